Context: an optimization exercise on an open-source flow, tuned for small area. The choices shown serve that exercise and are no tape-out recipe.
The RTL was checked by simulation tests, not by an equivalence proof against the original design.
The runs stand in the order in which they began. Some may have run side by side, so a run need not build on the results above it, and the first need not be the original design.
The series may have gaps, and a smaller design here may also do less where the tests do not look.
The clock port is modelled as an ideal driver; clocking choices that lean on that would not hold on a real chip.
Power is estimated from default activity; no workload was simulated.

<file path="constraint.sdc">
create_clock -name core_clock -period 20.0 [get_ports {clock}]
set_input_delay 4.0000 -clock core_clock [delete_from_list [all_inputs] [get_ports {clock}]]
set_output_delay 4.0000 -clock core_clock [all_outputs]
set_load 0.01 [all_outputs]
</file>
<file path="run.sh">
#!/bin/bash
# synth_recipe.tcl (not shown) runs the flow's synth.tcl, then flattens the netlist and writes it again
# the make line also repeats each setting of config.mk as NAME=value (left out here)
make -C /OpenROAD-flow-scripts/flow DESIGN_CONFIG=/design/flow/config.mk WORK_HOME=/design/flow/orfs CLKGATE_MAP_FILE= SYNTH_SCRIPT=/design/flow/synth_recipe.tcl finish
</file>
<file path="config.mk">
export PLATFORM = sky130hd
export DESIGN_NAME = projeto
export DESIGN_NICKNAME = projeto
export VERILOG_FILES = /design/flow/design.v
export SDC_FILE = /design/flow/constraint.sdc
export NUM_CORES = 4
export LEC_CHECK = 0
export CAP_MARGIN = 20
export CORE_MARGIN = 2
export CORE_UTILIZATION = 40
export SLEW_MARGIN = 20
</file>
<file path="design.v">
module projeto (sec_out, milsec_out, curr_state, clock, HEX7, HEX6, HEX5, HEX4, HEX3, HEX2, HEX1, HEX0,
					 colunas, linhas, number, pressed, ledA, ledB, ledC, ledD, negative_led, rst);
output reg[9:0] sec_out;
output reg[3:0] milsec_out;
reg[31:0] pulsos;
reg[31:0] pulsos_aux;
output reg[1:0] curr_state;
output reg[6:0] HEX7;
output reg[6:0] HEX6;
output reg[6:0] HEX5;
output reg[6:0] HEX4;
output reg[6:0] HEX3;
output reg[6:0] HEX2;
output reg[6:0] HEX1;
output reg[6:0] HEX0;
output reg [3:0] colunas;
input [3:0] linhas;
output reg [3:0] number;
output pressed;
parameter frequence = 100;
parameter delay_debounce = frequence / 10;
reg[31:0] pulsos_debounce;
reg[31:0] pulsos_debounce_aux;
reg A;
reg B;
reg C;
reg D;
reg calcMode;
reg soma_flag;
reg sub_flag;
reg mult_flag;
reg negative_flag;
reg [1:0] currInput;
reg [1:0] curr_state_calc;
reg [6:0] ln1;
reg [6:0] ln2;
reg [3:0] dezena1, dezena2;
reg [3:0] unidade1, unidade2;
reg [31:0] result;
output reg ledA;
output reg ledB;
output reg ledC;
output reg ledD;
output reg negative_led;
input clock;
input rst;
parameter reset = 0, contar = 1, pausar = 2, parar = 3;
parameter input0 = 0, input1 = 1, input2 = 2, input3 = 3;
parameter soma = 1, sub = 2, mult = 3;
assign pressed = 1'b0;
function [6:0] HEX (input [3:0] n); begin
	case(n)
		4'b0000: HEX=7'b1000000;
		4'b0001: HEX=7'b1111001;
		4'b0010: HEX=7'b0100100;
		4'b0011: HEX=7'b0110000;
		4'b0100: HEX=7'b0011001;
		4'b0101: HEX=7'b0010010;
		4'b0110: HEX=7'b0000010;
		4'b0111: HEX=7'b1111000;
		4'b1000: HEX=7'b0000000;
		4'b1001: HEX=7'b0011000;
		default: HEX=7'b1111111;
	endcase
end
endfunction
always @(posedge clock) begin
	if (rst) begin
		sec_out <= 0; milsec_out <= 0; pulsos <= 0; pulsos_aux <= 0;
	end else begin
	if (sec_out == 999 && milsec_out == 9) begin
		sec_out <= 0;
		milsec_out <= 0;
	end
	case (curr_state)
		reset: begin
			sec_out <= 0; milsec_out <= 0; pulsos <= 0; pulsos_aux <= 0;
		end
		contar: begin
			pulsos <= pulsos + 1;
			pulsos_aux <= pulsos_aux + 1;
			if(pulsos_aux == frequence / 10)begin
				pulsos_aux <= 0;
				if(milsec_out == 9) begin
					milsec_out <= 0;
				end else milsec_out <= milsec_out + 1'b1;
			end
			if(pulsos == frequence) begin
				sec_out <= sec_out + 1'b1;
				pulsos <= 0;
			end
		end
		pausar: begin
			pulsos <= pulsos + 1;
			pulsos_aux <= pulsos_aux + 1;
			if(pulsos_aux == frequence / 10)begin
					pulsos_aux <= 0;
					if(milsec_out == 9) begin
						milsec_out <= 0;
					end else milsec_out <= milsec_out + 1'b1;
			end
			if(pulsos == frequence) begin
				sec_out <= sec_out + 1'b1;
				pulsos <= 0;
			end
		end
		parar: begin
		end
	endcase
	end
end
always @ (posedge clock) begin
	if (rst) curr_state <= parar;
	else
	case (curr_state)
		reset: begin
			if (B == 1) begin
				curr_state <= contar;
			end else if (C == 1) begin
				curr_state <= pausar;
			end else if (D == 1) curr_state <= parar;
		end
		contar: begin
			if (A == 1) begin
				curr_state <= reset;
			end else if (C == 1) begin
				curr_state <= pausar;
			end else if (D == 1) begin
				curr_state <= parar;
			end
		end
		pausar: begin
			if (A == 1) begin
				curr_state <= reset;
			end else if (B == 1) begin
				curr_state <= contar;
			end else if (D == 1) begin
				curr_state <= parar;
			end
		end
		parar: begin
			if (B == 1) begin
				curr_state <= contar;
			end
		end
	endcase
end
always @ (posedge clock) begin
	if (rst) curr_state_calc <= 0;
	else if (soma_flag) curr_state_calc <= soma;
	else if (sub_flag) curr_state_calc <= sub;
	else if (mult_flag) curr_state_calc <= mult;
	else curr_state_calc <= 0;
end
always @ (posedge clock) begin
	if (rst) begin
		HEX7 <= 7'b1111111; HEX6 <= 7'b1111111; HEX5 <= 7'b1111111; HEX4 <= 7'b1111111;
		HEX3 <= 7'b1111111; HEX2 <= 7'b1111111; HEX1 <= 7'b1111111; HEX0 <= 7'b1111111;
		ledA <= 0; ledB <= 0; ledC <= 0; ledD <= 0; negative_led <= 0; negative_flag <= 0;
		ln1 <= 0; ln2 <= 0; dezena1 <= 0; unidade1 <= 0; dezena2 <= 0; unidade2 <= 0;
		result <= 0;
	end else if (calcMode) begin
		HEX3 <= 7'b1111111;
		HEX2 <= 7'b1111111;
		HEX1 <= 7'b1111111;
		HEX0 <= 7'b1111111;
		case (currInput)
			input0: begin
				HEX7 <= HEX(number);
				dezena1 <= number;
				ledA <= 1;
				ledB <= 0;
				ledC <= 0;
				ledD <= 0;
			end
			input1: begin
				HEX6 <= HEX(number);
				unidade1 <= number;
				ledA <= 0;
				ledB <= 1;
				ledC <= 0;
				ledD <= 0;
			end
			input2: begin
				HEX5 <= HEX(number);
				dezena2 <= number;
				ledA <= 0;
				ledB <= 0;
				ledC <= 1;
				ledD <= 0;
			end
			input3: begin
				HEX4 <= HEX(number);
				unidade2 <= number;
				ledA <= 0;
				ledB <= 0;
				ledC <= 0;
				ledD <= 1;
			end
		endcase
		ln1 <= unidade1 + (dezena1 * 10);
		ln2 <= unidade2 + (dezena2 * 10);
		case (curr_state_calc) 
			soma: begin
				result <= ln1 + ln2;
			end
			sub: begin
				if (ln1 > ln2) result <= ln1 - ln2;
				else begin
					result <= ln2 - ln1;
					negative_flag <= 1;
				end
			end
			mult: begin
				result <= ln1 * ln2;
			end
		endcase
		negative_flag <= 0;
		if (result != 0) begin
			HEX3 <= HEX(result / 1000);
			HEX2 <= HEX(((result % 1000)/100));
			HEX1 <= HEX((result % 100) / 10);
			HEX0 <= HEX(result % 10);
			if (ln2 > ln1 && sub_flag) negative_led <= 1;
			else negative_led <= 0;
		end else begin
			HEX3 <= HEX(0);
			HEX2 <= HEX(0);
			HEX1 <= HEX(0);
			HEX0 <= HEX(0);
		end
	end else begin
		HEX7 <= 7'b1111111;
		HEX6 <= 7'b1111111;
		HEX5 <= 7'b1111111;
		HEX4 <= 7'b1111111;
		ledA <= 0;
		ledB <= 0;
		ledC <= 0;
		ledD <= 0;
		ln1 <= 0;
		ln1 <= 0;
		dezena1 <= 0;
		unidade1 <= 0;
		dezena2 <= 0;
		unidade2 <= 0;
		result <= 0;
		case (curr_state) 
			reset: begin	
				HEX3 <= HEX(4'b0000);
				HEX2 <= HEX(4'b0000);
				HEX1 <= HEX(4'b0000);
				HEX0 <= HEX(4'b0000);
			end
			default: begin
				HEX3 <= HEX(sec_out / 100);
				HEX2 <= HEX(((sec_out % 100)/10));
				HEX1 <= HEX(sec_out % 10);
				HEX0 <= HEX(milsec_out);
			end
		endcase
	end
end
always @ (posedge clock) begin
	if (rst) begin
		pulsos_debounce <= 0; pulsos_debounce_aux <= 0; colunas <= 4'b1111; number <= 0;
		calcMode <= 0; currInput <= input0; A <= 0; B <= 0; C <= 0; D <= 0;
		soma_flag <= 0; sub_flag <= 0; mult_flag <= 0;
	end else if (pulsos_debounce < delay_debounce) begin
		pulsos_debounce <= pulsos_debounce + 1;
	end else begin
		pulsos_debounce <= 0;
		case (pulsos_debounce_aux)
			0: colunas <= 4'b0111;
			1: colunas <= 4'b1011;
			2: colunas <= 4'b1101;
			3: colunas <= 4'b1110;
		endcase
		if (pulsos_debounce_aux >= 3) pulsos_debounce_aux <= 0;
		else pulsos_debounce_aux <= pulsos_debounce_aux + 1;
		if (~&linhas) begin
			if (~colunas[0]) begin
				if (~linhas[0]) number <= 4'd1;
				else if (~linhas[1]) number <= 4'd4;
				else if (~linhas[2]) number <= 4'd7;
				else if (~linhas[3]) calcMode <= 1;
			end
			else if (~colunas[1]) begin
				if (~linhas[0]) number <= 4'd2;
				else if (~linhas[1]) number <= 4'd5;
				else if (~linhas[2]) number <= 4'd8;
				else if (~linhas[3]) number <= 4'd0;
			end
			else if (~colunas[2]) begin
				if (~linhas[0]) number <= 4'd3;
				else if (~linhas[1]) number <= 4'd6;
				else if (~linhas[2]) number <= 4'd9;
				else if (~linhas[3]) begin
					if (currInput >= 3) currInput <= 0;
					else currInput <= currInput + 1;
				end
			end
			else if (~colunas[3]) begin
				if (~linhas[0]) begin
					A <= 1;
					B <= 0;
					C <= 0;
					D <= 0;
					if (calcMode) begin
						soma_flag <= 1;
						sub_flag <= 0;
						mult_flag <= 0;
					end
				end else if (~linhas[1]) begin
					A <= 0;
					B <= 1;
					C <= 0;
					D <= 0;
					if (calcMode) begin
						soma_flag <= 0;
						sub_flag <= 1;
						mult_flag <= 0;
					end
				end else if (~linhas[2]) begin
					A <= 0;
					B <= 0;
					C <= 1;
					D <= 0;
					if (calcMode) begin
						soma_flag <= 0;
						sub_flag <= 0;
						mult_flag <= 1;
					end
				end else if (~linhas[3]) begin
					if (~calcMode) begin
						A <= 0;
						B <= 0;
						C <= 0;
						D <= 1;
					end else calcMode <= 0;
				end
			end
		end
	end
end
endmodule
</file>
==> results of run 1 <==
-- metrics by stage --
stage,total power [mW],utilization (%),cell area [um^2],hold WS (ns)
floorplan,0.7051,-,22920,0.4133
global placement,0.7572,43.17,24340,0.4287
detailed placement,0.7610,43.17,24340,0.4320
CTS,1.403,45.24,25510,0.4444
global route,1.449,45.25,25510,0.4589
finish,1.381,45.25,25510,0.4375
-- cells by family (layout without fill, tap and decap cells) --
logic type / after synthesis / in the layout / share of synthesized area (%)
and+or+nand+nor: 1131 / 1131 / 23.57
other: 1 / 29 / 0.01643
adders and majority gates: 186 / 186 / 11.10
AOI/OAI and AO/OA: 845 / 845 / 24.99
xor gates and xnor gates: 158 / 158 / 6.163
DFF: 277 / 277 / 24.30
buffers and inverters: 321 / 345 / 5.741
muxes: 86 / 86 / 4.113
-- cell usage in the layout, fill, tap and decap left out, drive strengths merged, types with 22 or more instances in the layout --
| cell type | instances |
|---|---|
| nor2 | 353 |
| nand2 | 302 |
| dfxtp | 277 |
| a21oi | 212 |
| o21ai | 204 |
| inv | 152 |
| ha | 144 |
| xnor2 | 105 |
| clkdlybuf4s50 | 89 |
| nor3 | 85 |
| nand3 | 77 |
| mux2i | 63 |
| xor2 | 53 |
| a31oi | 47 |
| nand4 | 44 |
| clkbuf | 43 |
| nor4 | 39 |
| buf | 39 |
| a211oi | 37 |
| and2 | 36 |
| a21o | 35 |
| nand2b | 34 |
| or3 | 33 |
| o211ai | 33 |
| nor2b | 33 |
| fa | 31 |
| conb | 29 |
| and3 | 28 |
| a22oi | 26 |
| o31ai | 22 |
-- registers in the layout, indices dropped and copies added (netlist names), 7 cells and up, named ones only --
name                 cells
HEX2                     7
HEX6                     7
pulsos_debounce_aux     32
HEX0                     7
sec_out                 10
pulsos_debounce         32
HEX5                     7
result                  15
ln1                      7
pulsos_aux              32
HEX3                     7
HEX7                     7
pulsos                  32
ln2                      7
HEX1                     7
HEX4                     7
-- path summary, 6_finish.rpt --
check	startpoint	endpoint	slack, ns	depth (start not counted)
setup / recovery	result[10]	HEX2[3]	10.79	28
hold / removal	flop	HEX0[3]	0.44	2
setup reg to reg	result[10]	HEX2[3]	10.79	28
hold reg to reg	flop	HEX0[3]	0.44	2
-- power breakdown --
part,internal (mW),switching [mW]
clock network,0.379,0.253
registers,0.568,0.0206
logic,0.0590,0.103
total,1.01,0.376
-- worst max-delay path: cells and delay by family, from the launching register on --
kind / cells / cell delay [ns]
simple gates: 7 / 2.21
buf+inv: 3 / 0.88
mux: 1 / 0.30
compound gates: 16 / 5.10
fa+ha+maj: 1 / 0.31
flops: 1 / 0.31
-- area by class of cell --
cell class | instances | area share [%]
clock inverters | 18 | 0.8533
repair buffers | 128 | 4.629
inverters | 156 | 2.295
well taps | 756 | 3.707
multi-input cells | 2435 | 63.08
clock buffers | 43 | 3.702
flip-flops and latches | 277 | 21.73
-- per-layer routing --
metal  vias to the layer above  part of all wire [%]  GRT usage, %
met3                        79                   4.9         2.842
met5                         -                     0             0
met4                         0                   2.0         5.269
met2                       519                    47         34.46
met1                     10260                    46         26.40
li1                      10840                     -             -
==> impl_metrics.toml, run 1 <==
[logic_synthesis]
yosysWarnings = 1
ys_seq_area_share_pct = 24.30
synthTopCellsByArea = "dfxtp_1, ha_1, nor2_1"
yosysMostFrequentCell = "nor2_1"
yosysTopAreaCell = "dfxtp_1"
ys_types = 113
ys_ff_latch = 277
synth.avg_cell_area_um2 = 7.593
syn_area_mm2 = 0.02282
async_reset_ff_share_pct = 0
synth_edf_count = 0
synth_common_cells = "nor2_1, nand2_1, dfxtp_1"
synth_top_area_share_pct = 24.30
synthCells = 3005
ys.flop_type = "dfxtp_1"

[clock_tree]
tritoncts = "built"
ctsResizeCount = 0
numCtsBuffers = 34
h-tree-depth = 2
hold_buffers = 0
clk_path_buf_depth = 3
clkSlewWorstSetupHoldPaths_ns = 0.06
cts_root_buf = "clkbuf_16"
clock_sinks = 277
clock_latency_ns = 0.55
post_cts_buffers = 0

[place]
place_inst = 3752
pre_cts_ws_ns = 10.94
io_buffer_count = 90
dp_hpwl_um = 44310
gp_congestion = 0.8721

[sta]
fin_ws_ns = 10.79
hold_violations = 0
setup_tns_ns = 0
setup_violations = 0
fin_crit_ns = 9.207
period_share_pct = 46.04
slew_violations = 0
maxSlewHeadroom_pct = 27.51
rsz0062_at_grt = "false"
max_freq_ghz = 0.1086
fin_worst_skew_ns = 0.02614
worst_pin_slew_ns = 1.080

[detailed_routing]
postRouteAntennaNets = 0
drt-vias-per-instance = 5.690
drt-initial-drc-count = 1323
drc = 0
post_drt_wl_per_cell_um = 15.86
drt_wl_total_um = 60470
drt_pass1_iterations = 7
vias = 21700

[global_route]
grt_pass1_wl_um = 102100
antenna_found_initial = 0
grtUsageTotal_pct = 20.10
globalRouteOverflowTotal = 0
grt_pass1_vias = 20640
grt_start_max_net_pins = 68

[die]
die_height_um = 242.8
initial_core_util_pct = 40.47
std_cell_rows = 87
dieArea_mm2 = 0.05897
io-pin-count = 92
core_mm2 = 0.05639
die_w_um = 242.8

[layout]
syn2layout_area_growth_pct = 11.82
drive_gt1_share_pct = 6.150
layout.cells.non_filler = 3813
final_nets = 3213
num-fill-cells = 5678
seq_area_mm2 = 0.005545
multi_input_area_mm2 = 0.01609
diodes = 0

[run_status]
status = "complete, no violations"

[worst_setup_path]
slowest_stage = "a21oi_1"
critPathMostFrequentCell = "nor2_1"
cp.required_ns = 20.43
endpoint_kind = "flop"
crit_path_start_kind = "flop"
path_max_fanout = 35
crit_type = "reg2reg"
arrival_ns = 9.63
max_stage_delay_ns = 0.75

[job]
drv_cap = 0

[pwr]
powerDensity_mw_per_mm2 = 54.13
ir_drop_mv = 0.07313
p_leak_nw = 9.835

[worst_hold_path]
min-delay-path-class = "reg2reg"
==> inputs of run 2 (changes only) <==
==> design.v (replaced) <==
module projeto (sec_out, milsec_out, curr_state, clock, HEX7, HEX6, HEX5, HEX4, HEX3, HEX2, HEX1, HEX0,
					 colunas, linhas, number, pressed, ledA, ledB, ledC, ledD, negative_led, rst);
output reg [9:0] sec_out;
output reg [3:0] milsec_out;
output reg [1:0] curr_state;
output [6:0] HEX7, HEX6, HEX5, HEX4, HEX3, HEX2, HEX1, HEX0;
output reg [3:0] colunas;
input [3:0] linhas;
output reg [3:0] number;
output pressed;
output reg ledA, ledB, ledC, ledD;
output reg negative_led;
input clock;
input rst;
assign pressed = 1'b0;
function [6:0] seg (input [3:0] k); begin
	seg[0] = (k[2]&~k[1]&~k[0]) | (~k[3]&~k[2]&~k[1]&k[0]) | (k[3]&k[1]);
	seg[1] = k[2] & ~(~k[3]&k[1]&k[0]) & ~(~k[1]&~k[0]);
	seg[2] = (k[3]&k[1]) | (~k[2]&k[1]&~k[0]);
	seg[3] = (k[2]&~k[1]&~k[0]) | (~k[2]&~k[1]&k[0]) | (k[2]&k[1]&k[0]);
	seg[4] = k[0] | (k[2]&~k[1]);
	seg[5] = (~k[2]&k[1]) | (k[1]&k[0]) | (~k[3]&~k[2]&k[0]);
	seg[6] = (k[2]&k[1]&k[0]) | (~k[3]&~k[2]&~k[1]);
end
endfunction
function [3:0] add3 (input [3:0] x); begin
	add3[3] = x[3] | (x[2]&x[1]) | (x[2]&x[0]);
	add3[2] = (x[2]&~x[1]&~x[0]) | (x[3]&x[0]);
	add3[1] = (~x[2]&x[1]) | (x[1]&x[0]) | (x[3]&~x[0]);
	add3[0] = (x[2]&x[1]&~x[0]) | (x[3]&~x[0]) | (~x[3]&~x[2]&x[0]);
end
endfunction
function [15:0] bcd (input [13:0] b);
	integer i;
	reg [29:0] s;
	begin
		s = {16'd0, b};
		for (i = 0; i < 14; i = i + 1) begin
			s[17:14] = add3(s[17:14]);
			s[21:18] = add3(s[21:18]);
			s[25:22] = add3(s[25:22]);
			s = s << 1;
		end
		bcd = s[29:14];
	end
endfunction
reg [3:0] pd;           
wire tick = pd[3] & pd[1];
reg calcMode;
reg [1:0] currInput;
reg [1:0] target;       
reg [1:0] op;           
reg [1:0] csc;
wire any = ~&linhas;
wire r0 = ~linhas[0];
wire r1 = linhas[0] & ~linhas[1];
wire r2 = linhas[0] & linhas[1] & ~linhas[2];
wire r3 = linhas[0] & linhas[1] & linhas[2] & ~linhas[3];
wire c0 = ~colunas[0], c1 = ~colunas[1], c2 = ~colunas[2], c3 = ~colunas[3];
wire t3 = target[1] & target[0];
always @(posedge clock) begin
	if (rst) begin
		pd <= 0; colunas <= 4'b1111; number <= 0; calcMode <= 0; currInput <= 0;
		target <= 2'd3; op <= 0;
	end else if (!tick) begin
		pd <= pd + 1'b1;
	end else begin
		pd <= 0;
		colunas <= {~(colunas[3] & colunas[2] & colunas[1]), colunas[3], colunas[2], colunas[1]};
		if (c0) begin
			if (r0) number <= 4'd1;
			else if (r1) number <= 4'd4;
			else if (r2) number <= 4'd7;
			else if (r3) calcMode <= 1'b1;
		end else if (c1) begin
			if (r0) number <= 4'd2;
			else if (r1) number <= 4'd5;
			else if (r2) number <= 4'd8;
			else if (r3) number <= 4'd0;
		end else if (c2) begin
			if (r0) number <= 4'd3;
			else if (r1) number <= 4'd6;
			else if (r2) number <= 4'd9;
			else if (r3) currInput <= currInput + 1'b1;
		end else if (c3) begin
			if (r0) begin
				target <= {t3, t3};
				if (calcMode) op <= 2'd1;
			end else if (r1) begin
				target <= 2'd1;
				if (calcMode) op <= 2'd2;
			end else if (r2) begin
				target <= {1'b1, t3};
				if (calcMode) op <= 2'd3;
			end else if (r3) begin
				if (!calcMode) target <= 2'd3;
				else calcMode <= 1'b0;
			end
		end
	end
end
always @(posedge clock) begin
	if (rst) curr_state <= 2'd3;
	else curr_state <= target;
	csc <= op;
end
reg [6:0] pulsos;       
reg [3:0] pulsos_aux;   
wire p_end = pulsos[6] & pulsos[5] & pulsos[2];
wire pa_end = pulsos_aux[3] & pulsos_aux[1];
wire ms9 = milsec_out[3] & milsec_out[0];
wire counting = curr_state == 2'd1 || curr_state == 2'd2;
always @(posedge clock) begin
	if (rst || curr_state == 2'd0) begin
		sec_out <= 0; milsec_out <= 0; pulsos <= 0; pulsos_aux <= 0;
	end else begin
		if (sec_out == 10'd999 && ms9) begin
			sec_out <= 0; milsec_out <= 0;
		end
		if (counting) begin
			pulsos <= p_end ? 7'd0 : pulsos + 1'b1;
			pulsos_aux <= pa_end ? 4'd0 : pulsos_aux + 1'b1;
			if (pa_end) milsec_out <= ms9 ? 4'd0 : milsec_out + 1'b1;
			if (p_end) sec_out <= sec_out + 1'b1;
		end
	end
end
reg [3:0] k7, k6, k5, k4, k3, k2, k1, k0;    
reg [6:0] ln1, ln2;
reg [13:0] result;
function [3:0] dig (input [3:0] k); dig = (k[3] & k[2]) ? 4'd0 : k; endfunction
wire [7:0] diff = {1'b0, ln1} - {1'b0, ln2};
wire ln2_gt = diff[7];
wire [6:0] absd = ln2_gt ? (ln2 - ln1) : diff[6:0];
wire [13:0] conv_in = calcMode ? result : (curr_state == 2'd0 ? 14'd0 : {4'd0, sec_out});
wire [15:0] b = bcd(conv_in);
always @(posedge clock) begin
	if (rst) begin
		k7 <= 4'hf; k6 <= 4'hf; k5 <= 4'hf; k4 <= 4'hf;
		k3 <= 4'hf; k2 <= 4'hf; k1 <= 4'hf; k0 <= 4'hf;
		ledA <= 0; ledB <= 0; ledC <= 0; ledD <= 0; negative_led <= 0;
		ln2 <= 0;
	end else if (calcMode) begin
		case (currInput)
			2'd0: k7 <= number;
			2'd1: k6 <= number;
			2'd2: k5 <= number;
			2'd3: k4 <= number;
		endcase
		ledA <= currInput == 2'd0;
		ledB <= currInput == 2'd1;
		ledC <= currInput == 2'd2;
		ledD <= currInput == 2'd3;
		ln2 <= dig(k4) + dig(k5) * 4'd10;
		{k3, k2, k1, k0} <= b;
		if (result != 0) negative_led <= ln2_gt & (op == 2'd2);
	end else begin
		k7 <= 4'hf; k6 <= 4'hf; k5 <= 4'hf; k4 <= 4'hf;
		ledA <= 0; ledB <= 0; ledC <= 0; ledD <= 0;
		k3 <= b[11:8] | {4{b[12]}};
		k2 <= b[7:4];
		k1 <= b[3:0];
		k0 <= curr_state == 2'd0 ? 4'd0 : milsec_out;
	end
end
always @(posedge clock) begin
	if (!calcMode) begin
		ln1 <= 0; result <= 0;
	end else begin
		ln1 <= dig(k6) + dig(k7) * 4'd10;
		case (csc)
			2'd1: result <= ln1 + ln2;
			2'd2: result <= absd;
			2'd3: result <= ln1 * ln2;
			default: ;
		endcase
	end
end
assign HEX7 = seg(k7);
assign HEX6 = seg(k6);
assign HEX5 = seg(k5);
assign HEX4 = seg(k4);
assign HEX3 = seg(k3);
assign HEX2 = seg(k2);
assign HEX1 = seg(k1);
assign HEX0 = seg(k0);
endmodule
--- a/config.mk
+++ b/config.mk
@@ -7,2 +7,3 @@
 export LEC_CHECK = 0
+export ABC_AREA = 1
 export CAP_MARGIN = 20
==> run 2 against run 1 <==
Compared with the run above: first-iteration DRC count is 56% lower; design area is 54% lower; hold slack lost 0.079 ns.
==> impl_metrics.toml, run 2 <==
[run_status]
status = "complete, no violations"

[logic_synthesis]
yosysMostFrequentCell = "nand2_1"
yosysWarnings = 1
muxShareOfSynthArea_pct = 0
ys_types = 53
synth_top_area_share_pct = 23.01
yosysTopAreaCell = "dfxtp_1"
synthCells = 1512
synth_simple_gate_area_share_pct = 31.24
synth-xor-area-share_pct = 1.069
synthTopCellsByArea = "dfxtp_1, nand2_1, inv_1"
ys.flop_type = "dfxtp_1"
synth_edf_count = 0
syn_area_mm2 = 0.009832
ys_seq_area_share_pct = 23.01
synth_top_family_by_area = "simple AND/OR/NAND/NOR gates"
ys_ff_latch = 113
synth.avg_cell_area_um2 = 6.503
synth_common_cells = "nand2_1, inv_1, nor2_1"
synth-compound-area-share_pct = 17.21
async_reset_ff_share_pct = 0
synth_adder_area_share_pct = 15.73

[sta]
rsz0062_at_grt = "false"
hold_violations = 0
fin_crit_ns = 6.868
setup_violations = 0
hold_ws_ns = 0.3583
period_share_pct = 34.34
slew_violations = 0
fin_worst_skew_ns = 0.01027
max_freq_ghz = 0.1456
maxSlewHeadroom_pct = 30.12
worst_pin_slew_ns = 1.042
setup_tns_ns = 0

[global_route]
grt_pass1_vias = 9481
antenna_found_initial = 0
grtUsageTotal_pct = 20.50
grt_start_max_net_pins = 32
grt_pass1_wl_um = 44420
globalRouteOverflowTotal = 0

[clock_tree]
cts_root_buf = "clkbuf_16"
numCtsBuffers = 17
ctsResizeCount = 0
clock_sinks = 113
clock_latency_ns = 0.42
hold_buffers = 0
tritoncts = "built"
h-tree-depth = 4
post_cts_buffers = 0
clk_path_buf_depth = 2
clkSlewWorstSetupHoldPaths_ns = 0.05

[layout]
final_nets = 1709
syn2layout_area_growth_pct = 18.48
seq_area_mm2 = 0.002262
fin_util_pct = 48.04
mostFrequentLayoutCells = "nand2_1, inv_1, nor2_1"
largest_registers = "result: 14 flops, sec_out: 10 flops"
diodes = 0
largest_reg_flops = 14
drive_gt1_share_pct = 6.273
regMostFlops = "result"
num-fill-cells = 2531
multi_input_area_mm2 = 0.006419
layout_commonest_cell = "nand2_1"

[detailed_routing]
vias = 9829
post_drt_wl_per_cell_um = 13.32
drt_pass1_iterations = 5
drt-vias-per-instance = 5.082
drc = 0
postRouteAntennaNets = 0
drt_wl_total_um = 25760
drt-initial-drc-count = 576

[place]
gp_congestion = 0.8557
dp_hpwl_um = 19790
io_buffer_count = 90

[worst_setup_path]
crit_type = "in2reg"
path_max_fanout = 31
arrival_ns = 7.17
crit_path_start_kind = "primary input"
endpoint_kind = "flop"
cp.required_ns = 20.30

[die]
die_w_um = 160.8
initial_core_util_pct = 40.55
die_height_um = 160.8
io-pin-count = 92
core_mm2 = 0.02425
std_cell_rows = 57
dieArea_mm2 = 0.02585

[pwr]
ir_drop_mv = 0.05776
fin_total_pwr_uw = 581.3
p_leak_nw = 5.690
powerDensity_mw_per_mm2 = 49.90

[worst_hold_path]
min-delay-path-class = "reg2reg"

[job]
drv_cap = 0
## run 2: cell count changes after synthesis, moves of 55 or more
cell      change
clkbuf_1     -94
nand3_1      +55
nor3_1       -59
ha_1         -70
a21oi_1     -134
xnor2_1     -100
o21ai_0      -86
dfxtp_1     -164
nor2_1      -210
mux2i_1      -62
inv_1       +110
## run 2: final cells by class
type | instances | area share (%)
Clock buffer | 18 | 3.684
Timing Repair Buffer | 91 | 7.798
Multi-Input combinational cell | 1100 | 55.10
Sequential cell | 113 | 19.42
Inverter | 275 | 8.904
Clock inverter | 13 | 1.611
Tap cell | 324 | 3.480
## run 2: logic make-up after synthesis
kind of cell	Yosys count
and+or+nand+nor	697
buffers and inverters	299
AOI/OAI and AO/OA	285
DFF	113
adders and majority gates	105
xor gates and xnor gates	12
other	1
## run 2: worst paths after layout
check,startpoint,to,slack (ns),cells after the start
hold / removal,op[0],csc[0],0.36,0
hold reg to reg,op[0],csc[0],0.36,0
setup reg to reg,ln2[2],result[12],14.89,26
setup / recovery,rst,k3[2],13.13,5
## run 2: worst max-delay path, cell delays in order
cell and delay (ns):
clkdlybuf4s50_1 0.71, nor2_1 0.78, clkinv_1 1.08, a211oi_1 0.51
nor2_1 0.08
## run 2: report_power, final
group          leakage [nW]  total, mW  switching, mW  internal [mW]
Sequential            0.917      0.230        0.00232          0.228
Clock                 0.292      0.324          0.116          0.208
Combinational          4.48     0.0274         0.0143         0.0131
Total                  5.69      0.581          0.133          0.449
## run 2: layer usage
metal | wire (um) | global-route usage, % | up-vias
li1 | - | - | 5116
met1 | 12350 | 26.92 | 4456
met2 | 11820 | 34.91 | 223
met3 | 1040 | 3.177 | 34
met4 | 546 | 5.966 | 0
met5 | 0 | 0 | -
## run 2: metrics by stage
stage          setup WS, ns  std cells  cell area (um^2)
6_report              13.13       1934             11650
5_1_grt               12.97       1934             11650
4_1_cts               13.62       1934             11650
3_5_place_dp          13.20       1903             11030
3_3_place_gp          13.31       1903             11030
2_1_floorplan         14.90       1512              9832
==> inputs of run 3 (changes only) <==
--- a/design.v
+++ b/design.v
@@ -133,3 +133,3 @@
 wire ln2_gt = diff[7];
-wire [6:0] absd = ln2_gt ? (ln2 - ln1) : diff[6:0];
+wire [6:0] absd = (diff[6:0] ^ {7{ln2_gt}}) + ln2_gt;
 wire [13:0] conv_in = calcMode ? result : (curr_state == 2'd0 ? 14'd0 : {4'd0, sec_out});
@@ -174,3 +174,3 @@
 			2'd3: result <= ln1 * ln2;
-			default: ;
+			default: result <= 0;
 		endcase
==> flow/run.sh (new file) <==
#!/bin/bash
# Own layout flow: the standard synthesis, then an area re-mapping of the
# combinational logic only (registers untouched), then the standard layout
# with port buffers of the smallest buffer and a clock tree of small buffers.
set -euo pipefail
W=$(pwd)
R=$W/orfs/results/$FLOW_PLATFORM/projeto/base
LIB=$FLOW_HOME/platforms/$FLOW_PLATFORM/lib/sky130_fd_sc_hd__tt_025C_1v80.lib
YOSYS=$FLOW_HOME/../tools/install/yosys/bin/yosys
command -v yosys >/dev/null 2>&1 && YOSYS=$(command -v yosys)

bash standard.sh synth > $W/log_1_standard_synth.txt 2>&1
cp $R/1_2_yosys.v $W/std_synth.v

sed "s#@LIB@#$LIB#g" flow/reopt.ys > $W/reopt_run.ys
$YOSYS -s $W/reopt_run.ys > $W/log_2_reopt_yosys.txt 2>&1
cp $W/reopt_synth.v $R/1_2_yosys.v
rm -f $R/1_synth.odb $R/1_synth.sdc

bash standard.sh \
  "BUFFER_PORTS_ARGS=-buffer_cell sky130_fd_sc_hd__buf_1" \
  "CTS_ARGS=-sink_clustering_enable -repair_clock_nets -dont_use_dummy_load -buf_list sky130_fd_sc_hd__clkbuf_4 -sink_clustering_size 16 -sink_clustering_max_diameter 60" \
  finish > $W/log_3_standard_layout.txt 2>&1
==> flow/area.abc (new file) <==
strash
&get -n
&deepsyn -T 60
&put
dch -f
amap
topo
==> flow/reopt.ys (new file) <==
# Re-map the combinational logic of the standard synthesis netlist for area.
# Flip-flop instances are kept as they are (same cells, same names).
read_liberty -ignore_miss_func @LIB@
read_verilog std_synth.v
hierarchy -top projeto
setattr -mod -set keep_hierarchy 1 sky130_fd_sc_hd__df* sky130_fd_sc_hd__edf* sky130_fd_sc_hd__sdf* sky130_fd_sc_hd__dl*
flatten
opt_clean
abc -liberty @LIB@ -dont_use *probe* -dont_use *lpflow* -script flow/area.abc
opt_clean -purge
hilomap -singleton -hicell sky130_fd_sc_hd__conb_1 HI -locell sky130_fd_sc_hd__conb_1 LO
splitnets
opt_clean -purge
select projeto
write_verilog -selected -noattr -noexpr -nohex -nodec reopt_synth.v
select -clear
read_liberty -lib -overwrite @LIB@
tee -o reopt_stat.txt stat -liberty @LIB@ -top projeto
==> standard.sh (new file) <==
#!/bin/bash
# synth_recipe.tcl (not shown) runs the flow's synth.tcl, then flattens the netlist and writes it again
# the make line also repeats each setting of config.mk as NAME=value (left out here)
make -C /OpenROAD-flow-scripts/flow DESIGN_CONFIG=/design/flow/config.mk WORK_HOME=/design/flow/orfs CLKGATE_MAP_FILE= SYNTH_SCRIPT=/design/flow/synth_recipe.tcl "${@:-finish}"
removed: run.sh
==> run 3 against run 2 <==
Compared with the run above: utilization shrank 2.5 points; total power decreased by 38%; global-route usage up 0.79 points; largest power group is now sequential cells; count of clock-buffer cells in the layout is 1 lower; clock power decreased by 65%; setup slack lost 2.3 ns; fmax down 25%; highest routed layer unchanged.
==> impl_metrics.toml, run 3 <==
[clock_tree]
clock_latency_ns = 0.54
cts_root_buf = "clkbuf_4"
hold_buffers = 0
ctsResizeCount = 0
numCtsBuffers = 17
clkSlewWorstSetupHoldPaths_ns = 0.11
clk_path_buf_depth = 2
clock_sinks = 113
post_cts_buffers = 0
tritoncts = "built"
h-tree-depth = 4

[sta]
maxSlewHeadroom_pct = 54.57
fin_worst_skew_ns = 0.03966
hold_violations = 0
setup_violations = 0
worst_pin_slew_ns = 0.6773
period_share_pct = 45.95
fin_ws_ns = 10.81
setup_tns_ns = 0
rsz0062_at_grt = "false"
max_freq_ghz = 0.1088
slew_violations = 0
fin_crit_ns = 9.190

[die]
io-pin-count = 92
initial_core_util_pct = 41.19
dieArea_mm2 = 0.01980
die_w_um = 140.7
core_mm2 = 0.01815
std_cell_rows = 49
die_height_um = 140.7

[worst_setup_path]
path_max_fanout = 23
crit_type = "reg2reg"
cp.required_ns = 20.42
critPathMostFrequentCell = "o21ai_0"
r2r-start = "calcMode"
arrival_ns = 9.61
endpoint_kind = "flop"
r2r_slack_ns = 10.81
crit_path_start_kind = "flop"
slowest_stage = "clkinv_1"
max_stage_delay_ns = 0.54
reg2reg_depth = 46
timing.rr.end = "k2[1]"

[place]
gp_congestion = 0.8889
pre_cts_ws_ns = 10.92
dp_hpwl_um = 16670
placed_cell_area_mm2 = 0.008129
io_buffer_count = 90

[layout]
syn2layout_area_growth_pct = 10.50
layout_commonest_cell = "nor2_1"
largest_reg_flops = 14
design_area_mm2 = 0.008259
fin_util_pct = 45.51
drive_gt1_share_pct = 1.601
largest_registers = "result: 14 flops, sec_out: 10 flops"
final_nets = 1320
mostFrequentLayoutCells = "nor2_1, clkinv_1, nand2_1"
regMostFlops = "result"

[worst_hold_path]
hold_end = "csc[0]"
whs_path_depth = 0
min-delay-path-class = "reg2reg"
hold_start = "op[0]"

[logic_synthesis]
synth.avg_cell_area_um2 = 6.224
synthCells = 1201
syn_area_mm2 = 0.007475
yosysWarnings = 1

[detailed_routing]
drc = 0
drt-initial-drc-count = 573
vias = 8299
drt_pass1_iterations = 5
drt-vias-per-instance = 5.382
post_drt_wl_per_cell_um = 13.43
postRouteAntennaNets = 0
drt_wl_total_um = 20700

[pwr]
powerDensity_mw_per_mm2 = 43.91
p_leak_nw = 2.732
ir_drop_mv = 0.02752

[job]
drv_cap = 0

[global_route]
antenna_found_initial = 1
globalRouteOverflowTotal = 0
grt_pass1_vias = 7381
grtUsageTotal_pct = 21.29
grt_pass1_wl_um = 34680
grt_start_max_net_pins = 28

[run_status]
status = "complete, no violations"
run 3: area by class of cell:
type                            count  area (um^2)
Fill cell                        1996         9888
Multi-Input combinational cell    935         4638
Tap cell                          229        286.5
Timing Repair Buffer               94        367.9
Clock buffer                       17        127.6
Inverter                          153        574.3
Sequential cell                   113         2262
Antenna cell                        1        2.502
run 3: metal layers:
layer	up-vias	wire, um	GRT usage (%)
met5	-	0	0
met4	0	368	6.053
met3	31	766	3.838
met2	155	9680	36.30
met1	3682	9889	27.65
li1	4431	-	-
run 3: power breakdown:
part           internal (mW)  switching, mW  leakage (nW)
Sequential             0.227        0.00216         0.918
Clock                 0.0386         0.0751        0.0782
Combinational        0.00662         0.0131          1.74
Total                  0.272         0.0903          2.73
run 3: through the flow:
stage / std cells / hold slack, ns / total power [mW]
after detailed placement: 1524 / 0.3763 / 0.2543
after global placement: 1524 / 0.3682 / 0.2542
after global routing: 1542 / 0.3934 / 0.3789
final: 1542 / 0.3800 / 0.3627
after CTS: 1541 / 0.3820 / 0.3659
after floorplan: 1201 / 0.3464 / 0.2469
run 3: worst max path at each step:
stage / start / slack (ns) / end / cells past startpoint
global placement: calcMode / 11.33 / k2[1] / 46
floorplan: calcMode / 11.77 / k2[1] / 46
detailed placement: calcMode / 10.92 / k2[1] / 46
global route: calcMode / 9.42 / k2[1] / 46
CTS: calcMode / 10.90 / k2[1] / 46
finish: calcMode / 10.81 / k2[1] / 46
run 3: worst max-delay path: cells and delay by family (launching register included):
| kind | cells | cell delay (ns) |
|---|---|---|
| AND/OR/NAND/NOR | 14 | 1.75 |
| buffers and inverters | 9 | 1.78 |
| AO/OA/AOI/OAI | 23 | 5.21 |
| flip-flops | 1 | 0.34 |
==> inputs of run 4 (changes only) <==
--- a/design.v
+++ b/design.v
@@ -15,10 +15,24 @@
 assign pressed = 1'b0;
-function [6:0] seg (input [3:0] k); begin
-	seg[0] = (k[2]&~k[1]&~k[0]) | (~k[3]&~k[2]&~k[1]&k[0]) | (k[3]&k[1]);
-	seg[1] = k[2] & ~(~k[3]&k[1]&k[0]) & ~(~k[1]&~k[0]);
-	seg[2] = (k[3]&k[1]) | (~k[2]&k[1]&~k[0]);
-	seg[3] = (k[2]&~k[1]&~k[0]) | (~k[2]&~k[1]&k[0]) | (k[2]&k[1]&k[0]);
-	seg[4] = k[0] | (k[2]&~k[1]);
-	seg[5] = (~k[2]&k[1]) | (k[1]&k[0]) | (~k[3]&~k[2]&k[0]);
-	seg[6] = (k[2]&k[1]&k[0]) | (~k[3]&~k[2]&~k[1]);
+function [6:0] segc (input [3:0] k); begin
+	segc[0] = (~k[3]&k[1]);
+	segc[1] = (k[3]&k[1]&~k[0]) | (~k[3]&~k[2]&k[0]);
+	segc[2] = (~k[2]&k[1]&k[0]);
+	segc[3] = (~k[3]);
+	segc[4] = ~((k[3]&~k[2]));
+	segc[5] = ~((~k[0]) | (~k[2]&~k[1]));
+	segc[6] = ~((~k[0]) | (k[3]&k[1]));
+end
+endfunction
+function [3:0] enc (input [3:0] d); begin
+	enc[0] = (d[1]&d[0]) | (~d[3]&~d[2]);
+	enc[1] = (~d[3]&~d[1]&d[0]) | (~d[2]&d[1]) | (d[2]&~d[0]);
+	enc[2] = (d[0]);
+	enc[3] = ~((d[2]&~d[1]&~d[0]) | (~d[2]&~d[1]&d[0]) | (d[2]&d[1]&d[0]));
+end
+endfunction
+function [3:0] decc (input [3:0] k); begin
+	decc[0] = (k[2]);
+	decc[1] = ~((~k[2]&~k[1]) | (k[2]&~k[0]) | (~k[3]&k[1]));
+	decc[2] = (k[1]&~k[0]) | (k[2]&~k[1]&k[0]);
+	decc[3] = (~k[1]&~k[0]);
 end
@@ -130,3 +144,3 @@
 reg [13:0] result;
-function [3:0] dig (input [3:0] k); dig = (k[3] & k[2]) ? 4'd0 : k; endfunction
+wire [3:0] ncode = enc(number);
 wire [7:0] diff = {1'b0, ln1} - {1'b0, ln2};
@@ -138,4 +152,4 @@
 	if (rst) begin
-		k7 <= 4'hf; k6 <= 4'hf; k5 <= 4'hf; k4 <= 4'hf;
-		k3 <= 4'hf; k2 <= 4'hf; k1 <= 4'hf; k0 <= 4'hf;
+		k7 <= 4'd3; k6 <= 4'd3; k5 <= 4'd3; k4 <= 4'd3;
+		k3 <= 4'd3; k2 <= 4'd3; k1 <= 4'd3; k0 <= 4'd3;
 		ledA <= 0; ledB <= 0; ledC <= 0; ledD <= 0; negative_led <= 0;
@@ -144,6 +158,6 @@
 		case (currInput)
-			2'd0: k7 <= number;
-			2'd1: k6 <= number;
-			2'd2: k5 <= number;
-			2'd3: k4 <= number;
+			2'd0: k7 <= ncode;
+			2'd1: k6 <= ncode;
+			2'd2: k5 <= ncode;
+			2'd3: k4 <= ncode;
 		endcase
@@ -153,12 +167,12 @@
 		ledD <= currInput == 2'd3;
-		ln2 <= dig(k4) + dig(k5) * 4'd10;
-		{k3, k2, k1, k0} <= b;
+		ln2 <= decc(k4) + decc(k5) * 4'd10;
+		k3 <= enc(b[15:12]); k2 <= enc(b[11:8]); k1 <= enc(b[7:4]); k0 <= enc(b[3:0]);
 		if (result != 0) negative_led <= ln2_gt & (op == 2'd2);
 	end else begin
-		k7 <= 4'hf; k6 <= 4'hf; k5 <= 4'hf; k4 <= 4'hf;
+		k7 <= 4'd3; k6 <= 4'd3; k5 <= 4'd3; k4 <= 4'd3;
 		ledA <= 0; ledB <= 0; ledC <= 0; ledD <= 0;
-		k3 <= b[11:8] | {4{b[12]}};
-		k2 <= b[7:4];
-		k1 <= b[3:0];
-		k0 <= curr_state == 2'd0 ? 4'd0 : milsec_out;
+		k3 <= b[12] ? 4'd3 : enc(b[11:8]);
+		k2 <= enc(b[7:4]);
+		k1 <= enc(b[3:0]);
+		k0 <= enc(curr_state == 2'd0 ? 4'd0 : milsec_out);
 	end
@@ -169,3 +183,3 @@
 	end else begin
-		ln1 <= dig(k6) + dig(k7) * 4'd10;
+		ln1 <= decc(k6) + decc(k7) * 4'd10;
 		case (csc)
@@ -178,10 +192,10 @@
 end
-assign HEX7 = seg(k7);
-assign HEX6 = seg(k6);
-assign HEX5 = seg(k5);
-assign HEX4 = seg(k4);
-assign HEX3 = seg(k3);
-assign HEX2 = seg(k2);
-assign HEX1 = seg(k1);
-assign HEX0 = seg(k0);
+assign HEX7 = segc(k7);
+assign HEX6 = segc(k6);
+assign HEX5 = segc(k5);
+assign HEX4 = segc(k4);
+assign HEX3 = segc(k3);
+assign HEX2 = segc(k2);
+assign HEX1 = segc(k1);
+assign HEX0 = segc(k0);
 endmodule
==> flow/area.abc (replaced) <==
strash
&get -n
&deepsyn -T 30
&if -K 4 -a
&mfs
&st
&deepsyn -T 30
&put
dch -f
amap
topo
==> run 4 against run 3 <==
Compared with the run above: die area fell by 2.2%; design area down 2.3%; non-clock buffer count is 2 lower; still clean; utilization shrank 0.58 points; fmax down 9.2%; final cell count is 3.4% lower; combinational power shrank 16%.
==> impl_metrics.toml, run 4 <==
[pwr]
power.switching_uw = 88.74
p_sw_share_pct = 24.58
fin_total_pwr_uw = 360.9
clkPwrFrac_pct = 31.7
combinationalPowerShare_pct = 4.6
p_leak_nw = 2.756
seqPwrFrac_pct = 63.7
intPower_uw = 272.2
ir_drop_mv = 0.02799
powerDensity_mw_per_mm2 = 44.72

[layout]
regMostFlops = "result"
drive_gt1_share_pct = 1.508
layout_commonest_cell = "nor2_1"
final_nets = 1268
mostFrequentLayoutCells = "nor2_1, clkinv_1, nand2_1"
largest_registers = "result: 14 flops, sec_out: 10 flops"
syn2layout_area_growth_pct = 10.54
num-fill-cells = 1944
seq_area_mm2 = 0.002262
design_area_mm2 = 0.008071
largest_reg_flops = 14
multi_input_area_mm2 = 0.004462

[worst_setup_path]
crit_path_start_kind = "flop"
r2r-start = "calcMode"
cp.required_ns = 20.40
max_stage_delay_ns = 0.65
slowest_stage = "o21ai_0"
crit_type = "reg2reg"
endpoint_kind = "flop"
arrival_ns = 10.52
critPathLaunch = "calcMode"
critPathMostFrequentCell = "nor2_1"
path_max_fanout = 20

[global_route]
grt_pass1_vias = 7322
antenna_found_initial = 1
grtUsageTotal_pct = 21.53
globalRouteOverflowTotal = 0
grt_pass1_wl_um = 34310
grt_start_max_net_pins = 22

[sta]
setup_violations = 0
fin_crit_ns = 10.12
fin_worst_skew_ns = 0.04757
max_freq_ghz = 0.09879
setup_tns_ns = 0
rsz0062_at_grt = "false"
period_share_pct = 50.61
maxSlewHeadroom_pct = 43.34
hold_violations = 0
worst_pin_slew_ns = 0.8285
slew_violations = 0

[clock_tree]
clock_sinks = 113
h-tree-depth = 4
tritoncts = "built"
clkSlewWorstSetupHoldPaths_ns = 0.11
cts_root_buf = "clkbuf_4"
clock_latency_ns = 0.54
ctsResizeCount = 0
numCtsBuffers = 17
post_cts_buffers = 0
hold_buffers = 0
clk_path_buf_depth = 2

[die]
die_height_um = 139.1
dieArea_mm2 = 0.01935
core_mm2 = 0.01796
std_cell_rows = 49
io-pin-count = 92
initial_core_util_pct = 40.65
die_w_um = 139.1

[worst_hold_path]
min-delay-path-class = "reg2reg"
hold_start = "op[1]"

[detailed_routing]
vias = 8208
postRouteAntennaNets = 0
drc = 0
drt-vias-per-instance = 5.509
drt_wl_total_um = 20860
drt_pass1_iterations = 5
drt-initial-drc-count = 607
post_drt_wl_per_cell_um = 14.00

[logic_synthesis]
yosysWarnings = 1
synth.avg_cell_area_um2 = 6.344
synthCells = 1151
syn_area_mm2 = 0.007302

[place]
dp_hpwl_um = 16270
io_buffer_count = 90
gp_congestion = 0.9030
placed_cell_area_mm2 = 0.007941

[run_status]
status = "complete, no violations"

[job]
drv_cap = 0
run 4: area by class of cell:
class,instances,share of cell area (%)
timing repair buffer,92,4.371
inverter,154,7.162
clock buffer,17,1.581
multi-input combinational,884,55.28
antenna,1,0.03100
sequential,113,28.03
tap,229,3.550
run 4: power groups by stage:
stage | clock network (mW) | registers (mW) | logic (mW)
after global placement | 0 | 0.235 | 0.0167
final | 0.115 | 0.230 | 0.0166
after global routing | 0.129 | 0.230 | 0.0188
after CTS | 0.119 | 0.230 | 0.0167
after floorplan | 0 | 0.235 | 0.0110
after detailed placement | 0 | 0.235 | 0.0167
run 4: final timing paths:
kind,slack (ns),cells after the start,endpoint
min,0.36,0,csc[1]
min reg2reg,0.36,0,csc[1]
max reg2reg,9.88,45,k2[0]
max,9.88,45,k2[0]
run 4: through the flow:
| stage | setup WS (ns) | std cells | util [%] | hold WS (ns) |
|---|---|---|---|---|
| 2_1_floorplan | 11.63 | 1151 | - | 0.3311 |
| 3_3_place_gp | 10.46 | 1472 | 44.21 | 0.3395 |
| 3_5_place_dp | 10.12 | 1472 | 44.21 | 0.3473 |
| 4_1_cts | 10.02 | 1489 | 44.92 | 0.3643 |
| 5_1_grt | 8.310 | 1490 | 44.93 | 0.3685 |
| 6_report | 9.877 | 1490 | 44.93 | 0.3587 |
run 4: routing by layer:
layer	wire length, um	GRT usage, %
met1	9591	27.43
met2	9558	36.04
met3	1057	3.902
met4	648	8.772
met5	0	0
run 4: critical path: cells and delay by family (launching register included):
kind,cells,cell delay [ns]
AO/OA/AOI/OAI,17,4.42
flip-flops,1,0.33
buffers and inverters,10,2.04
AND/OR/NAND/NOR,18,3.18
==> inputs of run 5 (changes only) <==
--- a/flow/run.sh
+++ b/flow/run.sh
@@ -2,4 +2,6 @@
 # Own layout flow: the standard synthesis, then an area re-mapping of the
-# combinational logic only (registers untouched), then the standard layout
-# with port buffers of the smallest buffer and a clock tree of small buffers.
+# combinational logic only (registers untouched; several ABC seeds, the
+# smallest netlist is kept), then the standard layout with port buffers of
+# the smallest buffer and a clock tree of small buffers without dummy loads,
+# where clock buffers driving slow clock edges are upsized (flow/post_cts.tcl).
 set -euo pipefail
@@ -14,4 +16,16 @@
 
-sed "s#@LIB@#$LIB#g" flow/reopt.ys > $W/reopt_run.ys
-$YOSYS -s $W/reopt_run.ys > $W/log_2_reopt_yosys.txt 2>&1
+best=""; best_area=""
+for seed in 1 3 5 11; do
+  sed "s#@SEED@#$seed#g" flow/area.abc > $W/area_$seed.abc
+  sed "s#@LIB@#$LIB#g; s#@ABC@#$W/area_$seed.abc#g; s#@OUT@#reopt_$seed.v#g" flow/reopt.ys > $W/reopt_$seed.ys
+  $YOSYS -s $W/reopt_$seed.ys > $W/log_2_reopt_yosys_$seed.txt 2>&1 &
+done
+wait
+for seed in 1 3 5 11; do
+  a=$(awk '/Chip area/ {print $NF}' $W/reopt_$seed.v.stat)
+  echo "seed $seed area $a" >> $W/reopt_areas.txt
+  if [[ -z "$best" ]] || awk -v a="$a" -v b="$best_area" 'BEGIN {exit !(a < b)}'; then best=$seed; best_area=$a; fi
+done
+echo "kept seed $best area $best_area" >> $W/reopt_areas.txt
+cp $W/reopt_$best.v $W/reopt_synth.v
 cp $W/reopt_synth.v $R/1_2_yosys.v
@@ -22,2 +36,3 @@
   "CTS_ARGS=-sink_clustering_enable -repair_clock_nets -dont_use_dummy_load -buf_list sky130_fd_sc_hd__clkbuf_4 -sink_clustering_size 16 -sink_clustering_max_diameter 60" \
+  "POST_CTS_TCL=$W/flow/post_cts.tcl" \
   finish > $W/log_3_standard_layout.txt 2>&1
==> flow/area.abc (replaced) <==
strash
&get -n
&deepsyn -T 30 -S @SEED@
&if -K 4 -a
&mfs
&st
&deepsyn -T 30 -S @SEED@
&put
dch -f
amap
topo
==> flow/post_cts.tcl (new file) <==
estimate_parasitics -placement
set upsized 0
foreach inst [get_cells clkbuf_*] {
  set m [get_property $inst ref_name]
  if {$m ne "sky130_fd_sc_hd__clkbuf_4"} continue
  set worst 0.0
  foreach pin [get_pins -of_objects [get_nets -of_objects [get_pins [get_name $inst]/X]] -filter "direction == input"] {
    set s [get_property $pin slew_max]
    if {$s > $worst} { set worst $s }
  }
  if {$worst > 0.100} {
    replace_cell $inst sky130_fd_sc_hd__clkbuf_8
    incr upsized
    puts "post-cts: [get_name $inst] clock slew [format %.3f $worst] ns, now clkbuf_8"
  }
}
puts "post-cts: upsized $upsized clock buffers"
if {$upsized > 0} {
  detailed_placement
  check_placement -verbose
  estimate_parasitics -placement
}
--- a/flow/reopt.ys
+++ b/flow/reopt.ys
@@ -8,3 +8,3 @@
 opt_clean
-abc -liberty @LIB@ -dont_use *probe* -dont_use *lpflow* -script flow/area.abc
+abc -liberty @LIB@ -dont_use *probe* -dont_use *lpflow* -script @ABC@
 opt_clean -purge
@@ -14,5 +14,5 @@
 select projeto
-write_verilog -selected -noattr -noexpr -nohex -nodec reopt_synth.v
+write_verilog -selected -noattr -noexpr -nohex -nodec @OUT@
 select -clear
 read_liberty -lib -overwrite @LIB@
-tee -o reopt_stat.txt stat -liberty @LIB@ -top projeto
+tee -o @OUT@.stat stat -liberty @LIB@ -top projeto
==> run 5 against run 4 <==
Compared with the run above: still clean; routed wire length shrank 4.6%; non-clock buffer count shrank 1; utilization is essentially flat; total power grew 0.68%; combinational power shrank 25%; setup slack lost 0.99 ns; clock power grew 8%; largest power group unchanged; highest routed layer unchanged.
==> impl_metrics.toml, run 5 <==
[run_status]
status = "complete, no violations"

[worst_setup_path]
crit_path_start_kind = "flop"
arrival_ns = 11.42
cp.required_ns = 20.30
crit_type = "reg2reg"
timing.rr.end = "k2[0]"
max_stage_delay_ns = 0.75
slowest_stage = "dfxtp_1"
r2r_slack_ns = 8.88
endpoint_kind = "flop"
path_max_fanout = 20
reg2reg_depth = 47
critPathLaunch = "calcMode"
r2r-start = "calcMode"
critPathMostFrequentCell = "nor2_1"

[place]
dp_hpwl_um = 15850
placed_cell_area_mm2 = 0.007850
io_buffer_count = 90
place_inst = 1453
pre_cts_ws_ns = 9.150
gp_congestion = 0.9104

[layout]
drive_gt1_share_pct = 1.450
regMostFlops = "result"
mostFrequentLayoutCells = "nor2_1, clkinv_1, nand2_1"
fin_util_pct = 44.89
largest_reg_flops = 14
layout.cells.non_filler = 1470
largest_registers = "result: 14 flops, sec_out: 10 flops"
syn2layout_area_growth_pct = 10.96
diodes = 0
design_area_mm2 = 0.008009
final_nets = 1249
layout_commonest_cell = "nor2_1"

[pwr]
p_leak_nw = 2.632
fin_total_pwr_uw = 363.4
powerDensity_mw_per_mm2 = 45.37
ir_drop_mv = 0.03277

[detailed_routing]
wirelength_met1_um = 9567
wl_met3_um = 885
vias = 7898
drc = 0
drt_pass1_iterations = 5
post_drt_wl_per_cell_um = 13.53
drt-initial-drc-count = 408
postRouteAntennaNets = 0
wl_met2_um = 9031
drt_wl_total_um = 19890
drt-vias-per-instance = 5.373
top_layer = "met4"

[logic_synthesis]
syn_area_mm2 = 0.007218
synthCells = 1133
synth.avg_cell_area_um2 = 6.371
yosysWarnings = 1

[clock_tree]
clock_sinks = 113
clkSlewWorstSetupHoldPaths_ns = 0.08
clock_latency_ns = 0.41
tritoncts = "built"

[worst_hold_path]
hold_start = "op[0]"
hold_end = "csc[0]"
min-delay-path-class = "reg2reg"
whs_path_depth = 0

[die]
dieArea_mm2 = 0.01914
std_cell_rows = 49
core_mm2 = 0.01784
die_w_um = 138.3
die_height_um = 138.3
io-pin-count = 92
initial_core_util_pct = 40.46

[sta]
maxSlewHeadroom_pct = 53.87
max_freq_ghz = 0.08996
fin_ws_ns = 8.884
rsz0062_at_grt = "false"
setup_tns_ns = 0
fin_worst_skew_ns = 0.02505
hold_violations = 0
slew_violations = 0
setup_violations = 0
worst_pin_slew_ns = 0.6877
hold_ws_ns = 0.3974
fin_crit_ns = 11.12
period_share_pct = 55.58

[job]
drv_cap = 0

[global_route]
grtUsageTotal_pct = 20.79
antenna_found_initial = 0
grt_pass1_vias = 7174
globalRouteOverflowTotal = 0
grt_pass1_wl_um = 33320
grt_start_max_net_pins = 24
[run 5: cell type report]
class,count,area [um^2]
Multi-Input combinational cell,882,4438
Inverter,138,518.0
Timing Repair Buffer,91,345.3
Tap cell,229,286.5
Sequential cell,113,2262
Clock buffer,17,158.9
Fill cell,1947,9832
[run 5: power by group]
part	internal [mW]	switching [mW]	total, mW
clock	0.0499	0.0739	0.124
sequential	0.226	0.000903	0.227
combinational	0.00385	0.00866	0.0125
total	0.280	0.0835	0.363
[run 5: critical path: cells and delay by family (launching register included)]
kind | cells | cell delay (ns)
flip-flops | 1 | 0.75
buffers and inverters | 6 | 1.69
AO/OA/AOI/OAI | 21 | 5.82
AND/OR/NAND/NOR | 20 | 2.79
[run 5: how the worst max path moves through the flow]
stage                       end  slack, ns  depth (start not counted)
after global placement    k2[0]       9.75                         45
after detailed placement  k2[0]       9.15                         45
after global routing      k2[0]       7.42                         46
final                     k2[0]       8.88                         47
after floorplan           k2[0]      11.13                         48
[run 5: per-layer routing]
metal	up-vias	global-route usage [%]
met5	-	0
met4	0	7.734
met3	34	3.221
met2	205	34.60
met1	3448	27.32
li1	4211	-
==> inputs of run 6 (changes only) <==
--- a/design.v
+++ b/design.v
@@ -6,3 +6,3 @@
 output [6:0] HEX7, HEX6, HEX5, HEX4, HEX3, HEX2, HEX1, HEX0;
-output reg [3:0] colunas;
+output [3:0] colunas;
 input [3:0] linhas;
@@ -10,3 +10,3 @@
 output pressed;
-output reg ledA, ledB, ledC, ledD;
+output ledA, ledB, ledC, ledD;
 output reg negative_led;
@@ -72,3 +72,7 @@
 wire r3 = linhas[0] & linhas[1] & linhas[2] & ~linhas[3];
-wire c0 = ~colunas[0], c1 = ~colunas[1], c2 = ~colunas[2], c3 = ~colunas[3];
+reg started;            
+reg [1:0] col;          
+wire c0 = started & (col == 2'd0), c1 = started & (col == 2'd1);
+wire c2 = started & (col == 2'd2), c3 = started & (col == 2'd3);
+assign colunas = ~{c3, c2, c1, c0};
 wire t3 = target[1] & target[0];
@@ -76,3 +80,3 @@
 	if (rst) begin
-		pd <= 0; colunas <= 4'b1111; number <= 0; calcMode <= 0; currInput <= 0;
+		pd <= 0; started <= 0; col <= 0; number <= 0; calcMode <= 0; currInput <= 0;
 		target <= 2'd3; op <= 0;
@@ -82,3 +86,4 @@
 		pd <= 0;
-		colunas <= {~(colunas[3] & colunas[2] & colunas[1]), colunas[3], colunas[2], colunas[1]};
+		started <= 1'b1;
+		col <= started ? col - 1'b1 : 2'd3;
 		if (c0) begin
@@ -154,3 +159,3 @@
 		k3 <= 4'd3; k2 <= 4'd3; k1 <= 4'd3; k0 <= 4'd3;
-		ledA <= 0; ledB <= 0; ledC <= 0; ledD <= 0; negative_led <= 0;
+		negative_led <= 0;
 		ln2 <= 0;
@@ -163,6 +168,2 @@
 		endcase
-		ledA <= currInput == 2'd0;
-		ledB <= currInput == 2'd1;
-		ledC <= currInput == 2'd2;
-		ledD <= currInput == 2'd3;
 		ln2 <= decc(k4) + decc(k5) * 4'd10;
@@ -172,3 +173,2 @@
 		k7 <= 4'd3; k6 <= 4'd3; k5 <= 4'd3; k4 <= 4'd3;
-		ledA <= 0; ledB <= 0; ledC <= 0; ledD <= 0;
 		k3 <= b[12] ? 4'd3 : enc(b[11:8]);
@@ -180,6 +180,6 @@
 always @(posedge clock) begin
+	ln1 <= decc(k6) + decc(k7) * 4'd10;
 	if (!calcMode) begin
-		ln1 <= 0; result <= 0;
-	end else begin
-		ln1 <= decc(k6) + decc(k7) * 4'd10;
+		result <= 0;
+	end else begin
 		case (csc)
@@ -192,2 +192,12 @@
 end
+reg cm_d;
+reg [1:0] ci_d;
+always @(posedge clock) begin
+	cm_d <= calcMode & ~rst;
+	ci_d <= currInput;
+end
+assign ledA = cm_d & (ci_d == 2'd0);
+assign ledB = cm_d & (ci_d == 2'd1);
+assign ledC = cm_d & (ci_d == 2'd2);
+assign ledD = cm_d & (ci_d == 2'd3);
 assign HEX7 = segc(k7);
--- a/flow/run.sh
+++ b/flow/run.sh
@@ -17,11 +17,21 @@
 best=""; best_area=""
-for seed in 1 3 5 11; do
+SEEDS="1 3 5 7 9 11 13 15"
+run_seed() {
+  local seed=$1
   sed "s#@SEED@#$seed#g" flow/area.abc > $W/area_$seed.abc
   sed "s#@LIB@#$LIB#g; s#@ABC@#$W/area_$seed.abc#g; s#@OUT@#reopt_$seed.v#g" flow/reopt.ys > $W/reopt_$seed.ys
-  $YOSYS -s $W/reopt_$seed.ys > $W/log_2_reopt_yosys_$seed.txt 2>&1 &
+  $YOSYS -s $W/reopt_$seed.ys > $W/log_2_reopt_yosys_$seed.txt 2>&1
+}
+# four at a time (the flow has 4 CPUs)
+n=0
+for seed in $SEEDS; do
+  run_seed $seed &
+  n=$((n + 1))
+  if (( n % 4 == 0 )); then wait; fi
 done
 wait
-for seed in 1 3 5 11; do
-  a=$(awk '/Chip area/ {print $NF}' $W/reopt_$seed.v.stat)
+for seed in $SEEDS; do
+  a=$(awk '/Chip area/ {print $NF}' $W/reopt_$seed.v.stat 2>/dev/null || true)
   echo "seed $seed area $a" >> $W/reopt_areas.txt
+  [[ -n "$a" ]] || continue
   if [[ -z "$best" ]] || awk -v a="$a" -v b="$best_area" 'BEGIN {exit !(a < b)}'; then best=$seed; best_area=$a; fi
==> run 6 against run 5 <==
Compared with the run above: clock skew up 0.0098 ns; sequential share of layout area decreased by 0.28 points; setup slack improved by 0.13 ns; clock power fell by 11%; count of clock-buffer cells in the layout is 8 lower; sequential power is 2% lower; fmax rose by 1.2%; utilization down 0.20 points; register-to-register slack improved by 0.13 ns; critical endpoint is now k2[3]; largest cell class unchanged; highest routed layer unchanged.
==> impl_metrics.toml, run 6 <==
[run_status]
status = "complete, no violations"

[die]
initial_core_util_pct = 40.44
io-pin-count = 92
std_cell_rows = 49
core_mm2 = 0.01778
die_w_um = 138.1
die_height_um = 138.1
dieArea_mm2 = 0.01906

[detailed_routing]
vias = 7886
post_drt_wl_per_cell_um = 13.26
postRouteAntennaNets = 0
drt-vias-per-instance = 5.289
drt_wl_total_um = 19770
drc = 0
drt_pass1_iterations = 7
drt-initial-drc-count = 485

[worst_setup_path]
critPathLaunch = "calcMode"
path_max_fanout = 21
crit_type = "reg2reg"
max_stage_delay_ns = 0.79
arrival_ns = 11.21
r2r-start = "calcMode"
slowest_stage = "a311oi_1"
endpoint_kind = "flop"
reg2reg_depth = 49
cp.required_ns = 20.23
crit_path_start_kind = "flop"

[pwr]
p_leak_nw = 2.594
powerDensity_mw_per_mm2 = 43.49
ir_drop_mv = 0.02856

[sta]
hold_ws_ns = 0.3776
hold_violations = 0
maxSlewHeadroom_pct = 38.88
rsz0062_at_grt = "false"
max_freq_ghz = 0.09106
fin_ws_ns = 9.018
slew_violations = 0
setup_tns_ns = 0
fin_worst_skew_ns = 0.03481
fin_crit_ns = 10.98
setup_violations = 0
period_share_pct = 54.91
worst_pin_slew_ns = 0.9106

[clock_tree]
tritoncts = "built"
clock_latency_ns = 0.39
clkSlewWorstSetupHoldPaths_ns = 0.09
clock_sinks = 111

[layout]
largest_reg_flops = 14
layout_commonest_cell = "nor2_1"
regMostFlops = "result"
drive_gt1_share_pct = 0.8716
diodes = 0
syn2layout_area_growth_pct = 10.53
largest_registers = "result: 14 flops, sec_out: 10 flops"
mostFrequentLayoutCells = "nor2_1, clkinv_1, nand2_1"
final_nets = 1270
num-fill-cells = 1952
layout.cells.non_filler = 1491

[logic_synthesis]
synth.avg_cell_area_um2 = 6.192
yosysWarnings = 1
syn_area_mm2 = 0.007189
synthCells = 1161

[global_route]
grt_pass1_vias = 6860
grt_pass1_wl_um = 32170
grtUsageTotal_pct = 20.04
grt_start_max_net_pins = 30
antenna_found_initial = 0
globalRouteOverflowTotal = 0

[worst_hold_path]
whs_path_depth = 0
min-delay-path-class = "reg2reg"
hold_start = "op[1]"

[job]
drv_cap = 0

[place]
io_buffer_count = 90
pre_cts_ws_ns = 9.285
dp_hpwl_um = 15620
gp_congestion = 0.8779
place_inst = 1482
run 6: changes by cell type in the layout (fill, tap and decap cells not counted), sizes merged, moves of 5 or more:
cell / before / now
a21oi: 90 / 109
a22oi: 18 / 4
clkbuf: 17 / 9
clkinv: 138 / 145
nand2: 124 / 130
nand3: 6 / 14
nor2: 274 / 295
nor4: 7 / 2
o21ai: 113 / 119
o22a: 15 / 7
run 6: metal layers:
layer | vias up | track usage, % | part of all wire, %
met4 | 0 | 5.263 | 1.3
met1 | 3475 | 25.25 | 46
li1 | 4237 | - | -
met3 | 16 | 3.187 | 4.1
met5 | - | 0 | 0
met2 | 158 | 35.67 | 48
run 6: report_power, final:
group	switching, mW	internal, mW
Combinational	0.00883	0.00396
Sequential	0.000930	0.222
Clock	0.0710	0.0386
run 6: area by class of cell:
class                      count  area [um^2]  area share (%)
clock buffer                   9        117.6           1.480
inverter                     145        544.3           6.849
multi-input combinational    905         4423           55.66
sequential                   111         2222           27.96
tap                          229        286.5           3.606
timing repair buffer          92        352.8           4.440
run 6: worst max-delay path: cells and delay by family, from the launching register on:
| family | cells | cell delay (ns) |
|---|---|---|
| compound gates | 24 | 6.17 |
| flops | 1 | 0.65 |
| buf+inv | 9 | 1.73 |
| simple gates | 16 | 2.25 |
run 6: worst paths after layout:
path              slack [ns]     end
hold / removal          0.38  csc[1]
setup / recovery        9.02   k2[3]
setup reg to reg        9.02   k2[3]
hold reg to reg         0.38  csc[1]
run 6: through the flow:
stage	total power, mW	utilization [%]	cell area, um^2
2_1_floorplan	0.2359	-	7189
3_3_place_gp	0.2412	44.03	7829
3_5_place_dp	0.2412	44.03	7829
5_1_grt	0.3584	44.69	7946
6_report	0.3456	44.69	7946
==> inputs of run 7 (changes only) <==
--- a/flow/run.sh
+++ b/flow/run.sh
@@ -17,3 +17,3 @@
 best=""; best_area=""
-SEEDS="1 3 5 7 9 11 13 15"
+SEEDS="1 2 3 4 5 6 7 8 9 10 11 12 13 14 15 16"
 run_seed() {
==> run 7 against run 6 <==
Compared with the run above: clock skew increased by 0.0035 ns; setup slack improved by 1.2 ns; sequential share of layout area about the same; total power increased by 1.2%; still clean on timing, DRC and antenna; critical endpoint is now k1[3]; sequential power about the same.
==> impl_metrics.toml, run 7 <==
[layout]
mostFrequentLayoutCells = "nor2_1, clkinv_1, nand2_1"
drive_gt1_share_pct = 0.8900
layout.cells.non_filler = 1465
syn2layout_area_growth_pct = 10.62
design_area_mm2 = 0.007948
fin_util_pct = 44.70
largest_reg_flops = 14
final_nets = 1244
num-fill-cells = 1911
regMostFlops = "result"
layout_commonest_cell = "nor2_1"
diodes = 0
largest_registers = "result: 14 flops, sec_out: 10 flops"

[place]
placed_cell_area_mm2 = 0.007824
io_buffer_count = 90
place_inst = 1456
pre_cts_ws_ns = 10.36
gp_congestion = 0.9419
dp_hpwl_um = 16470

[detailed_routing]
post_drt_wl_per_cell_um = 14.10
drt-initial-drc-count = 609
drc = 0
drt-vias-per-instance = 5.418
drt_pass1_iterations = 8
vias = 7937
drt_wl_total_um = 20660
postRouteAntennaNets = 0

[worst_setup_path]
crit_family = "compound AO/OA/AOI/OAI gates"
reg2reg_depth = 46
crit_buf_inv = 9
critPathLaunch = "calcMode"
r2r-start = "calcMode"
max_stage_delay_ns = 0.54
crit_path_start_kind = "flop"
crit_cells = 46
cp.required_ns = 20.24
path_max_fanout = 22
endpoint = "k1[3]"
r2r_slack_ns = 10.18
arrival_ns = 10.07
timing.rr.end = "k1[3]"
slowest_stage = "a211oi_1"
crit_type = "reg2reg"
endpoint_kind = "flop"

[sta]
slew_violations = 0
setup_tns_ns = 0
period_share_pct = 49.11
hold_ws_ns = 0.3945
max_freq_ghz = 0.1018
fin_ws_ns = 10.18
maxSlewHeadroom_pct = 47.29
rsz0062_at_grt = "false"
fin_crit_ns = 9.823
worst_pin_slew_ns = 0.7878
setup_violations = 0
fin_worst_skew_ns = 0.03835
hold_violations = 0

[logic_synthesis]
syn_area_mm2 = 0.007184
yosysWarnings = 1
synthCells = 1135
synth.avg_cell_area_um2 = 6.330

[die]
initial_core_util_pct = 40.41
std_cell_rows = 49
die_w_um = 138.0
core_mm2 = 0.01778
dieArea_mm2 = 0.01905
io-pin-count = 92
die_height_um = 138.0

[global_route]
antenna_found_initial = 0
grt_pass1_wl_um = 33620
grtUsageTotal_pct = 21.15
globalRouteOverflowTotal = 0
grt_start_max_net_pins = 23
grt_pass1_vias = 6889

[worst_hold_path]
min-delay-path-class = "reg2reg"

[pwr]
p_leak_nw = 2.579
ir_drop_mv = 0.03729
powerDensity_mw_per_mm2 = 44.02
fin_total_pwr_uw = 349.9

[clock_tree]
clock_sinks = 111
clock_latency_ns = 0.40
tritoncts = "built"
clkSlewWorstSetupHoldPaths_ns = 0.12

[run_status]
status = "complete, no violations"

[job]
drv_cap = 0
-- run 7: final cells by class --
class	count	area (um^2)	area share, %
Tap cell	229	286.5	3.605
Multi-Input combinational cell	881	4425	55.68
Clock buffer	9	123.9	1.559
Timing Repair Buffer	92	352.8	4.440
Inverter	143	536.8	6.754
Sequential cell	111	2222	27.96
-- run 7: worst min path at each step --
stage | start | to | slack [ns] | cells past startpoint
after global routing | op[1] | csc[1] | 0.41 | 0
after detailed placement | op[1] | csc[1] | 0.38 | 0
after floorplan | op[1] | csc[1] | 0.35 | 0
final | op[0] | csc[0] | 0.39 | 0
after global placement | op[0] | csc[0] | 0.38 | 0
-- run 7: where the power goes --
part,internal (mW),switching [mW]
clock network,0.0408,0.0731
registers,0.222,0.00113
logic,0.00386,0.00882
-- run 7: per-layer routing --
layer	vias up	routed length, um	GRT usage (%)
li1	4187	-	-
met1	3497	10020	29.15
met2	221	9207	34.13
met3	32	996	3.395
met4	0	433	6.498
met5	-	0	0
==> inputs of run 8 (changes only) <==
--- a/flow/run.sh
+++ b/flow/run.sh
@@ -17,3 +17,3 @@
 best=""; best_area=""
-SEEDS="1 2 3 4 5 6 7 8 9 10 11 12 13 14 15 16"
+SEEDS="1 3 5 7 9 11 13 15"
 run_seed() {
--- a/flow/post_cts.tcl
+++ b/flow/post_cts.tcl
@@ -10,3 +10,3 @@
   }
-  if {$worst > 0.100} {
+  if {$worst > 0.085} {
     replace_cell $inst sky130_fd_sc_hd__clkbuf_8
==> run 8 against run 7 <==
Compared with the run above: design area about the same; clock power about the same; critical path depth increased by 3; highest routed layer unchanged; setup slack got worse by 1.1 ns; global-route usage decreased by 1.1 points; sequential power about the same.
==> impl_metrics.toml, run 8 <==
[worst_setup_path]
endpoint_kind = "flop"
r2r_slack_ns = 9.05
cp.required_ns = 20.23
path_max_fanout = 21
max_stage_delay_ns = 0.78
slowest_stage = "a311oi_1"
r2r-start = "calcMode"
arrival_ns = 11.18
crit_type = "reg2reg"
critPathLaunch = "calcMode"
crit_path_start_kind = "flop"
reg2reg_depth = 49
timing.rr.end = "k2[3]"

[layout]
final_nets = 1270
layout.cells.non_filler = 1491
regMostFlops = "result"
largest_registers = "result: 14 flops, sec_out: 10 flops"
mostFrequentLayoutCells = "nor2_1, clkinv_1, nand2_1"
layout_commonest_cell = "nor2_1"
drive_gt1_share_pct = 0.8716
fin_util_pct = 44.73
largest_reg_flops = 14
syn2layout_area_growth_pct = 10.62
diodes = 0

[sta]
fin_worst_skew_ns = 0.04464
period_share_pct = 54.74
hold_ws_ns = 0.3776
setup_violations = 0
hold_violations = 0
max_freq_ghz = 0.09135
worst_pin_slew_ns = 0.8950
setup_tns_ns = 0
fin_crit_ns = 10.95
slew_violations = 0
rsz0062_at_grt = "false"
maxSlewHeadroom_pct = 39.93

[logic_synthesis]
synth.avg_cell_area_um2 = 6.192
synthCells = 1161
syn_area_mm2 = 0.007189
yosysWarnings = 1

[global_route]
grtUsageTotal_pct = 20.06
grt_pass1_vias = 6871
grt_start_max_net_pins = 30
antenna_found_initial = 0
globalRouteOverflowTotal = 0
grt_pass1_wl_um = 32200

[clock_tree]
clock_sinks = 111
clock_latency_ns = 0.39
clkSlewWorstSetupHoldPaths_ns = 0.09
tritoncts = "built"

[place]
place_inst = 1482
dp_hpwl_um = 15620
gp_congestion = 0.8779
io_buffer_count = 90

[die]
die_height_um = 138.1
die_w_um = 138.1
io-pin-count = 92
initial_core_util_pct = 40.44
dieArea_mm2 = 0.01906
std_cell_rows = 49
core_mm2 = 0.01778

[pwr]
p_leak_nw = 2.596
ir_drop_mv = 0.02856
powerDensity_mw_per_mm2 = 43.67
fin_total_pwr_uw = 347.3

[detailed_routing]
drt_wl_total_um = 19780
post_drt_wl_per_cell_um = 13.26
vias = 7877
drt-initial-drc-count = 488
drc = 0
drt_pass1_iterations = 5
drt-vias-per-instance = 5.283
postRouteAntennaNets = 0

[worst_hold_path]
hold_end = "csc[1]"
whs_path_depth = 0
min-delay-path-class = "reg2reg"
hold_start = "op[1]"

[run_status]
status = "complete, no violations"

[job]
drv_cap = 0
## run 8: worst max-delay path by stage
stage	to	slack [ns]	cells after the start
global placement	k1[3]	9.85	55
global route	k1[3]	7.75	49
finish	k2[3]	9.05	49
detailed placement	k1[3]	9.29	49
floorplan	k2[1]	11.13	54
## run 8: report_power, final
| part | switching (mW) | internal, mW |
|---|---|---|
| Sequential | 0.000929 | 0.222 |
| Combinational | 0.00884 | 0.00396 |
| Clock | 0.0706 | 0.0407 |
## run 8: worst max-delay path: cells and delay by family, from the launching register on
| family | cells | cell delay [ns] |
|---|---|---|
| AO/OA/AOI/OAI | 24 | 6.10 |
| AND/OR/NAND/NOR | 16 | 2.26 |
| buffers and inverters | 9 | 1.74 |
| flip-flops | 1 | 0.65 |
## run 8: area by class of cell
type / count / area (um^2)
multi-input cells: 905 / 4423
well taps: 229 / 286.5
repair buffers: 92 / 352.8
flip-flops and latches: 111 / 2222
clock buffers: 9 / 123.9
inverters: 145 / 544.3
fillers: 1950 / 9827
## run 8: per-stage QoR
stage,setup slack (ns),cell area [um^2]
finish,9.053,7953
global route,7.746,7953
detailed placement,9.285,7829
global placement,9.845,7829
floorplan,11.13,7189
## run 8: layer usage
layer / global-route usage (%) / vias to the layer above / part of all wire [%]
met1: 25.25 / 3466 / 47
li1: - / 4241 / -
met5: 0 / - / 0
met4: 5.263 / 0 / 1.2
met2: 35.75 / 156 / 48
met3: 3.187 / 14 / 4.0

static timing again, ports no longer ideal:
The results above use ideal ports. As a check the final layouts listed here were re-extracted and re-timed, cells and wires unchanged.
Step 1 (the two cells are an assumption about what drives the block):
set clk [get_ports {clock}]
set_driving_cell -lib_cell sky130_fd_sc_hd__clkbuf_16 $clk
set_driving_cell -lib_cell sky130_fd_sc_hd__buf_2 [delete_from_list [all_inputs] $clk]
Step 2 adds t to the input delays and takes it off the output delays; t is the mean of the earliest and latest rising clock arrival at the registers after step 1. Input paths then give back, and output paths get back, about the clock's delay inside the block.
Slacks: ideal / step 1 / step 2; pairs: ideal / step 1.
| run | t, ns | setup slack, ns | worst setup path after step 2 | pins driven straight from the clock port |
|---|---|---|---|---|
| run 1 | 0.592 | 10.793 / 10.793 / 10.793 | register to register | 1 |
| run 2 | 0.465 | 13.132 / 13.142 / 12.677 | input to register | 1 |
| run 3 | 0.561 | 10.810 / 10.810 / 10.810 | register to register | 1 |
| run 4 | 0.555 | 9.877 / 9.877 / 9.877 | register to register | 1 |
| run 5 | 0.442 | 8.884 / 8.884 / 8.884 | register to register | 1 |
| run 6 | 0.413 | 9.018 / 9.018 / 9.018 | register to register | 1 |
| run 7 | 0.423 | 10.177 / 10.177 / 10.177 | register to register | 1 |
| run 8 | 0.408 | 9.053 / 9.053 / 9.053 | register to register | 1 |
After both steps every run listed still meets setup and hold. The setup slack of run 2, which loses most, moves by +0.010 ns with the drivers and by -0.455 ns with both steps.
